What follows belongs to an exercise in optimizing a design on an open flow for small area, a short achievable clock period and few clock cycles per item; a production flow would make more cautious choices.
RTL that was checked went through simulation tests only; none was proved equivalent to the original.
Order is by start time. A run may have started before the one above it ended, and the first run may already hold edits.
Some runs may be left out. An edit can pass the tests and still lose a function that they never use.
For run 2, only the layout was checked, not whether the RTL still works.
No activity file was given, so power comes from the tool's default toggle rates.

==> design.v <==
module ALU(
    input [31:0] A,
    input [31:0] B,
    input [3:0]ALU_op,
    output reg flag,
    output reg [31:0] C
    );
    wire [31:0] shifter [2:0];
    Shifter shifter0(
            .A(A),
            .B(B),
            .caze(2'b00),
            .shifter(shifter[0])
           );
      Shifter shifter1(
            .A(A),
            .B(B),
            .caze(2'b01),
            .shifter(shifter[1])
           );
       Shifter shifter2(
            .A(A),
            .B(B),
            .caze(2'b10),
            .shifter(shifter[2])
           );
    always@(*)
    begin
        C = 32'h0;
        flag = 0;
        case(ALU_op)
            4'b0000:    
            begin
                C = A + B;
	flag = 0;
            end
            4'b0001:
            begin
                C = A - B;
	flag = 0;
            end  
            4'b0010:
            begin
                C = A ^ B;
	flag = 0;
            end 
            4'b0011:
            begin
                C = A | B;
	flag = 0;
            end 
            4'b0100:
            begin
                C = A & B;
	flag = 0;
            end
            4'b0101:               
            begin
                 C = A - B;
                if(C == 0)
                begin
                    flag = 1;
                end
                else
                begin
                    flag = 0;
                end
            end
            4'b0110:                
            begin
                 C = A - B;
                if(C != 0)
                begin
                    flag = 1;
                end
                else
                begin
                    flag = 0;
                end
            end
            4'b0111:               
            begin
                 C = A - B;
                if($signed(A) < $signed(B))
                begin
                    flag = 1;
                end
                else
                begin
                    flag = 0;
                end
            end
            4'b1000:             
            begin
                 C = A - B;
                if(!($signed(A) < $signed(B)))
                begin
                    flag = 1;
                end
                else
                begin
                    flag = 0;
                end
            end
             4'b1001:
            begin
                C = shifter[0];
	flag = 0;
            end
            4'b1010:
            begin
                C = shifter[1];
	flag = 0;
            end
            4'b1011:
            begin
                C = shifter[2];
	flag = 0;
            end
            4'b1100:            
            begin
                C = B;
	flag = 0;
            end
        endcase
    end
endmodule
module Mux_ALU_B(
        input [31:0] imm,
        input [31:0] rD2,
        input ALU_B_sel,
        output [31:0] B
    );
    assign B = ALU_B_sel ? rD2 : imm;
endmodule
module cpu(
        input clk,
        input reset,
        input [31:0] IF_inst,
        input [31:0] MEM_WriteData,
        output WB_RegWrite,
        output [31:0] IF_pc,
	output [31:0] WB_pc,
        output [31:0] MEM_C,
        output [31:0] MEM_rD2,
        output MEM_wr_i,
        output WB_bubble,
        output [31:0] WB_WriteData,
output [31:0] WB_inst
    );
    wire case_A1;
    wire case_B1;
    wire case_C1;
	wire case_A2;
    wire case_B2;
    wire case_C2;
    wire [1:0] ID_pc_sel;
    wire [3:0] ID_ALU_op;
    wire ID_ALU_B_sel;
    wire [2:0] Imm_sel;
    wire ID_wr_i;
    wire jump;
    wire stop; 
    wire EX_branch;
    wire IF_bubble;
    wire [31:0] IF_pc4;  
    wire [31:0] ID_pc;
    wire [31:0] ID_pc4;
    wire [31:0] ID_inst;
    wire [31:0] ID_imm;
    wire [31:0] ID_A;
    wire [31:0] ID_B;
    wire [31:0] ID_rD2;
    wire [31:0] ID_pc_imm;
	wire ID_bubble;
	wire ID_bubble1;
    wire ID_bubble2;
	wire [1:0] ID_wD_sel;
	wire ID_RegWrite;
	wire ID_re1;
    	wire ID_re2;
   wire [31:0] EX_pc;
    wire [31:0] EX_pc4;
    wire [31:0] EX_pc_imm;
    wire [31:0] EX_npc;
    wire [31:0] EX_A;
    wire [31:0] EX_B;
    wire [31:0] EX_C;
    wire [1:0] EX_pc_sel;
    wire [3:0] EX_ALU_op;
    wire  EX_wr_i;
    wire [31:0] EX_rD2;
    wire [31:0] EX_inst;
    wire EX_bubble;
wire [1:0] EX_wD_sel;
wire EX_RegWrite;
wire [31:0] EX_imm;
	wire EX_re1;
    	wire EX_re2;
	wire EX_ALU__B_sel;
    wire [31:0] MEM_WriteData2;
	wire [31:0] MEM_pc;
    wire [31:0] MEM_inst;
    wire MEM_bubble;
wire [1:0] MEM_wD_sel;
wire [31:0] MEM_pc4;
wire MEM_RegWrite;
wire [31:0] MEM_imm;
wire MEM_re1;
    	wire MEM_re2;
wire [1:0] WB_wD_sel;
wire [31:0] WB_pc4;
wire [31:0] WB_C;
wire WB_re1;
    	wire WB_re2;
	wire cnt;
	assign cnt =(jump==1)?0:0;
    pc pc_1(
    .clk(clk),
    .reset(reset),
    .new_pc(EX_npc),
	.stop(stop),
    .pc(IF_pc)
    );
    pc_add pc_add_1(
    .pc(IF_pc),
    .pc4(IF_pc4)
    );
     IF_ID U_IF_ID(
        .clk(clk),
        .reset(reset),
        .jump(jump),
        .stop(stop),
        .pc_i(IF_pc),
        .pc4_i(IF_pc4),
        .inst_i(IF_inst), 
        .pc_o(ID_pc),
        .pc4_o(ID_pc4),
        .inst_o(ID_inst),
        .bubble(ID_bubble1)
    );
    RF RF_1(
    .clk(clk),
    .RegWrite(WB_RegWrite),
	.inst2(ID_inst),
    .inst5(WB_inst),
    .WriteData(WB_WriteData),
    .rD1(ID_A),
    .rD2(ID_rD2)
    );
     IMM IMM_1(
    .inst(ID_inst),
    .Imm_sel(Imm_sel),
    .imm(ID_imm)
    );
    npc npc_01(
    .pc(ID_pc),
    .imm(ID_imm),
    .new_pc(ID_pc_imm)
    );
    Mux_ALU_B Mux_ALU_B_1(
    .imm(EX_imm),
    .rD2(EX_rD2),
    .ALU_B_sel(EX_ALU_B_sel),
    .B(EX_B)
    );
    ID_EX U_ID_EX(
        .clk(clk),
        .reset(reset),
        .jump(jump),
        .stop(stop),
        .case_A1(case_A1),
        .case_B1(case_B1),
        .case_C1(case_C1),
        .case_A2(case_A2),
        .case_B2(case_B2),
        .case_C2(case_C2),
        .EX_to_ID(EX_C),
        .MEM_to_ID(MEM_WriteData2),
        .WB_to_ID(WB_WriteData),
        .wr_i_i(ID_wr_i),
        .pc_sel_i(ID_pc_sel),
        .ALU_op_i(ID_ALU_op),
        .A_i(ID_A),
        .rD2_i(ID_rD2),
        .inst_i(ID_inst),
        .pc_imm_i(ID_pc_imm),
        .bubble_i(ID_bubble),
	.wD_sel_i(ID_wD_sel),
	.pc4_i(ID_pc4),
	.pc_i(ID_pc),
	.RegWrite_i(ID_RegWrite),
	.imm_i(ID_imm),
	.re1_i(ID_re1),
	.re2_i(ID_re2),
	.ALU_B_sel_i(ID_ALU_B_sel),
        .wr_i_o(EX_wr_i),
        .pc_sel_o(EX_pc_sel),
        .ALU_op_o(EX_ALU_op),
        .A_o(EX_A),
        .rD2_o(EX_rD2),
        .inst_o(EX_inst),
        .pc_imm_o(EX_pc_imm),
        .bubble_o(EX_bubble),
	.wD_sel_o(EX_wD_sel),
	.pc4_o(EX_pc4),
	.pc_o(EX_pc),
	.RegWrite_o(EX_RegWrite),
	.imm_o(EX_imm),
	.re1_o(EX_re1),
	.re2_o(EX_re2),
	.ALU_B_sel_o(EX_ALU_B_sel)
    );
    ALU ALU_1(
    .A(EX_A),
    .B(EX_B),
    .ALU_op(EX_ALU_op),
    .flag(EX_branch),
    .C(EX_C)
    );
     Mux_pc Mux_pc_1(
    .pc_add_i(IF_pc4),
    .npc_i(EX_pc_imm),
    .ALU_i(EX_C),
    .branch(EX_branch),
    .pc_sel(EX_pc_sel),
    .pc(EX_npc)
    );
    EX_MEM U_EX_MEM(
    .clk(clk),
    .reset(reset),
    .C_i(EX_C),
    .rD2_i(EX_rD2),
    .wr_i_i(EX_wr_i),
    .inst_i(EX_inst),
    .bubble_i(EX_bubble),
	.wD_sel_i(EX_wD_sel),
	.pc_i(EX_pc),
	.pc4_i(EX_pc4),
	.RegWrite_i(EX_RegWrite),
	.imm_i(EX_imm),
	.re1_i(EX_re1),
	.re2_i(EX_re2),
    .C_o(MEM_C),
    .rD2_o(MEM_rD2),
    .wr_i_o(MEM_wr_i),
    .inst_o(MEM_inst),
    .bubble_o(MEM_bubble),
	.wD_sel_o(MEM_wD_sel),
	.pc_o(MEM_pc),
	.pc4_o(MEM_pc4),
	.RegWrite_o(MEM_RegWrite),
	.imm_o(MEM_imm),
	.re1_o(MEM_re1),
	.re2_o(MEM_re2)
    );
    MEM_WB U_MEM_WB(
    .clk(clk),
    .reset(reset),
    .WriteData_i(MEM_WriteData2),
    .inst_i(MEM_inst),
    .bubble_i(MEM_bubble),
	.wD_sel_i(MEM_wD_sel),
	.pc_i(MEM_pc),
	.pc4_i(MEM_pc4),
	.C_i(MEM_C),
	.RegWrite_i(MEM_RegWrite),
	.re1_i(MEM_re1),
	.re2_i(MEM_re2),
    .WriteData_o(WB_WriteData),
    .inst_o(WB_inst),
    .bubble_o(WB_bubble),
	.wD_sel_o(WB_wD_sel),
	.pc_o(WB_pc),
	.pc4_o(WB_pc4),
	.C_o(WB_C),
	.RegWrite_o(WB_RegWrite),
	.re1_o(WB_re1),
	.re2_o(WB_re2)
    );
    Mux_wD Mux_wD_1(
    .wD_sel(MEM_wD_sel),
    .pc4(MEM_pc4),
    .DRAM_i(MEM_WriteData),
    .C(MEM_C),
    .imm(MEM_imm),
    .WriteData(MEM_WriteData2)
    );
    control_unit control_unit_1(
	.jump(jump),
        .inst(ID_inst),
        .pc_sel(ID_pc_sel),
        .ALU_op(ID_ALU_op),
        .RegWrite(ID_RegWrite),
        .ALU_B_sel(ID_ALU_B_sel),
        .Imm_sel(Imm_sel),
        .wr_i(ID_wr_i),
        .wD_sel(ID_wD_sel),
        .re1(ID_re1),
        .re2(ID_re2)
    );
    data_hazard_test U_data_hazard_test(
        .reset(reset),
        .IF_inst(IF_inst),
        .ID_inst(ID_inst),
        .EX_inst(EX_inst),
        .MEM_inst(MEM_inst),
        .WB_inst(WB_inst),
        .RegWrite3(EX_RegWrite),
	.RegWrite4(MEM_RegWrite),
	.RegWrite5(WB_RegWrite),
        .re1(ID_re1),
        .re2(ID_re2),
        .case_A1(case_A1),
        .case_B1(case_B1),
        .case_C1(case_C1),
	.case_A2(case_A2),
        .case_B2(case_B2),
        .case_C2(case_C2)
    );
    jump_test U_jump_test(
	.inst(EX_inst),
        .branch(EX_branch),
        .pc_sel(EX_pc_sel),
	.bubble(EX_bubble),
	.bubble2(ID_bubble2),
        .jump(jump)
    );
    stop_test U_stop_test(
        .inst1(ID_inst),
        .inst2(EX_inst),
	.inst3(MEM_inst),
        .stop(stop)
    );
    Mux_ID_bubble U_Mux_ID_bubble(
    .jump(jump),
    .bubble1(ID_bubble1),
    .bubble2(ID_bubble2),
    .bubble(ID_bubble)
   );
endmodule
module control_unit(
	input jump,
        input [31:0] inst,
        output reg [1:0] pc_sel,
        output reg ALU_B_sel,
        output reg wr_i,
        output reg RegWrite,
        output reg [3:0] ALU_op,
        output reg [2:0] Imm_sel,
        output reg [1:0]wD_sel,
        output reg re1,
        output reg re2
      );
      wire [6:0] opcode;
      wire [6:0] funct7;
      wire [2:0] funct3;
      assign opcode = inst[6:0];
      assign funct7 = inst[31:25];
      assign funct3 = inst[14:12]; 
      always@(*)
      begin
	pc_sel = 0;
        ALU_B_sel = 0;
        wr_i = 0;
        RegWrite = 0;
        ALU_op = 0;
        Imm_sel = 0;
        wD_sel = 0;
        re1 = 0;
        re2 = 0;
	if(jump == 0)
	begin
        case(opcode)
            7'b0110011:
                begin
                    if(funct7 == 7'b0000000)
                    begin
                        if(funct3 == 3'b000)
                        begin 
                            pc_sel = 2'b00;
                            ALU_B_sel = 1;
                            wr_i = 0;
                            RegWrite = 1;
                            ALU_op = 'b0000;
                            Imm_sel = 3'b000;
                            wD_sel = 2'b01;
                            re1 = 1;
                            re2 = 1;
                        end
                        else if(funct3 == 3'b111)
                        begin 
                            pc_sel = 2'b00;
                            ALU_B_sel = 1;
                            wr_i = 0;
                            RegWrite = 1;
                            ALU_op = 'b0100;
                            Imm_sel = 3'b000;
                            wD_sel = 2'b01;
                            re1 = 1;
                            re2 = 1;
                        end
                        else if(funct3 == 3'b110)
                        begin 
                            pc_sel = 2'b00;
                            ALU_B_sel = 1;
                            wr_i = 0;
                            RegWrite = 1;
                            ALU_op = 'b0011;
                            Imm_sel = 3'b000;
                            wD_sel = 2'b01;
                            re1 = 1;
                            re2 = 1;
                        end
                        else if(funct3 == 3'b100)
                        begin 
                            pc_sel = 2'b00;
                            ALU_B_sel = 1;
                            wr_i = 0;
                            RegWrite = 1;
                            ALU_op = 'b0010;
                            Imm_sel = 3'b000;
                            wD_sel = 2'b01;
                            re1 = 1;
                            re2 = 1;
                        end
                        else if(funct3 == 3'b001)
                        begin 
                            pc_sel = 2'b00;
                            ALU_B_sel = 1;
                            wr_i = 0;
                            RegWrite = 1;
                            ALU_op = 'b1001;
                            Imm_sel = 3'b000;
                            wD_sel = 2'b01;
                            re1 = 1;
                            re2 = 1;
                        end
                        else if(funct3 == 3'b101)
                        begin 
                            pc_sel = 2'b00;
                            ALU_B_sel = 1;
                            wr_i = 0;
                            RegWrite = 1;
                            ALU_op = 'b1010;
                            Imm_sel = 3'b000;
                            wD_sel = 2'b01;
                            re1 = 1;
                            re2 = 1;
                        end
                    end
                    else if(funct7 == 7'b0100000)
                    begin
                        if(funct3 == 3'b000)
                        begin 
                            pc_sel = 2'b00;
                            ALU_B_sel = 1;
                            wr_i = 0;
                            RegWrite = 1;
                            ALU_op = 'b0001;
                            Imm_sel = 3'b000;
                            wD_sel = 2'b01;
                            re1 = 1;
                            re2 = 1;
                         end
                         else if(funct3 == 3'b101)
                         begin 
                            pc_sel = 2'b00;
                            ALU_B_sel = 1;
                            wr_i = 0;
                            RegWrite = 1;
                            ALU_op = 'b1011;
                            Imm_sel = 3'b000;
                            wD_sel = 2'b01;
                            re1 = 1;
                            re2 = 1;
                         end
                    end
                end
            7'b0010011:
                if(funct3 == 3'b000)
                begin 
                    pc_sel = 2'b00;
                    ALU_B_sel = 0;
                    wr_i = 0;
                    RegWrite = 1;
                    ALU_op = 'b0000;
                    Imm_sel = 3'b000;
                    wD_sel = 2'b01;
                    re1 = 1;
                    re2 = 0;
                end
                else if(funct3 == 3'b111)
                begin 
                    pc_sel = 2'b00;
                    ALU_B_sel = 0;
                    wr_i = 0;
                    RegWrite = 1;
                    ALU_op = 'b0100;
                    Imm_sel = 3'b000;
                    wD_sel = 2'b01;
                    re1 = 1;
                    re2 = 0;
                end
                else if(funct3 == 3'b110)
                begin 
                    pc_sel = 2'b00;
                    ALU_B_sel = 0;
                    wr_i = 0;
                    RegWrite = 1;
                    ALU_op = 'b0011;
                    Imm_sel = 3'b000;
                    wD_sel = 2'b01;
                    re1 = 1;
                    re2 = 0;
                end
                else if(funct3 == 3'b100)
                begin 
                    pc_sel = 2'b00;
                    ALU_B_sel = 0;
                    wr_i = 0;
                    RegWrite = 1;
                    ALU_op = 'b0010;
                    Imm_sel = 3'b000;
                    wD_sel = 2'b01;
                    re1 = 1;
                    re2 = 0;
                end
                else if(funct3 == 3'b001)
                begin 
                    pc_sel = 2'b00;
                    ALU_B_sel = 0;
                    wr_i = 0;
                    RegWrite = 1;
                    ALU_op = 'b1001;
                    Imm_sel = 3'b000;
                    wD_sel = 2'b01;
                    re1 = 1;
                    re2 = 0;
                end
                else if(funct3 == 3'b101)
                begin
                   if(funct7 == 7'b0000000)
                   begin 
                        pc_sel = 2'b00;
                        ALU_B_sel = 0;
                        wr_i = 0;
                        RegWrite = 1;
                        ALU_op = 'b1010;
                        Imm_sel = 3'b000;
                        wD_sel = 2'b01;
                        re1 = 1;
                        re2 = 0;
                   end
                   else if(funct7 == 7'b0100000)
                   begin 
                        pc_sel = 2'b00;
                        ALU_B_sel = 0;
                        wr_i = 0;
                        RegWrite = 1;
                        ALU_op = 'b1011;
                        Imm_sel = 3'b000;
                        wD_sel = 2'b01;
                        re1 = 1;
                        re2 = 0;
                   end
                end
            7'b0000011: 
            begin
                pc_sel = 2'b00;
                ALU_B_sel = 0;
                wr_i = 0;
                RegWrite = 1;
                ALU_op = 'b0000;
                Imm_sel = 3'b000;
                wD_sel = 2'b10;
                re1 = 1;
                re2 = 0;
            end
            7'b1100111:
            begin 
                pc_sel = 2'b11;
                ALU_B_sel = 0;
                wr_i = 0;
                RegWrite = 1;
                ALU_op = 'b0000;
                Imm_sel = 3'b000;
                wD_sel = 2'b00;
                re1 = 1;
                re2 = 0;
            end
            7'b0100011:
            begin 
                pc_sel = 2'b00;
                ALU_B_sel = 0;
                wr_i = 1;
                RegWrite = 0;
                ALU_op = 'b0000;
                Imm_sel = 3'b001;
                wD_sel = 2'b00;
                re1 = 1;
                re2 = 1;
            end
            7'b1100011:
            begin
                if(funct3 == 3'b000)
                begin 
                    pc_sel = 2'b01;
                    ALU_B_sel = 1;
                    wr_i = 0;
                    RegWrite = 0;
                    ALU_op = 'b0101;
                    Imm_sel = 3'b010;
                    wD_sel = 2'b00;
                    re1 = 1;
                    re2 = 1;
                end
                else if(funct3 == 3'b001)
                begin 
                    pc_sel = 2'b01;
                    ALU_B_sel = 1;
                    wr_i = 0;
                    RegWrite = 0;
                    ALU_op = 'b0110;
                    Imm_sel = 3'b010;
                    wD_sel = 2'b00;
                    re1 = 1;
                    re2 = 1;
                end
                else if(funct3 == 3'b100)
                begin 
                    pc_sel = 2'b01;
                    ALU_B_sel = 1;
                    wr_i = 0;
                    RegWrite = 0;
                    ALU_op = 'b0111;
                    Imm_sel = 3'b010;
                    wD_sel = 2'b00;
                    re1 = 1;
                    re2 = 1;
                end
                else if(funct3 == 3'b101)
                begin 
                    pc_sel = 2'b01;
                    ALU_B_sel = 1;
                    wr_i = 0;
                    RegWrite = 0;
                    ALU_op = 'b1000;
                    Imm_sel = 3'b010;
                    wD_sel = 2'b00;
                    re1 = 1;
                    re2 = 1;
                end
            end
            7'b0110111:
            begin 
                pc_sel = 2'b00;
                ALU_B_sel = 0;
                wr_i = 0;
                RegWrite = 1;
                ALU_op = 'b1100;
                Imm_sel = 3'b100;
                wD_sel = 2'b11;
                re1 = 0;
                re2 = 0;
            end
            7'b1101111:
            begin 
                pc_sel = 2'b10;
                ALU_B_sel = 1;
                wr_i = 0;
                RegWrite = 1;
                ALU_op = 'b0000;
                Imm_sel = 3'b011;
                wD_sel = 2'b00;
                re1 = 0;
                re2 = 0;
            end
        endcase
	end
else
	begin
	pc_sel = 0;
                ALU_B_sel = 0;
                wr_i = 0;
                RegWrite = 0;
                ALU_op = 0;
                Imm_sel = 0;
                wD_sel = 0;
                re1 = 0;
                re2 = 0;
	end
      end    
endmodule
module data_hazard_test(
    input reset,
    input [31:0] IF_inst,
    input [31:0] ID_inst,
    input [31:0] EX_inst,
    input [31:0] MEM_inst,
    input [31:0] WB_inst,
    input RegWrite3,
	input RegWrite4,
	input RegWrite5,
    input re1,
    input re2,
    output reg   case_A1,
    output reg  case_B1,
    output reg case_C1,
output reg   case_A2,
    output reg  case_B2,
    output reg case_C2
    );
    reg [4:0] ID_RS1;
    reg [4:0] ID_RS2;
    reg [4:0] EX_RD;
    reg [4:0] MEM_RD;
    reg [4:0] WB_RD;
    reg [6:0] ID_opcode;
    always@(*)
    begin
        ID_RS1 = ID_inst[19:15];
        ID_RS2 = ID_inst[24:20];
        ID_opcode = ID_inst[6:0];
        EX_RD = EX_inst[11:7];
        MEM_RD = MEM_inst[11:7];
        WB_RD = WB_inst[11:7];
        if(reset != 1)
        begin
            case_A1 = 0;
            case_B1 = 0;
            case_C1 = 0;
            case_A2 = 0;
            case_B2 = 0;
            case_C2 = 0;
        end
        if((ID_RS1 == EX_RD ) && (RegWrite3 == 1)&&(re1 == 1) &&(ID_RS1 != 0))
        begin
            case_A1 = 1;
        end
	else 
	begin
		case_A1 = 0;
	end
        if((ID_RS2 == EX_RD) && (RegWrite3 == 1)&&(re2 == 1)  &&(ID_RS2 != 0))
        begin
            case_A2 = 1;
        end
        else
        begin
            case_A2 = 0;
        end
        if((ID_RS1 == MEM_RD) && (RegWrite4 == 1) &&(re1 == 1) &&(ID_RS1!= 0))
        begin
            case_B1 = 1;
        end
	else 
	begin
	case_B1 = 0;
	end
        if((ID_RS2== MEM_RD) && (RegWrite4 == 1)&&(re2 == 1)  &&(ID_RS2 != 0))
        begin
            case_B2 = 1;
        end
        else
        begin
            case_B2 = 0;
        end
        if((ID_RS1 == WB_RD) && (RegWrite5 == 1)&&(re1 == 1)  &&(ID_RS1 != 0))
        begin
            case_C1 = 1;
        end
	else 
	begin
                      case_C1 = 0;
	end
        if((ID_RS2 == WB_RD) && (RegWrite5 == 1) &&(re2 == 1) &&(ID_RS2 != 0))
        begin
            case_C2 = 1;
        end
        else
        begin
            case_C2 = 0;
        end
    end
endmodule
module EX_MEM(
    input clk,
    input reset,
    input [31:0] C_i,
    input [31:0] rD2_i,
    input wr_i_i,
    input [31:0] inst_i,
    input bubble_i,
input [1:0] wD_sel_i,
input [31:0] pc_i,
input [31:0] pc4_i,
input RegWrite_i,
input [31:0] imm_i,
input re1_i,
	input re2_i,
    output reg [31:0] C_o,
    output reg [31:0] rD2_o,
    output reg wr_i_o,
    output reg [31:0] inst_o,
    output reg bubble_o,
output reg [1:0] wD_sel_o,
output reg [31:0] pc_o,
output reg [31:0] pc4_o,
output reg RegWrite_o,
output reg [31:0] imm_o,
output reg re1_o,
	output reg re2_o
    );
    always @ (posedge clk or negedge reset)
    begin
        if(~reset) 
        begin
            C_o <= 32'h0;
            rD2_o <= 32'h0;
            wr_i_o <= 'h0;  
            inst_o <= 32'h0;
            bubble_o <= 1;
wD_sel_o <= 2'h0;
pc_o <= 32'h0;
pc4_o <= 32'h0;
RegWrite_o <= 0;
imm_o <= 32'h0;
re1_o <= 0;
	re2_o <= 0;
        end
        else
        begin    
           C_o <= C_i;
           rD2_o <= rD2_i;
           wr_i_o <= wr_i_i;
           inst_o <= inst_i;
wD_sel_o <= wD_sel_i;
pc_o <= pc_i;
pc4_o <= pc4_i;
imm_o <= imm_i;
RegWrite_o <= RegWrite_i;
re1_o <= re1_i;
re2_o <= re2_i;
           if(bubble_i == 1)
            begin
                bubble_o <= 1;
            end
            else
            begin
                bubble_o <= 0;
            end
        end
    end    
endmodule
module ID_EX(
    input clk,
    input reset,
    input wr_i_i,
    input jump,
    input stop,
    input  case_A1,
    input  case_B1,
    input  case_C1,
	 input  case_A2,
    input  case_B2,
    input  case_C2,
    input [31:0] EX_to_ID,
    input [31:0] MEM_to_ID,
    input [31:0] WB_to_ID,
    input [1:0] pc_sel_i,
    input [3:0] ALU_op_i,
    input [31:0] A_i,
    input [31:0] rD2_i,
    input [31:0] inst_i,
    input [31:0] pc_imm_i,
    input bubble_i,
	input [31:0] pc4_i,
	input [1:0] wD_sel_i,
	input [31:0] pc_i,
	input RegWrite_i,
	input [31:0] imm_i,
	input re1_i,
	input re2_i,
	input ALU_B_sel_i,
    output reg wr_i_o,
    output reg [1:0] pc_sel_o,
    output reg [3:0] ALU_op_o,
    output reg [31:0] A_o,
    output reg [31:0] rD2_o,
    output reg [31:0] inst_o,
    output reg [31:0] pc_imm_o,
    output reg bubble_o,
	output reg [31:0] pc4_o,
	output reg [1:0] wD_sel_o,
	output reg [31:0] pc_o,
	output reg RegWrite_o,
	output reg [31:0] imm_o,
	output reg re1_o,
	output reg re2_o,
	output reg ALU_B_sel_o
    );
    always @ (posedge clk or negedge reset)
    begin
        if(~reset) 
        begin
            wr_i_o <= 'h0;
            pc_sel_o <= 2'h0;
            ALU_op_o <= 3'h0;
            A_o <= 32'h0;
            rD2_o <= 32'h0;
            inst_o <= 32'h0;
            pc_imm_o <= 32'h0;
            bubble_o <= 1;
	pc4_o <= 32'h0;
	wD_sel_o <= 2'h0;
	pc_o <= 32'h0;
	RegWrite_o <= 0;
	imm_o <= 32'h0;
	re1_o <= 0;
	re2_o <= 0;
	ALU_B_sel_o <= 0;
        end
        else if( stop == 1)
        begin
            wr_i_o <= 'h0;
            pc_sel_o <= 2'h0;
            ALU_op_o <= 3'h0;
            A_o <= 32'h0;
            rD2_o <= 32'h0;
            inst_o <= 32'h0;
            pc_imm_o <= 32'h0;
	wD_sel_o <= 2'h0;
	pc4_o <= 32'h0;
	pc_o <= 32'h0;
	RegWrite_o <= 0;
	imm_o <= 32'h0;
	re1_o <= 0;
	re2_o <= 0;
           	ALU_B_sel_o <= 0;
	bubble_o <= 1;
        end
       else if(jump == 1)
	begin
	wr_i_o <= 'h0;
            pc_sel_o <= 2'h0;
            ALU_op_o <= 3'h0;
            A_o <= 32'h0;
            rD2_o <= 32'h0;
            inst_o <= 32'h0;
            pc_imm_o <= 32'h0;
	wD_sel_o <= 2'h0;
	pc4_o <= 32'h0;
	pc_o <= 32'h0;
	RegWrite_o <= 0;
	imm_o <= 32'h0;
	re1_o <= 0;
	re2_o <= 0;
	bubble_o <= 1;
	end
    else if(stop==0) 
        begin  
           if(bubble_i == 1)
            begin
                bubble_o <= 1;
            end
            else
            begin
                bubble_o <= 0;
            end
           wr_i_o <= wr_i_i;
           pc_sel_o <= pc_sel_i;
           ALU_op_o <= ALU_op_i;
           inst_o <= inst_i;
           pc_imm_o <= pc_imm_i;
	pc4_o <= pc4_i;
	wD_sel_o <= wD_sel_i;
	pc_o <= pc_i;
	RegWrite_o <= RegWrite_i;
	imm_o <= imm_i;
	re1_o <= re1_i;
	re2_o <= re2_i;
	ALU_B_sel_o <= ALU_B_sel_i;
           if(case_A1 == 1)
           begin
                A_o <= EX_to_ID;
           end
           else if(case_B1 == 1)
           begin
                A_o <= MEM_to_ID;     
           end
           else if(case_C1 == 1 )
           begin
                A_o <= WB_to_ID;
           end
    else
           begin
                A_o <= A_i;
           end
           if(case_A2 == 1)
           begin
	rD2_o<= EX_to_ID; 
           end
           else if(case_B2 == 1)
           begin
	 rD2_o<= MEM_to_ID; 
           end
           else if(case_C2 == 1  )
           begin
	rD2_o<= WB_to_ID;
           end
           else
           begin
	rD2_o <= rD2_i;
           end 
        end
        else          
	 if(bubble_i == 1)
            begin
                bubble_o <= 1;
            end
            else
            begin
                bubble_o <= 0;
            end;
    end    
endmodule
module IF_ID(
    input clk,
    input reset,
    input jump,
    input stop,
    input [31:0] pc_i,
    input [31:0] pc4_i,
    input [31:0] inst_i,
    output reg [31:0] pc_o,
    output reg [31:0] pc4_o,
    output reg [31:0] inst_o,
    output reg bubble
    );
    always @ (posedge clk or negedge reset)
    begin
        if(~reset) 
        begin
            pc_o <= 32'h0;
            pc4_o <= 32'h0;
            inst_o <= 32'h0;
           bubble <= 1;
        end
        else if (stop == 1&&jump ==0)
        begin
            pc_o <= pc_o;
            pc4_o <= pc4_o;
            inst_o <= inst_o;
            bubble <= 0;
        end
        else if(stop == 0&&jump ==0)
        begin    
            pc_o <= pc_i;
            pc4_o <= pc4_i;
            inst_o <= inst_i;
            bubble <= 0;
        end
	else if(jump == 1)
	begin
	pc_o <= 0;
            pc4_o <= 0;
            inst_o <= 0;
            bubble <= 1;
	end
       else
	bubble <= 0;
end 
endmodule
module IMM(
    input [31:0] inst,
    input [2:0] Imm_sel,       
    output reg [31:0] imm
    );
    reg first;
always@(*)
begin
    imm = 32'h0;
    case(Imm_sel)
        3'b000:                      
        begin
            imm[11:0] = inst [31:20];
            if(inst[31] == 1)
            begin
                imm[31:12] = 20'hfffff;
            end
            else if(inst[31] == 0)
            begin
                imm[31:12] = 20'h00000;
            end
        end
        3'b001:                       
        begin
            imm[4:0] = inst[11:7];
            imm[11:5] = inst[31:25];
            if(inst[31] == 1)
            begin
                imm[31:12] = 20'hfffff;
            end
            else if(inst[31] == 0)
            begin
                imm[31:12] = 20'h00000;
            end
        end
        3'b010:                        
        begin
            imm[0] = 0;
            imm[4:1] = inst[11:8];
            imm[10:5] = inst[30:25];
            imm[11] = inst[7];
            if(inst[31] == 1)
            begin
                imm[31:12] = 20'hfffff;
            end
            else if(inst[31] == 0)
            begin
                imm[31:12] = 20'h00000;
            end
        end
        3'b011:                  
        begin
            imm[0] = 0;
            imm[19:12] = inst[19:12];
            imm[11] = inst[20];
            imm[10:1] = inst[30:21];
            imm[20] = inst[31];
            if(inst[31] == 1)
            begin
                imm[31:20] = 12'hfff;
            end
            else if(inst[31] == 0)
            begin
                imm[31:20] = 12'h000;
            end
        end
        3'b100:                 
        begin
            imm[31:12] = inst[31:12];
            imm[11:0] = 12'h000;
        end
   endcase 
end
endmodule
module MEM_WB(
    input clk,
    input reset,
    input [31:0] WriteData_i,
    input [31:0] inst_i,
    input bubble_i,
input [1:0] wD_sel_i,
input [31:0] pc_i,
input [31:0] pc4_i,
input [31:0] C_i,
input RegWrite_i,
input re1_i,
input re2_i,
    output reg [31:0] WriteData_o,
    output reg [31:0] inst_o,
    output reg bubble_o,
output reg [1:0] wD_sel_o,
output reg [31:0] pc_o,
output reg [31:0] pc4_o,
output reg [31:0] C_o,
output reg RegWrite_o,
output reg re1_o,
	output reg re2_o   
    );
    always @ (posedge clk or negedge reset)
    begin
        if(~reset) 
        begin
            WriteData_o <= 32'h0;
            inst_o <= 32'h0;
            bubble_o <= 1;
wD_sel_o <= 2'h0;
pc_o <= 32'h0;
pc4_o <= 32'h0;
C_o <= 32'h0;
RegWrite_o <= 0;
re1_o <= 0;
	re2_o <= 0;
        end
        else
        begin    
           WriteData_o <= WriteData_i;
           inst_o <= inst_i;
wD_sel_o <= wD_sel_i;
pc_o <= pc_i;
pc4_o <= pc4_i;
C_o<= C_i;
RegWrite_o <= RegWrite_i;
re1_o <= re1_i;
re2_o <= re2_i;
           if(bubble_i == 1)
            begin
                bubble_o <= 1;
            end
            else
            begin
                bubble_o <= 0;
            end
        end
    end    
endmodule
module npc(
        input [31:0] pc,
        input [31:0] imm,
        output reg [31:0] new_pc
    );
    always @(*)
    begin
        new_pc = pc + imm;
    end
endmodule
module pc(
    input clk,
    input reset,
    input [31:0] new_pc,
	input stop,
    output reg [31:0] pc 
    );
    always @(posedge clk or negedge reset)
    begin
        if(!reset)
        begin
           pc <= -4;
        end
	else if(stop == 1)
	begin
		pc <= pc;
	end
        else begin
            pc <= new_pc;
        end
    end
endmodule
module pc_add(
    input [31:0] pc,
    output [31:0] pc4
    );
    assign pc4 =pc + 4;
endmodule
module Mux_pc(
        input [31:0] pc_add_i,
        input [31:0] npc_i,
        input [31:0] ALU_i,
        input branch, 
        input [1:0] pc_sel,
        output reg [31:0] pc
    );
    always@ (*)
    begin
        case(pc_sel)     
            2'b00:        
                pc = pc_add_i;
            2'b01:        
                if(branch == 1)
                begin
                    pc = npc_i;
                end
                else begin
                pc = pc_add_i;
                end
            2'b10:        
                pc = npc_i;
            2'b11:        
                pc = ALU_i; 
        endcase
    end
endmodule
module RF(
    input clk,
    input RegWrite,
	input [31:0] inst2,
    input [31:0] inst5,
    input [31:0] WriteData,
    output  [31:0]  rD1,
    output  [31:0]  rD2
    );
    reg [4:0] rR1;
    reg [4:0] rR2;
    reg [4:0] Rw;
    reg [31:0] register[0:31];
    always@(*)
    begin
        rR1 = inst2 [19:15];
        rR2 = inst2 [24:20];
        Rw = inst5 [11:7];
    end
    assign rD1 = (rR1 == 0) ? 32'h0 : register[rR1];
    assign rD2 = (rR2 == 0) ? 32'h0 : register[rR2];
    always @(posedge clk)
    begin
        if(RegWrite && Rw != 0) 
        begin
            register[Rw] <= WriteData;
        end
    end
endmodule
module Shifter(
        input [31:0] A,
        input [31:0] B,
        input [1:0] caze,
        output [31:0] shifter
    );
    reg [31:0] temp;
    wire [4:0] b;
    assign b = B[4:0];
    assign shifter = temp;
    always@(*)
    begin
        temp = A;
        case(caze)
            2'b00: 
            begin
                temp = b[0] ? {A[30:0],1'b0} : A ;
                temp = b[1] ? {temp[29:0],2'b0} : temp;
                temp = b[2] ? {temp[27:0],4'b0} : temp;
                temp = b[3] ? {temp[23:0],8'b0} : temp;
                temp = b[4] ? {temp[15:0],16'b0} : temp; 
            end
            2'b01: 
            begin
                temp = b[0] ? {1'b0, A[31:1]} : A;
                temp = b[1] ? {2'b0, temp[31:2]} : temp;
                temp = b[2] ? {4'b0, temp[31:4]} : temp;
                temp = b[3] ? {8'b0, temp[31:8]} : temp;
                temp = b[4] ? {16'b0, temp[31:16]} : temp;
            end
            2'b10: 
            begin
                temp = b[0] ? {{A[31]}, A[31:1]} : A;
                temp = b[1] ? {{2{A[31]}}, temp[31:2]} : temp;
                temp = b[2] ? {{4{A[31]}}, temp[31:4]} : temp;
                temp = b[3] ? {{8{A[31]}}, temp[31:8]} : temp;
                temp = b[4] ? {{16{A[31]}}, temp[31:16]} : temp;
            end
        endcase
    end
endmodule
module stop_test(
    input [31:0] inst1, 
    input [31:0] inst2, 
 	input [31:0] inst3,	
    output reg stop
    );
    wire [6:0] EX_opcode;
    assign EX_opcode = inst2[6:0];
    always@(*)
    begin
        if(EX_opcode == 7'b0000011)
        begin
            if((inst1[24:20] == inst2[11:7])||(inst1[19:15] == inst2[11:7]))
            begin
                stop = 1;
            end
            else
            begin
                stop = 0;
            end
        end
        else
        begin
            stop = 0;
        end
    end
endmodule
module Mux_ID_bubble(
        input jump,
        input bubble1,
        input bubble2,
        output bubble
    );
    assign bubble=(jump == 0)?bubble1:bubble2;
endmodule
module jump_test(
	input [31:0] inst, 
    input branch, 
    input [1:0] pc_sel, 
input bubble,
	output reg bubble2,
    output reg jump 
    );
    reg pc_sel_2; 
    always@(*)
    begin
        if(pc_sel == 2'b00)
        begin
            jump = 0;
	bubble2 = 0;
        end  
        else if(pc_sel == 2'b01)
        begin
            if(branch == 1 && inst[6:0] == 7'b1100011)
            begin
               	bubble2 = 1;
                jump = 1;
            end
            else
            begin
	bubble2 = 0;
                jump = 0;
            end    
        end
        else 
	begin
	if(inst[6:0] == 7'b1100111 || inst[6:0] == 7'b1101111)
	 begin
	bubble2 = 1;
                jump = 1;
	end
	else 
	begin
	bubble2 = 0;
                jump = 0;
	end
	end
    end
endmodule
module riscv_top(
    input clk,
    input rst_n,
    output [15:0] imem_addr,
    input  [31:0] imem_rdata,
    output [15:0] dmem_addr,
    input  [31:0] dmem_rdata,
    output        dmem_we,
    output [31:0] dmem_wdata,
    output        debug_wb_have_inst,    
    output [31:0] debug_wb_pc,           
    output        debug_wb_ena,          
    output [4:0]  debug_wb_reg,          
    output [31:0] debug_wb_value         
    );
    wire RegWrite;
    wire [31:0] inst1;
wire [31:0] inst2;
    wire [31:0] pc1;
wire [31:0] pc2;
    wire [31:0] C;
    wire [31:0] rD2;
    wire wr_i;
    wire [31:0] WriteData;
    wire bubble;
wire [31:0] new_WriteData;
    cpu cpu_u (
    .clk(clk),
    .reset(rst_n),
    .IF_inst(inst1),
    .MEM_WriteData(WriteData),
    .WB_RegWrite(RegWrite),
    .IF_pc(pc1),
	.WB_pc(pc2),
    .MEM_C(C),
    .MEM_rD2(rD2),
    .MEM_wr_i(wr_i),
    .WB_bubble(bubble),
    .WB_WriteData(new_WriteData),
	.WB_inst(inst2)
    );
    assign debug_wb_have_inst = (bubble == 0)?1:0;
    assign debug_wb_pc = pc2;
    assign debug_wb_ena = RegWrite;
    assign debug_wb_reg = inst2[11:7];
    assign debug_wb_value = new_WriteData;
    assign imem_addr = pc1[17:2];
    assign inst1 = imem_rdata;
    assign dmem_addr = C[17:2];
    assign WriteData = dmem_rdata;
    assign dmem_we = wr_i;
    assign dmem_wdata = rD2;
endmodule
module Mux_wD(
    input [1:0]wD_sel,
    input [31:0] pc4,
    input [31:0] DRAM_i,
    input [31:0] imm,
    input [31:0] C,
    output reg [31:0] WriteData
    );
    always@ (*)
    begin
        if(wD_sel == 2'b00)               
        begin
            WriteData = pc4;
        end
        else if(wD_sel == 2'b01)
        begin
            WriteData = C;
        end
        else if(wD_sel == 2'b10)       
        begin
            WriteData = DRAM_i;
        end
        else                          
        begin
            WriteData = imm;
        end
    end
endmodule
==> run.sh <==
#!/bin/bash
# synth_recipe.tcl (not shown) runs the flow's synth.tcl, then flattens the netlist and writes it again
# the make line also repeats each setting of config.mk as NAME=value (left out here)
make -C /OpenROAD-flow-scripts/flow DESIGN_CONFIG=/design/flow/config.mk WORK_HOME=/design/flow/orfs CLKGATE_MAP_FILE= SYNTH_SCRIPT=/design/flow/synth_recipe.tcl finish
==> config.mk <==
export PLATFORM = sky130hd
export DESIGN_NAME = riscv_top
export DESIGN_NICKNAME = riscv_top
export VERILOG_FILES = /design/flow/design.v
export SDC_FILE = /design/flow/constraint.sdc
export NUM_CORES = 4
export LEC_CHECK = 0
export CAP_MARGIN = 20
export CORE_MARGIN = 2
export CORE_UTILIZATION = 40
export SLEW_MARGIN = 20
==> constraint.sdc <==
create_clock -name core_clock -period 10.5 [get_ports {clk}]
set_input_delay 2.1000 -clock core_clock [delete_from_list [all_inputs] [get_ports {clk}]]
set_output_delay 2.1000 -clock core_clock [all_outputs]
set_load 0.01 [all_outputs]
==> Flow_metrics.wiki, run 1 <==
{| class="wikitable"
! Metric !! Value
|-
| Clock tree from TritonCTS || done
|-
| Effective utilization at floorplan || 0.402
|-
| Nets || 6,184
|-
| Worst skew pair latency || 0.86 ns
|-
| Non-filler cells, final || 8,840
|-
| Setup violations, final || 0
|-
| Total Power || 18.6 mW
|-
| Number of vias in the routed layout || 55,200
|-
| Max VDD drop || 0.166 mV
|-
| Crit start category || flip-flop
|-
| Result of the run || finished clean
|-
| Crit-path max FO || 11
|-
| Final wirelength || 294 mm
|-
| Warnings, synthesis || 17
|-
| DR WL/cell || 33.3 microns
|-
| Vias in the first global route || 54,200
|-
| Routability Congestion || 0.989
|-
| Launching point of the worst reg2reg path || cpu_u.U_ID_EX.ALU_B_sel_o
|-
| Worst-margin pin slew || 1.31 ns
|-
| Die height || 454 microns
|-
| Worst hold path startpoint || cpu_u.U_ID_EX.pc4_o[28]
|-
| Total power density per cell area || 201 mW/mm^2
|-
| Filler Cells Inserted || 17,800
|-
| Row count || 165
|-
| Final worst-path cycle share || 0.957
|-
| Final ANT Viol Nets || 0
|-
| Sink Count || 1,610
|-
| Fmax || 0.0995 GHz
|-
| Sequential element share of the synthesized area || 0.560
|-
| Number of flip-flops under the largest register name || 1,024
|-
| H-tree Lvls || 4
|-
| Pin count of the biggest net entering global routing || 170
|-
| Final worst-path setup slack || 0.449 ns
|-
| Sum of negative setup slack || 0 ns
|-
| Maximum clock path buffer count || 3
|-
| Path type of the worst setup path || flip-flop to flip-flop
|-
| Pins Over Slew Limit || 0
|-
| Most frequently used flop master after synthesis || edfxtp_1
|-
| CTS-repair resized insts || 0
|-
| Crit path capture type || flip-flop
|-
| Count of mapped cells out of synthesis || 5,843
|-
| Number of buffers inserted during clock tree synthesis || 169
|-
| Global-route wire length before repair || 414 mm
|-
| Maximum cell stage delay along the critical path || 0.63 ns
|-
| Yosys reg bits || 1,610
|-
| Async S/R FF share, synth || 0.364
|-
| Crit Reg-Reg Endpoint || cpu_u.U_ID_EX.pc_imm_o[28]
|-
| Full die area || 0.206 sq mm
|-
| Clock Root Buffer || clkbuf_16
|-
| Average footprint of a synthesized cell || 13.9 sq um
|-
| Leakage power summed over all cells || 33.8 nW
|-
| DRC violations left || 0
|-
| Horiz. Die Dim || 454 microns
|-
| I/O pin count || 202
|-
| Hold Path Cell Cnt || 0
|-
| Unique cell type count in the Yosys netlist || 99
|-
| Setup repair after global routing missed its margin || false
|-
| Clock slew at the register clock pins of the worst setup and hold paths || 0.06 ns
|-
| Global route total overflow || 0
|-
| Overall routing resource usage || 0.284
|-
| Flop-to-flop setup slack || 0.45 ns
|-
| Core outline area || 0.202 sq mm
|-
| WP data required || 11.25 ns
|-
| WP data arrival || 10.80 ns
|-
| Hold violation count in the final report || 0
|-
| Top register by number of flip-flops || cpu_u.RF_1.register
|-
| Class of the tightest hold or removal check || flip-flop to flip-flop
|-
| Minimum setup slack after placement || 0.479 ns
|-
| Capture endpoint of the worst hold path || cpu_u.U_EX_MEM.pc4_o[28]
|-
| Total standard cell area after synthesis || 0.0811 sq mm
|-
| Synthesis-to-finish area growth || 14.1%
|-
| Skew final || 0.0739 ns
|-
| Via/cell ratio || 6.24
|-
| Fraction of layout cells with a size suffix above 1 || 0.214
|-
| Final min period || 10.05 ns
|-
| Initial antenna violation count || 18
|-
| End-of-flow core utilization || 0.459
|-
| Post-synth EDFFs || 1,024
|-
| Post-DP HPWL || 197 mm
|-
| Iteration-0 DRC count of the detailed router || 6,696
|-
| Number of instances in the placed design || 8,495
|-
| Slew headroom || 0.128
|-
| IO Port Bufs || 201
|-
| First-pass iteration count of the detailed router || 9
|-
| Master of the slowest instance on the critical path || or4_1
|-
| Number of cell instances on the worst register-to-register path || 37
|-
| Count of max-cap constraint violations || 0
|}
-- what timing repair did --
action / CTS / global route
buffers inserted: 0 / 2
setup endpoints to repair: 0 / 5
hold buffers: 0 / 0
-- cells in the mapped netlist (20+ instances only) --
library cell	n	area, sq um
a211oi_1	64	480
a21o_1	21	158
a21oi_1	306	1530
a22oi_1	20	150
a31oi_1	28	175
and2_1	31	194
and3_1	110	688
buf_1	106	398
buf_4	34	255
clkbuf_1	336	1260
dfrtp_1	552	13800
dfstp_2	34	893
edfxtp_1	1024	30700
ha_1	118	1480
inv_1	119	447
mux2i_1	231	2310
mux4_2	675	15200
nand2_1	447	1680
nand2b_1	20	125
nand3_1	57	285
nor2_1	499	1870
nor2b_1	37	231
nor3_1	61	305
nor4_1	20	125
o211ai_1	34	255
o21a_1	20	150
o21ai_0	329	1650
o221ai_1	21	184
o22ai_1	44	275
o31ai_1	37	278
xnor2_1	70	613
xor2_1	50	438
-- cell type report --
cell class              instances  area (sq um)  share of cell area
clock buffers                 222          4510              0.0487
inverters                     129           485             0.00524
flip-flops and latches       1610         45500               0.491
well taps                    2672          3340              0.0361
repair buffers                432          3830              0.0413
multi-input cells            3655         33800               0.365
clock inverters                93          1060              0.0115
diodes                         27          67.6            0.000729
-- logic make-up after synthesis --
group                      share of synthesized area
AOI/OAI and AO/OA                             0.0844
xor gates and xnor gates                      0.0132
adders and majority gates                     0.0196
buffers and inverters                         0.0299
DFF                                            0.560
muxes                                          0.218
other                                      0.0000462
and+or+nand+nor                               0.0743
-- placed cells by master, fill, tap and decap left out, types with 18 or more instances in the layout --
master	instances
mux2i_1	226
nand2b_1	19
clkbuf_16	169
o221ai_1	21
dfrtp_1	536
and3_1	110
nor3_1	60
nand2_1	445
o31ai_1	37
a21oi_1	306
nor2b_1	37
a22oi_1	20
nor2_1	464
nor4_1	18
o22ai_1	44
mux2_2	19
ha_1	118
nor2_4	33
mux4_2	675
o211ai_1	34
nand3_1	55
o21a_1	19
o21ai_0	328
xor2_1	50
xnor2_1	70
clkinv_2	28
clkdlybuf4s50_1	200
inv_1	119
edfxtp_1	1024
conb_1	32
clkinv_1	34
buf_4	224
and2_1	30
a31oi_1	28
clkbuf_1	45
dfstp_2	34
diode_2	27
a211oi_1	63
a21o_1	21
-- how the worst max path moves through the flow --
stage                                  to                 startpoint
2_1_floorplan  cpu_u.U_ID_EX.pc_imm_o[28]  cpu_u.U_ID_EX.ALU_B_sel_o
6_report       cpu_u.U_ID_EX.pc_imm_o[28]  cpu_u.U_ID_EX.ALU_B_sel_o
3_5_place_dp   cpu_u.U_ID_EX.pc_imm_o[28]  cpu_u.U_ID_EX.ALU_B_sel_o
5_1_grt        cpu_u.U_ID_EX.pc_imm_o[29]  cpu_u.U_ID_EX.ALU_B_sel_o
3_3_place_gp   cpu_u.U_ID_EX.pc_imm_o[30]  cpu_u.U_ID_EX.ALU_B_sel_o
4_1_cts        cpu_u.U_ID_EX.pc_imm_o[28]  cpu_u.U_ID_EX.ALU_B_sel_o
-- routing by layer --
metal / part of all wire / up-vias / global-route usage / wire, microns
met5: 0.00011 / - / 0 / 32
met4: 0.051 / 4 / 0.133 / 14900
met3: 0.082 / 523 / 0.0493 / 24200
met2: 0.46 / 2685 / 0.439 / 137000
met1: 0.40 / 29000 / 0.391 / 119000
li1: - / 22900 / - / -
-- stage by stage --
stage | hold slack (ns) | area, sq um
floorplan | 0.331 | 81300
global placement | 0.331 | 87000
detailed placement | 0.335 | 87000
CTS | 0.290 | 92500
global route | 0.293 | 92600
finish | 0.295 | 92600
-- where the power goes --
group / switching [mW] / internal (mW) / leakage (nW) / total, mW
Combinational: 2.55 / 1.53 / 14.7 / 4.08
Sequential: 0.590 / 7.86 / 16.3 / 8.45
Clock: 2.63 / 3.41 / 2.71 / 6.04
-- critical path: cells and delay by family (launching register included) --
family | cells | cell delay [ns]
AOI/OAI and AO/OA | 17 | 3.74
and+or+nand+nor | 11 | 3.10
adders and majority gates | 4 | 1.69
buffers and inverters | 3 | 0.49
muxes | 2 | 0.49
DFF | 1 | 0.45
Testbench counts, summed over its fixed seeds: cycles 19,542, instrs 15,783.
==> run 2, diff against run 1 <==
==> design.v (replaced) <==
module riscv_top(
    input clk,
    input rst_n,
    output [15:0] imem_addr,
    input  [31:0] imem_rdata,
    output [15:0] dmem_addr,
    input  [31:0] dmem_rdata,
    output        dmem_we,
    output [31:0] dmem_wdata,
    output        debug_wb_have_inst,
    output [31:0] debug_wb_pc,
    output        debug_wb_ena,
    output [4:0]  debug_wb_reg,
    output [31:0] debug_wb_value
    );
    reg  [30:0] pc_f;                     
    reg  [30:0] pc_d;                     
    reg  [31:0] inst_d;
    reg         v_d;
    reg  [30:0] pc_e;                     
    reg  [30:0] tgt_e;                    
    reg  [31:0] a_e, b_e, sd_e;
    reg  [4:0]  rd_e;
    reg  [2:0]  fn_e;                     
    reg         alt_e;                    
    reg         v_e, wen_e, ld_e, st_e, br_e, jalr_e, link_e, pred_e;
    reg  [30:0] pc_m;                     
    reg  [31:0] res_m, sd_m;
    reg  [4:0]  rd_m;
    reg         v_m, wen_m, ld_m, st_m;
    reg  [30:0] pc_w;                     
    reg  [31:0] val_w;
    reg  [4:0]  rd_w;
    reg         v_w, wen_w;
    reg  [31:0] rf [1:31];
    wire [6:0] op_d  = inst_d[6:0];
    wire [2:0] f3_d  = inst_d[14:12];
    wire [6:0] f7_d  = inst_d[31:25];
    wire [4:0] rs1_d = inst_d[19:15];
    wire [4:0] rs2_d = inst_d[24:20];
    wire [4:0] rd_d  = inst_d[11:7];
    wire is_op   = op_d == 7'b0110011;
    wire is_opi  = op_d == 7'b0010011;
    wire is_ld   = op_d == 7'b0000011;
    wire is_st   = op_d == 7'b0100011;
    wire is_br   = op_d == 7'b1100011;
    wire is_lui  = op_d == 7'b0110111;
    wire is_jal  = op_d == 7'b1101111;
    wire is_jalr = op_d == 7'b1100111;
    wire f3_ok   = f3_d[2:1] != 2'b01;                    
    wire r_ok    = is_op & f3_ok & ((f7_d == 7'b0000000) |
                   ((f7_d == 7'b0100000) & (f3_d == 3'b000 | f3_d == 3'b101)));
    wire i_ok    = is_opi & f3_ok & ((f3_d != 3'b101) | (f7_d == 7'b0000000) | (f7_d == 7'b0100000));
    wire br_ok   = is_br & (f3_d[2:1] == 2'b00 || f3_d[2:1] == 2'b10);
    wire use1    = r_ok | i_ok | is_ld | is_st | br_ok | is_jalr;
    wire use2    = r_ok | is_st | br_ok;
    wire wen_d   = r_ok | i_ok | is_ld | is_lui | is_jal | is_jalr;
    wire [31:0] imm_i = {{20{inst_d[31]}}, inst_d[31:20]};
    wire [31:0] imm_s = {{20{inst_d[31]}}, inst_d[31:25], inst_d[11:7]};
    wire [31:0] imm_b = {{20{inst_d[31]}}, inst_d[7], inst_d[30:25], inst_d[11:8], 1'b0};
    wire [31:0] imm_u = {inst_d[31:12], 12'b0};
    wire [31:0] imm_j = {{12{inst_d[31]}}, inst_d[19:12], inst_d[20], inst_d[30:21], 1'b0};
    wire [31:0] imm_d = is_st ? imm_s : is_lui ? imm_u : imm_i;
    wire [30:0] tgt_d = pc_d + (is_jal ? imm_j[31:1] : imm_b[31:1]);
    wire pred_d = is_jal | (br_ok & inst_d[31]);
    wire [31:0] rf1 = (rs1_d == 5'd0) ? 32'd0 : rf[rs1_d];
    wire [31:0] rf2 = (rs2_d == 5'd0) ? 32'd0 : rf[rs2_d];
    wire [31:0] res_e;
    wire [31:0] val_m = ld_m ? dmem_rdata : res_m;
    wire e1 = wen_e & (rd_e == rs1_d) & (rs1_d != 5'd0);
    wire m1 = wen_m & (rd_m == rs1_d) & (rs1_d != 5'd0);
    wire w1 = wen_w & (rd_w == rs1_d) & (rs1_d != 5'd0);
    wire e2 = wen_e & (rd_e == rs2_d) & (rs2_d != 5'd0);
    wire m2 = wen_m & (rd_m == rs2_d) & (rs2_d != 5'd0);
    wire w2 = wen_w & (rd_w == rs2_d) & (rs2_d != 5'd0);
    wire [31:0] fa = e1 ? res_e : m1 ? val_m : w1 ? val_w : rf1;
    wire [31:0] fb = e2 ? res_e : m2 ? val_m : w2 ? val_w : rf2;
    wire stall   = v_d & ld_e & (rd_e != 5'd0) &
                   ((use1 & (rs1_d == rd_e)) | (use2 & (rs2_d == rd_e)));
    wire redir_e;
    wire [30:0] rpc_e;
    wire redir_d = v_d & pred_d & ~stall;
    assign imem_addr = pc_f[16:1];
    always @(posedge clk or negedge rst_n) begin
        if (!rst_n) begin
            pc_f <= 31'h7ffffffe;
            v_d  <= 1'b0;
        end else if (redir_e) begin
            pc_f <= rpc_e;
            v_d  <= 1'b0;
        end else if (stall) begin
            pc_f <= pc_f;
        end else if (redir_d) begin
            pc_f <= tgt_d;
            v_d  <= 1'b0;
        end else begin
            pc_f <= pc_f + 31'd2;
            v_d  <= 1'b1;
        end
    end
    always @(posedge clk) begin
        if (!stall) begin
            pc_d   <= pc_f;
            inst_d <= imem_rdata;
        end
    end
    wire kill_e = redir_e | stall | ~v_d;
    always @(posedge clk or negedge rst_n) begin
        if (!rst_n) begin
            v_e <= 1'b0; wen_e <= 1'b0; ld_e <= 1'b0; st_e <= 1'b0;
            br_e <= 1'b0; jalr_e <= 1'b0; link_e <= 1'b0; pred_e <= 1'b0;
        end else if (kill_e) begin
            v_e <= 1'b0; wen_e <= 1'b0; ld_e <= 1'b0; st_e <= 1'b0;
            br_e <= 1'b0; jalr_e <= 1'b0; link_e <= 1'b0; pred_e <= 1'b0;
        end else begin
            v_e    <= 1'b1;
            wen_e  <= wen_d;
            ld_e   <= is_ld;
            st_e   <= is_st;
            br_e   <= br_ok;
            jalr_e <= is_jalr;
            link_e <= is_jal | is_jalr;
            pred_e <= pred_d;
        end
    end
    always @(posedge clk) begin
        pc_e  <= pc_d;
        tgt_e <= tgt_d;
        rd_e  <= rd_d;
        a_e   <= is_lui ? 32'd0 : fa;
        b_e   <= (r_ok | br_ok) ? fb : imm_d;
        sd_e  <= fb;
        fn_e  <= (r_ok | i_ok) ? f3_d : is_lui ? 3'b010 : br_ok ? {2'b00, ~f3_d[2]} : 3'b000;
        alt_e <= (r_ok & f7_d[5]) | (i_ok & (f3_d == 3'b101) & f7_d[5]) | br_ok;
    end
    wire [31:0] bb   = alt_e ? ~b_e : b_e;
    wire [31:0] sum  = a_e + bb + {31'd0, alt_e};
    wire [4:0]  sh   = b_e[4:0];
    wire [31:0] sll  = a_e << sh;
    wire [31:0] srx  = $signed({alt_e & a_e[31], a_e}) >>> sh;
    reg  [31:0] alu;
    always @(*) begin
        case (fn_e)
            3'b000: alu = sum;
            3'b001: alu = sll;
            3'b010: alu = b_e;
            3'b100: alu = a_e ^ b_e;
            3'b101: alu = srx;
            3'b110: alu = a_e | b_e;
            3'b111: alu = a_e & b_e;
            default: alu = sum;
        endcase
    end
    wire [30:0] link = pc_e + 31'd2;
    assign res_e = link_e ? {link, 1'b0} : alu;
    wire eq  = a_e == b_e;
    wire lt  = $signed(a_e) < $signed(b_e);
    reg  [1:0] bf_e;                      
    always @(posedge clk) bf_e <= {f3_d[2], f3_d[0]};
    wire cond  = (bf_e[1] ? lt : eq) ^ bf_e[0];
    assign redir_e = (br_e & (cond ^ pred_e)) | jalr_e;
    assign rpc_e   = jalr_e ? sum[31:1] : pred_e ? link : tgt_e;
    always @(posedge clk or negedge rst_n) begin
        if (!rst_n) begin
            v_m <= 1'b0; wen_m <= 1'b0; ld_m <= 1'b0; st_m <= 1'b0;
        end else begin
            v_m <= v_e; wen_m <= wen_e; ld_m <= ld_e; st_m <= st_e;
        end
    end
    always @(posedge clk) begin
        pc_m  <= pc_e;
        res_m <= res_e;
        sd_m  <= sd_e;
        rd_m  <= rd_e;
    end
    assign dmem_addr  = res_m[17:2];
    assign dmem_we    = st_m;
    assign dmem_wdata = sd_m;
    always @(posedge clk or negedge rst_n) begin
        if (!rst_n) begin
            v_w <= 1'b0; wen_w <= 1'b0;
        end else begin
            v_w <= v_m; wen_w <= wen_m;
        end
    end
    always @(posedge clk) begin
        pc_w  <= pc_m;
        val_w <= val_m;
        rd_w  <= rd_m;
    end
    always @(posedge clk) begin
        if (wen_w && rd_w != 5'd0) rf[rd_w] <= val_w;
    end
    assign debug_wb_have_inst = v_w;
    assign debug_wb_pc        = {pc_w, 1'b0};
    assign debug_wb_ena       = wen_w;
    assign debug_wb_reg       = rd_w;
    assign debug_wb_value     = val_w;
endmodule
==> run 2 against run 1 <==
  * Maximum frequency up 100%
  * Largest cell class unchanged
  * Clock power down 9.6%
  * Critical path type unchanged
  * Area after synthesis fell by 9.7%
  * Combinational power decreased by 9.8%
  * Highest routed layer unchanged
  * Final cell count fell by 12%
==> Flow_metrics.wiki, run 2 <==
{| class="wikitable"
! Metric !! Value
|-
| IO Port Bufs || 200 (was 201)
|-
| Number of buffers inserted during clock tree synthesis || 156 (was 169)
|-
| Global-route wire length before repair || 359 mm (was 414 mm)
|-
| Number of flip-flops under the largest register name || 992 (was 1,024)
|-
| Most frequent standard cell in the layout excluding fill and tap cells || edfxtp_1 (unchanged)
|-
| Synthesis-to-finish area growth || 12.9% (was 14.1%)
|-
| Post-synth EDFFs || 1,055 (was 1,024)
|-
| CTS-repair resized insts || 0 (unchanged)
|-
| Crit path capture type || flip-flop (unchanged)
|-
| Yosys reg bits || 1,448 (was 1,610)
|-
| Crit start category || flip-flop (unchanged)
|-
| Unique cell type count in the Yosys netlist || 105 (was 99)
|-
| Clock tree from TritonCTS || done (unchanged)
|-
| Initial antenna violation count || 9 (was 18)
|-
| Routability Congestion || 0.988 (was 0.989)
|-
| Leakage power summed over all cells || 28.4 nW (was 33.8 nW)
|-
| Non-filler cells, final || 7,810 (was 8,840)
|-
| Slew headroom || 0.223 (was 0.128)
|-
| Class of the tightest hold or removal check || flip-flop to flip-flop (unchanged)
|-
| Master of the slowest instance on the critical path || buf_4 (was or4_1)
|-
| Clock slew at the register clock pins of the worst setup and hold paths || 0.06 ns (about the same)
|-
| Total standard cell area after synthesis || 0.0733 sq mm (was 0.0811 sq mm)
|-
| Die height || 432 microns (was 454 microns)
|-
| Combined flip-flop and latch cell area || 0.0399 sq mm (was 0.0455 sq mm)
|-
| Hold violation count in the final report || 0 (unchanged)
|-
| Pin count of the biggest net entering global routing || 111 (was 170)
|-
| Buffers inserted by post-CTS timing repair || 0 (unchanged)
|-
| Cell taking the most area after synthesis || edfxtp_1 (unchanged)
|-
| Pins Over Slew Limit || 0 (unchanged)
|-
| CP cell instances || buf_12, buf_4, mux4_2, mux4_2, nand2_1, a21oi_1, a211oi_1, a211oi_1, a221oi_1, o21ai_0
|-
| Setup violations, final || 0 (unchanged)
|-
| Global route total overflow || 0 (unchanged)
|-
| WP data arrival || 5.58 ns (was 10.80 ns)
|-
| Effective utilization at floorplan || 0.402 (about the same)
|-
| Top register by number of flip-flops || rf (was cpu_u.RF_1.register)
|-
| Filler Cells Inserted || 16,000 (was 17,800)
|-
| Horiz. Die Dim || 432 microns (was 454 microns)
|-
| Skew final || 0.0401 ns (was 0.0739 ns)
|-
| DRC violations left || 0 (unchanged)
|-
| Full die area || 0.187 sq mm (was 0.206 sq mm)
|-
| Count of max-cap constraint violations || 0 (unchanged)
|-
| Result of the run || finished clean (unchanged)
|-
| Most frequently used cell type in the post-synthesis netlist || edfxtp_1 (unchanged)
|-
| Warnings, synthesis || 1 (was 17)
|-
| Setup repair after global routing missed its margin || false (unchanged)
|-
| Total power density per cell area || 204 mW/mm^2 (was 201 mW/mm^2)
|-
| Fraction of layout cells with a size suffix above 1 || 0.211 (was 0.214)
|-
| Nets || 5,523 (was 6,184)
|-
| Worst skew pair latency || 0.83 ns (was 0.86 ns)
|-
| Capture endpoint of the worst hold path || pc_w[14] (was cpu_u.U_EX_MEM.pc4_o[28])
|-
| Maximum cell stage delay along the critical path || 0.80 ns (was 0.63 ns)
|-
| WP data required || 11.16 ns (was 11.25 ns)
|-
| Hold Path Cell Cnt || 0 (unchanged)
|-
| Via/cell ratio || 6.32 (was 6.24)
|-
| Maximum clock path buffer count || 3 (unchanged)
|-
| I/O pin count || 202 (unchanged)
|-
| Clock Root Buffer || clkbuf_16 (unchanged)
|-
| Top cell type's share of synthesized area || 0.432 (was 0.379)
|-
| Row count || 157 (was 165)
|-
| Overall routing resource usage || 0.269 (was 0.284)
|-
| Final wirelength || 254 mm (was 294 mm)
|-
| DR WL/cell || 32.5 microns (was 33.3 microns)
|-
| Final ANT Viol Nets || 0 (unchanged)
|-
| Commonest non-fill, non-tap cells in the layout || edfxtp_1, mux4_2, nor2_1 (was edfxtp_1, mux4_2, dfrtp_1)
|-
| Final worst-path cycle share || 0.469 (was 0.957)
|-
| Most frequently used flop master after synthesis || edfxtp_1 (unchanged)
|-
| First-pass iteration count of the detailed router || 8 (was 9)
|-
| Number of cell instances on the worst register-to-register path || 10 (was 37)
|-
| Sequential element share of the synthesized area || 0.543 (was 0.560)
|-
| Async S/R FF share, synth || 0.0318 (was 0.364)
|-
| Flop-to-flop setup slack || 5.58 ns (was 0.45 ns)
|-
| Worst-margin pin slew || 1.15 ns (was 1.31 ns)
|-
| Most area-consuming cells after synthesis || edfxtp_1, mux4_2, dfxtp_1, ha_1, mux2i_1 (was edfxtp_1, mux4_2, dfrtp_1, mux2i_1, nor2_1)
|-
| Final min period || 4.92 ns (was 10.05 ns)
|-
| Multi-input combinational cell area || 0.0313 sq mm (was 0.0338 sq mm)
|-
| Vias in the first global route || 48,800 (was 54,200)
|-
| Worst hold path startpoint || pc_m[14] (was cpu_u.U_ID_EX.pc4_o[28])
|-
| Number of instances in the placed design || 7,522 (was 8,495)
|-
| Hold Buf Count CTS || 0 (unchanged)
|-
| Iteration-0 DRC count of the detailed router || 5,865 (was 6,696)
|-
| H-tree Lvls || 4 (unchanged)
|-
| Crit-path max FO || 101 (was 11)
|-
| Core outline area || 0.182 sq mm (was 0.202 sq mm)
|-
| Sink Count || 1,448 (was 1,610)
|-
| Crit Reg-Reg Endpoint || b_e[27] (was cpu_u.U_ID_EX.pc_imm_o[28])
|-
| Count of mapped cells out of synthesis || 5,220 (was 5,843)
|-
| Max VDD drop || 0.130 mV (was 0.166 mV)
|-
| Average footprint of a synthesized cell || 14.0 sq um (was 13.9 sq um)
|-
| Path type of the worst setup path || flip-flop to flip-flop (unchanged)
|-
| Fmax || 0.203 GHz (was 0.0995 GHz)
|-
| Post-DP HPWL || 159 mm (was 197 mm)
|-
| Number of vias in the routed layout || 49,300 (was 55,200)
|-
| Most instantiated cells after synthesis || edfxtp_1, mux4_2, nor2_1 (was edfxtp_1, mux4_2, dfrtp_1)
|-
| Sum of negative setup slack || 0 ns (unchanged)
|}
==> run 2: cell types whose count changed after synthesis, sizes merged, moves of 43 or more <==
cell	previous run	this run
dfxtp	0	347
o21ai	335	246
dfrtp	552	16
a211oi	65	148
nand2	447	270
a21oi	307	264
nor2	500	371
and3	110	31
clkbuf	336	240
mux4	675	605
==> run 2: how the worst max path moves through the flow <==
stage | startpoint | to | cells after the start
detailed placement | flip-flop | b_e[27] | 10
finish | flip-flop | b_e[27] | 10
floorplan | inst_d[5] | pc_f[16] | 20
global placement | flip-flop | b_e[27] | 10
global route | flip-flop | b_e[27] | 10
CTS | val_w[11] | debug_wb_value[11] | 1
==> run 2: kinds of logic after synthesis <==
logic type | synth area share
flip-flops | 0.543
AO/OA/AOI/OAI | 0.0954
AND/OR/NAND/NOR | 0.0620
multiplexers | 0.218
buffers and inverters | 0.0341
adder cells (fa/ha/maj) | 0.0277
XOR/XNOR | 0.0192
other | 0.0000512
==> run 2: through the flow <==
stage                     power [mW]  hold slack, ns  area (sq um)  worst slack (ns)  utilization
after floorplan                 9.78           0.310         73300              6.44            -
after global placement          11.5           0.310         77700              5.64        0.426
after detailed placement        11.5           0.312         77700              5.65        0.426
after CTS                       16.9           0.321         82700              5.48        0.453
after global routing            17.5           0.329         82800              5.32        0.454
final                           16.9           0.316         82800              5.58        0.454
==> run 2: cell type report <==
cell class / instances / share of cell area
flip-flops and latches: 1448 / 0.482
multi-input cells: 3214 / 0.378
clock buffers: 203 / 0.0515
repair buffers: 337 / 0.0373
well taps: 2385 / 0.0361
clock inverters: 80 / 0.00933
inverters: 139 / 0.00630
diodes: 4 / 0.000121
==> run 2: routing by layer <==
metal	track usage	up-vias	part of all wire
met5	0	-	0.000051
met4	0.150	2	0.061
met3	0.0457	597	0.079
met2	0.441	2561	0.48
met1	0.339	25400	0.38
li1	-	20800	-
==> run 2: power breakdown <==
part / leakage [nW] / switching, mW / internal (mW)
combinational: 12.9 / 2.27 / 1.41
clock: 2.48 / 2.33 / 3.13
sequential: 13.0 / 0.604 / 7.17
total: 28.4 / 5.21 / 11.7
==> run 2: worst max-delay path: cells and delay by family, from the launching register on <==
family          cells  cell delay (ns)
compound gates      5             1.25
buf+inv             2             1.43
flops               1             0.68
mux                 2             1.06
simple gates        1             0.08
==> run 3, diff against run 2 <==
--- a/design.v
+++ b/design.v
@@ -14,9 +14,11 @@
     output [31:0] debug_wb_value
     );
     reg  [30:0] pc_f;                     
+    reg         btb_v;                    
+    reg  [30:0] btb_pc, btb_tgt;
     reg  [30:0] pc_d;                     
     reg  [31:0] inst_d;
-    reg         v_d;
+    reg         v_d, bp_d;                
     reg  [30:0] pc_e;                     
     reg  [30:0] tgt_e;                    
     reg  [31:0] a_e, b_e, sd_e;
@@ -63,8 +65,16 @@
     wire [31:0] imm_d = is_st ? imm_s : is_lui ? imm_u : imm_i;
     wire [30:0] tgt_d = pc_d + (is_jal ? imm_j[31:1] : imm_b[31:1]);
     wire pred_d = is_jal | (br_ok & inst_d[31]);
-    wire [31:0] rf1 = (rs1_d == 5'd0) ? 32'd0 : rf[rs1_d];
-    wire [31:0] rf2 = (rs2_d == 5'd0) ? 32'd0 : rf[rs2_d];
+    reg  [31:0] rf1, rf2;
+    integer k;
+    always @(*) begin
+        rf1 = 32'd0;
+        rf2 = 32'd0;
+        for (k = 1; k < 32; k = k + 1) begin
+            rf1 = rf1 | ({32{rs1_d == k[4:0]}} & rf[k]);
+            rf2 = rf2 | ({32{rs2_d == k[4:0]}} & rf[k]);
+        end
+    end
     wire [31:0] res_e;
     wire [31:0] val_m = ld_m ? dmem_rdata : res_m;
     wire e1 = wen_e & (rd_e == rs1_d) & (rs1_d != 5'd0);
@@ -79,8 +89,21 @@
                    ((use1 & (rs1_d == rd_e)) | (use2 & (rs2_d == rd_e)));
     wire redir_e;
     wire [30:0] rpc_e;
-    wire redir_d = v_d & pred_d & ~stall;
+    wire redir_d = v_d & pred_d & ~bp_d & ~stall;
     assign imem_addr = pc_f[16:1];
+    wire hit_f = btb_v & (pc_f == btb_pc);
+    always @(posedge clk or negedge rst_n) begin
+        if (!rst_n)
+            btb_v <= 1'b0;
+        else if (redir_d)
+            btb_v <= 1'b1;
+    end
+    always @(posedge clk) begin
+        if (redir_d) begin
+            btb_pc  <= pc_d;
+            btb_tgt <= tgt_d;
+        end
+    end
     always @(posedge clk or negedge rst_n) begin
         if (!rst_n) begin
             pc_f <= 31'h7ffffffe;
@@ -94,7 +117,7 @@
             pc_f <= tgt_d;
             v_d  <= 1'b0;
         end else begin
-            pc_f <= pc_f + 31'd2;
+            pc_f <= hit_f ? btb_tgt : pc_f + 31'd2;
             v_d  <= 1'b1;
         end
     end
@@ -102,6 +125,7 @@
         if (!stall) begin
             pc_d   <= pc_f;
             inst_d <= imem_rdata;
+            bp_d   <= hit_f;
         end
     end
     wire kill_e = redir_e | stall | ~v_d;
@@ -120,7 +144,7 @@
             br_e   <= br_ok;
             jalr_e <= is_jalr;
             link_e <= is_jal | is_jalr;
-            pred_e <= pred_d;
+            pred_e <= pred_d;   
         end
     end
     always @(posedge clk) begin
==> run 3 against run 2 <==
  * Sequential share of layout area is 3.1 points higher
  * Non-clock buffer count grew 62
  * Flip-flop and latch count is 54 higher
  * Critical path depth unchanged
  * Clock skew up 0.036 ns
==> Flow_metrics.wiki, run 3 <==
{| class="wikitable"
! Metric !! Value
|-
| Hold Buf Count CTS || 0 (unchanged)
|-
| Cell family contributing the most delay on the critical path || simple AND/OR/NAND/NOR gates (was buffers and inverters)
|-
| Hold violation count in the final report || 0 (unchanged)
|-
| Sum of negative setup slack || 0 ns (unchanged)
|-
| Top cell type's share of synthesized area || 0.477 (was 0.432)
|-
| Async S/R FF share, synth || 0.0313 (was 0.0318)
|-
| Leakage power summed over all cells || 28.6 nW (was 28.4 nW)
|-
| Worst skew pair latency || 0.88 ns (was 0.83 ns)
|-
| Final min period || 5.33 ns (was 4.92 ns)
|-
| Buffers inserted by post-CTS timing repair || 0 (unchanged)
|-
| Number of instances in the placed design || 8,263 (was 7,522)
|-
| Master of the slowest instance on the critical path || a41o_1 (was buf_4)
|-
| Total standard cell area after synthesis || 0.0704 sq mm (was 0.0733 sq mm)
|-
| Horiz. Die Dim || 423 microns (was 432 microns)
|-
| Filler Cells Inserted || 15,700 (was 16,000)
|-
| Clock tree from TritonCTS || done (unchanged)
|-
| Total power density per cell area || 224 mW/mm^2 (was 204 mW/mm^2)
|-
| Global route total overflow || 0 (unchanged)
|-
| Top register by number of flip-flops || rf (unchanged)
|-
| Worst-margin pin slew || 1.26 ns (was 1.15 ns)
|-
| Maximum clock path buffer count || 3 (unchanged)
|-
| Number of vias in the routed layout || 60,800 (was 49,300)
|-
| Row count || 153 (was 157)
|-
| Minimum setup slack after placement || 5.27 ns (was 5.65 ns)
|-
| Commonest non-fill, non-tap cells in the layout || edfxtp_1, a22oi_1, nand2_1 (was edfxtp_1, mux4_2, nor2_1)
|-
| Full die area || 0.179 sq mm (was 0.187 sq mm)
|-
| CP cell instances || buf_4, inv_1, ha_1, nor4_1, nand3_1, a211oi_1, a41o_1, or2_1, nor2_1, o31ai_2 (was buf_12, buf_4, mux4_2, mux4_2, nand2_1, a21oi_1, a211oi_1, a211oi_1, a221oi_1, o21ai_0)
|-
| Final worst-path cycle share || 0.508 (was 0.469)
|-
| Pins Over Slew Limit || 0 (unchanged)
|-
| WP data required || 11.26 ns (was 11.16 ns)
|-
| Global-route wire length before repair || 468 mm (was 359 mm)
|-
| Overall routing resource usage || 0.375 (was 0.269)
|-
| Initial antenna violation count || 13 (was 9)
|-
| Vias in the first global route || 57,600 (was 48,800)
|-
| Effective utilization at floorplan || 0.403 (was 0.402)
|-
| Most frequently used flop master after synthesis || edfxtp_1 (unchanged)
|-
| WP data arrival || 6.10 ns (was 5.58 ns)
|-
| Non-filler cells, final || 8,569 (was 7,810)
|-
| DRC violations left || 0 (unchanged)
|-
| Final wirelength || 346 mm (was 254 mm)
|-
| Yosys reg bits || 1,502 (was 1,448)
|-
| IO Port Bufs || 200 (unchanged)
|-
| Final worst-path setup slack || 5.17 ns (was 5.58 ns)
|-
| Die height || 423 microns (was 432 microns)
|-
| Count of max-cap constraint violations || 0 (unchanged)
|-
| Clock Root Buffer || clkbuf_16 (unchanged)
|-
| Maximum cell stage delay along the critical path || 0.93 ns (was 0.80 ns)
|-
| Crit-path max FO || 43 (was 101)
|-
| Sink Count || 1,502 (was 1,448)
|-
| Routability Congestion || 0.996 (was 0.988)
|-
| Post-synth EDFFs || 1,118 (was 1,055)
|-
| Setup violations, final || 0 (unchanged)
|-
| Clock slew at the register clock pins of the worst setup and hold paths || 0.06 ns (about the same)
|-
| Post-DP HPWL || 206 mm (was 159 mm)
|-
| Sequential element share of the synthesized area || 0.590 (was 0.543)
|-
| Slew headroom || 0.160 (was 0.223)
|-
| Setup repair after global routing missed its margin || false (unchanged)
|-
| CTS-repair resized insts || 0 (unchanged)
|-
| Crit start category || flip-flop (unchanged)
|-
| Cell taking the most area after synthesis || edfxtp_1 (unchanged)
|-
| Nets || 6,324 (was 5,523)
|-
| Via/cell ratio || 7.10 (was 6.32)
|-
| Iteration-0 DRC count of the detailed router || 13,500 (was 5,865)
|-
| Class of the tightest hold or removal check || flip-flop to flip-flop (unchanged)
|-
| Fraction of layout cells with a size suffix above 1 || 0.119 (was 0.211)
|-
| H-tree Lvls || 4 (unchanged)
|-
| Path type of the worst setup path || flip-flop to flip-flop (unchanged)
|-
| Final ANT Viol Nets || 0 (unchanged)
|-
| Buffers & Inverters on Critical Path || 2 (unchanged)
|-
| Number of buffers inserted during clock tree synthesis || 156 (unchanged)
|-
| Most frequently used cell type in the post-synthesis netlist || edfxtp_1 (unchanged)
|-
| Synthesis-to-finish area growth || 15.2% (was 12.9%)
|-
| Fmax || 0.187 GHz (was 0.203 GHz)
|-
| Count of mapped cells out of synthesis || 5,969 (was 5,220)
|-
| Crit path capture type || flip-flop (unchanged)
|-
| Flop-to-flop setup slack || 5.17 ns (was 5.58 ns)
|-
| Most frequent standard cell in the layout excluding fill and tap cells || edfxtp_1 (unchanged)
|-
| Most instantiated cells after synthesis || edfxtp_1, a22oi_1, nand2_1 (was edfxtp_1, mux4_2, nor2_1)
|-
| First-pass iteration count of the detailed router || 13 (was 8)
|-
| Core outline area || 0.174 sq mm (was 0.182 sq mm)
|-
| Max VDD drop || 0.181 mV (was 0.130 mV)
|-
| Result of the run || finished clean (unchanged)
|-
| Unique cell type count in the Yosys netlist || 98 (was 105)
|-
| Warnings, synthesis || 1 (unchanged)
|-
| Pin count of the biggest net entering global routing || 71 (was 111)
|-
| Average footprint of a synthesized cell || 11.8 sq um (was 14.0 sq um)
|-
| Most area-consuming cells after synthesis || edfxtp_1, dfxtp_1, a22oi_1, ha_1, nand2_1 (was edfxtp_1, mux4_2, dfxtp_1, ha_1, mux2i_1)
|-
| DR WL/cell || 40.4 microns (was 32.5 microns)
|-
| Skew final || 0.0765 ns (was 0.0401 ns)
|-
| Number of flip-flops under the largest register name || 992 (unchanged)
|-
| I/O pin count || 202 (unchanged)
|}
==> run 3: cell families (layout without fill, tap and decap cells) <==
logic type	after synthesis	after routing	synth area share
buffers and inverters	560	823	0.0333
other	1	13	0.0000533
AND/OR/NAND/NOR	1532	1532	0.0998
multiplexers	165	165	0.0363
flip-flops	1502	1502	0.590
adder cells (fa/ha/maj)	161	161	0.0288
AO/OA/AOI/OAI	1846	1846	0.186
XOR/XNOR	202	202	0.0251
==> run 3: worst register-to-register path: stages (launching register included) <==
cell	delay [ns]
dfxtp_4	0.68
buf_4	0.69
inv_1	0.33
ha_1	0.37
nor4_1	0.62
nand3_1	0.32
a211oi_1	0.36
a41o_1	0.93
or2_1	0.64
nor2_1	0.12
o31ai_2	0.19
==> run 3: metrics by stage <==
step / power, mW / utilization / instance area, sq um / hold slack [ns]
2_1_floorplan: 10.2 / - / 70400 / 0.310
3_3_place_gp: 12.2 / 0.434 / 75700 / 0.310
3_5_place_dp: 12.3 / 0.434 / 75700 / 0.312
4_1_cts: 18.0 / 0.464 / 81000 / 0.326
5_1_grt: 18.6 / 0.465 / 81000 / 0.329
6_report: 18.2 / 0.465 / 81000 / 0.325
==> run 3: path summary, 6_finish.rpt <==
path                            startpoint  endpoint  depth (start not counted)
worst max register to register      b_e[0]   pc_f[7]                         10
max in group asynchronous            rst_n      ld_m                          2
worst min register to register    pc_m[23]  pc_w[23]                          0
worst min-delay path              pc_m[23]  pc_w[23]                          0
worst max-delay path                b_e[0]   pc_f[7]                         10
min in group asynchronous            rst_n     btb_v                          2
==> run 3: routing by layer <==
| layer | vias up | routed length [microns] | track usage |
|---|---|---|---|
| met2 | 5950 | 148000 | 0.560 |
| met3 | 1835 | 48600 | 0.129 |
| met5 | - | 156 | 0.00457 |
| met1 | 29500 | 115000 | 0.441 |
| met4 | 12 | 34400 | 0.291 |
| li1 | 23500 | - | - |
==> run 3: area by class of cell <==
type | instances | area [sq um] | area share
sequential | 1502 | 41600 | 0.513
tap | 2325 | 2910 | 0.0359
inverter | 131 | 493 | 0.00608
antenna | 12 | 30.0 | 0.000371
clock inverter | 88 | 1080 | 0.0133
timing repair buffer | 399 | 3490 | 0.0430
multi-input combinational | 3907 | 27200 | 0.336
clock buffer | 205 | 4250 | 0.0525
==> run 3: power breakdown <==
part / switching [mW] / total, mW / internal [mW]
logic: 2.62 / 3.99 / 1.36
clock network: 2.54 / 5.82 / 3.28
registers: 0.762 / 8.34 / 7.58
Testbench counts for the RTL of run 3, summed over its fixed seeds: cycles 17,645, instrs 15,783.
==> run 4, diff against run 3 <==
==> design.v (replaced) <==
module ks_add #(parameter W = 32) (
    input  [W-1:0] a,
    input  [W-1:0] b,
    input          cin,
    output [W-1:0] sum,
    output         cout
    );
    localparam L = (W > 16) ? 5 : (W > 8) ? 4 : (W > 4) ? 3 : (W > 2) ? 2 : 1;
    wire [W-1:0] p0 = a ^ b;
    wire [W-1:0] g0 = a & b;
    wire [W-1:0] g [0:L];
    wire [W-1:0] p [0:L];
    assign g[0] = {g0[W-1:1], g0[0] | (p0[0] & cin)};
    assign p[0] = p0;
    genvar l, i;
    generate
        for (l = 0; l < L; l = l + 1) begin : lvl
            for (i = 0; i < W; i = i + 1) begin : bt
                if (i >= (1 << l)) begin : comb
                    assign g[l+1][i] = g[l][i] | (p[l][i] & g[l][i - (1 << l)]);
                    assign p[l+1][i] = p[l][i] & p[l][i - (1 << l)];
                end else begin : ps
                    assign g[l+1][i] = g[l][i];
                    assign p[l+1][i] = p[l][i];
                end
            end
        end
    endgenerate
    assign sum  = p0 ^ {g[L][W-2:0], cin};
    assign cout = g[L][W-1];
endmodule
module incdec #(parameter W = 8) (
    input  [W-1:0] x,
    output [W-1:0] inc,
    output [W-1:0] dec
    );
    genvar i;
    generate
        for (i = 0; i < W; i = i + 1) begin : bt
            if (i == 0) begin : b0
                assign inc[0] = ~x[0];
                assign dec[0] = ~x[0];
            end else begin : bn
                assign inc[i] = x[i] ^ (&x[i-1:0]);
                assign dec[i] = x[i] ^ ~(|x[i-1:0]);
            end
        end
    endgenerate
endmodule
module riscv_top(
    input clk,
    input rst_n,
    output [15:0] imem_addr,
    input  [31:0] imem_rdata,
    output [15:0] dmem_addr,
    input  [31:0] dmem_rdata,
    output        dmem_we,
    output [31:0] dmem_wdata,
    output        debug_wb_have_inst,
    output [31:0] debug_wb_pc,
    output        debug_wb_ena,
    output [4:0]  debug_wb_reg,
    output [31:0] debug_wb_value
    );
    reg  [30:0] pc_f;                     
    reg  [30:0] pc_d;                     
    reg  [30:0] alt_d;                    
    reg  [31:0] inst_d;
    reg         v_d, pred_d;              
    reg  [31:1] s1_d, s2_d;               
    reg         f1_d, f2_d;               
    reg         c_use1, c_use2, c_wen, c_bsel, c_sub, c_alt, c_alu,
                c_link, c_lui, c_ld, c_st, c_br, c_jalr;
    reg  [30:0] pc_m;                     
    reg  [31:0] res_m, sd_m;
    reg  [4:0]  rd_m;
    reg         v_m, wen_m, ld_m, st_m;
    reg  [30:0] pc_w;                     
    reg  [31:0] val_w;
    reg  [4:0]  rd_w;
    reg         v_w, wen_w;
    reg  [31:0] rf [1:31];
    wire [31:0] fi = imem_rdata;
    wire [6:0]  op_f = fi[6:0];
    wire [2:0]  f3_f = fi[14:12];
    wire [6:0]  f7_f = fi[31:25];
    wire is_op   = op_f == 7'b0110011;
    wire is_opi  = op_f == 7'b0010011;
    wire is_ld   = op_f == 7'b0000011;
    wire is_st   = op_f == 7'b0100011;
    wire is_br   = op_f == 7'b1100011;
    wire is_lui  = op_f == 7'b0110111;
    wire is_jal  = op_f == 7'b1101111;
    wire is_jalr = op_f == 7'b1100111;
    wire f3_ok   = f3_f[2:1] != 2'b01;                    
    wire r_ok    = is_op & f3_ok & ((f7_f == 7'b0000000) |
                   ((f7_f == 7'b0100000) & (f3_f == 3'b000 | f3_f == 3'b101)));
    wire i_ok    = is_opi & f3_ok & ((f3_f != 3'b101) | (f7_f == 7'b0000000) | (f7_f == 7'b0100000));
    wire br_ok   = is_br & ~f3_f[1];                       
    wire pred_f  = is_jal | (br_ok & fi[31]);
    wire [19:0] offj = {fi[31], fi[19:12], fi[20], fi[30:21]};
    wire [11:0] offb = {fi[31], fi[7], fi[30:25], fi[11:8]};
    wire [19:0] lowj;
    wire [11:0] lowb;
    wire        cj, cb;
    ks_add #(20) add_j (.a(pc_f[19:0]), .b(offj), .cin(1'b0), .sum(lowj), .cout(cj));
    ks_add #(12) add_b (.a(pc_f[11:0]), .b(offb), .cin(1'b0), .sum(lowb), .cout(cb));
    wire [10:0] hij_p, hij_m;
    wire [18:0] hib_p, hib_m;
    incdec #(11) idj (.x(pc_f[30:20]), .inc(hij_p), .dec(hij_m));
    incdec #(19) idb (.x(pc_f[30:12]), .inc(hib_p), .dec(hib_m));
    wire [10:0] hij = (cj == fi[31]) ? pc_f[30:20] : cj ? hij_p : hij_m;
    wire [18:0] hib = (cb == fi[31]) ? pc_f[30:12] : cb ? hib_p : hib_m;
    wire [30:0] tgt_f = is_jal ? {hij, lowj} : {hib, lowb};
    wire [30:0] pc4_f = pc_f + 31'd2;
    assign imem_addr = pc_f[16:1];
    reg  [31:1] s1_f, s2_f;
    integer j;
    always @(*) begin
        for (j = 1; j < 32; j = j + 1) begin
            s1_f[j] = fi[19:15] == j[4:0];
            s2_f[j] = fi[24:20] == j[4:0];
        end
    end
    wire [2:0] f3_d  = inst_d[14:12];
    wire [4:0] rd_d  = inst_d[11:7];
    wire [31:0] imm_i = {{20{inst_d[31]}}, inst_d[31:20]};
    wire [31:0] imm_s = {{20{inst_d[31]}}, inst_d[31:25], inst_d[11:7]};
    wire [31:0] imm_u = {inst_d[31:12], 12'b0};
    wire [31:0] imm_d = c_st ? imm_s : imm_i;
    reg  [31:0] rf1, rf2;
    integer k;
    always @(*) begin
        rf1 = 32'd0;
        rf2 = 32'd0;
        for (k = 1; k < 32; k = k + 1) begin
            rf1 = rf1 | ({32{s1_d[k]}} & rf[k]);
            rf2 = rf2 | ({32{s2_d[k]}} & rf[k]);
        end
    end
    wire [31:0] val_m = ld_m ? dmem_rdata : res_m;
    wire [31:0] a  = f1_d ? res_m : rf1;
    wire [31:0] r2 = f2_d ? res_m : rf2;
    wire [31:0] b  = c_bsel ? r2 : imm_d;
    wire stall = v_d & ld_m & ((c_use1 & f1_d) | (c_use2 & f2_d));
    wire go    = v_d & ~stall;
    wire [31:0] sum;
    wire        sum_c;
    ks_add #(32) add_e (.a(a), .b(c_sub ? ~b : b), .cin(c_sub), .sum(sum), .cout(sum_c));
    wire [4:0]  sh  = b[4:0];
    wire        shl = ~f3_d[2];
    reg  [31:0] a_rev, sr_rev;
    integer q;
    always @(*) for (q = 0; q < 32; q = q + 1) a_rev[q] = a[31 - q];
    wire [31:0] sh_in = shl ? a_rev : a;
    wire [31:0] sr    = $signed({c_alt & ~shl & a[31], sh_in}) >>> sh;
    always @(*) for (q = 0; q < 32; q = q + 1) sr_rev[q] = sr[31 - q];
    wire [31:0] shr = shl ? sr_rev : sr;
    reg  [31:0] alu;
    always @(*) begin
        case (f3_d)
            3'b001:  alu = shr;
            3'b100:  alu = a ^ b;
            3'b101:  alu = shr;
            3'b110:  alu = a | b;
            3'b111:  alu = a & b;
            default: alu = sum;
        endcase
    end
    wire [31:0] res = c_link ? {alt_d, 1'b0} : c_lui ? imm_u : c_alu ? alu : sum;
    wire eq   = a == r2;
    wire lt   = (a[31] ^ r2[31]) ? a[31] : sum[31];    
    wire cond = (f3_d[2] ? lt : eq) ^ f3_d[0];
    wire redir = v_d & ((c_br & (cond ^ pred_d)) | c_jalr);
    wire [30:0] rpc = c_jalr ? sum[31:1] : alt_d;
    wire redir_go = redir & ~stall;
    always @(posedge clk or negedge rst_n) begin
        if (!rst_n) begin
            pc_f   <= 31'h7ffffffe;
            v_d    <= 1'b0;
            pred_d <= 1'b0;
        end else if (redir_go) begin
            pc_f   <= rpc;
            v_d    <= 1'b0;
            pred_d <= 1'b0;
        end else if (!stall) begin
            pc_f   <= pred_f ? tgt_f : pc4_f;
            v_d    <= 1'b1;
            pred_d <= pred_f;
        end
    end
    always @(posedge clk) begin
        if (!stall) begin
            pc_d   <= pc_f;
            alt_d  <= (pred_f | is_jalr) ? pc4_f : tgt_f;
            inst_d <= fi;
            s1_d   <= s1_f;
            s2_d   <= s2_f;
            c_use1 <= r_ok | i_ok | is_ld | is_st | br_ok | is_jalr;
            c_use2 <= r_ok | br_ok;                   
            c_wen  <= r_ok | i_ok | is_ld | is_lui | is_jal | is_jalr;
            c_bsel <= r_ok | br_ok;
            c_sub  <= (r_ok & f7_f[5] & (f3_f == 3'b000)) | br_ok;
            c_alt  <= f7_f[5];
            c_alu  <= r_ok | i_ok;
            c_link <= is_jal | is_jalr;
            c_lui  <= is_lui;
            c_ld   <= is_ld;
            c_st   <= is_st;
            c_br   <= br_ok;
            c_jalr <= is_jalr;
        end
    end
    always @(posedge clk) begin
        if (stall) begin
            f1_d <= 1'b0;
            f2_d <= 1'b0;
        end else begin
            f1_d <= go & c_wen & (rd_d == fi[19:15]) & (fi[19:15] != 5'd0);
            f2_d <= go & c_wen & (rd_d == fi[24:20]) & (fi[24:20] != 5'd0);
        end
    end
    always @(posedge clk or negedge rst_n) begin
        if (!rst_n) begin
            v_m <= 1'b0; wen_m <= 1'b0; ld_m <= 1'b0; st_m <= 1'b0;
        end else begin
            v_m   <= go;
            wen_m <= go & c_wen;
            ld_m  <= go & c_ld;
            st_m  <= go & c_st;
        end
    end
    always @(posedge clk) begin
        pc_m  <= pc_d;
        res_m <= res;
        sd_m  <= f2_d ? val_m : rf2;
        rd_m  <= rd_d;
    end
    assign dmem_addr  = res_m[17:2];
    assign dmem_we    = st_m;
    assign dmem_wdata = sd_m;
    always @(posedge clk) begin
        if (wen_m && rd_m != 5'd0) rf[rd_m] <= val_m;
    end
    always @(posedge clk or negedge rst_n) begin
        if (!rst_n) begin
            v_w <= 1'b0; wen_w <= 1'b0;
        end else begin
            v_w <= v_m; wen_w <= wen_m;
        end
    end
    always @(posedge clk) begin
        pc_w  <= pc_m;
        val_w <= val_m;
        rd_w  <= rd_m;
    end
    assign debug_wb_have_inst = v_w;
    assign debug_wb_pc        = {pc_w, 1'b0};
    assign debug_wb_ena       = wen_w;
    assign debug_wb_reg       = rd_w;
    assign debug_wb_value     = val_w;
endmodule
--- a/config.mk
+++ b/config.mk
@@ -8,4 +8,5 @@
 export CAP_MARGIN = 20
 export CORE_MARGIN = 2
 export CORE_UTILIZATION = 40
+export SETUP_SLACK_MARGIN = 5
 export SLEW_MARGIN = 20
==> run 4 against run 3 <==
  * Highest routed layer unchanged
  * Critical path type unchanged
  * Register-to-register slack worse by 1.0 ns
  * Final cell count is 11% lower
  * Still clean on timing, DRC and antenna
  * Clock power shrank 11%
  * Critical endpoint is now pc_f[24]
  * Total power is 11% lower
  * Sequential share of layout area is 0.57 points lower
  * Worst hold slack got worse by 0.00096 ns
  * Synthesized cell count fell by 15%
  * Global-route usage grew 0.95 points
  * Routed wire length down 6.5%
  * Clock skew down 0.023 ns
==> Flow_metrics.wiki, run 4 <==
{| class="wikitable"
! Metric !! Value
|-
| Nets || 5,638 (was 6,324)
|-
| Via/cell ratio || 7.44 (was 7.10)
|-
| Initial antenna violation count || 17 (was 13)
|-
| Routability Congestion || 1.01 (was 0.996)
|-
| Setup violations, final || 0 (unchanged)
|-
| Total standard cell area after synthesis || 0.0640 sq mm (was 0.0704 sq mm)
|-
| Maximum clock path buffer count || 3 (unchanged)
|-
| Skew final || 0.0538 ns (was 0.0765 ns)
|-
| Result of the run || finished clean (unchanged)
|-
| Path type of the worst setup path || flip-flop to flip-flop (unchanged)
|-
| Hold violation count in the final report || 0 (unchanged)
|-
| Average footprint of a synthesized cell || 12.6 sq um (was 11.8 sq um)
|-
| Crit-path max FO || 18 (was 43)
|-
| Sum of negative setup slack || 0 ns (unchanged)
|-
| Top register by number of flip-flops || rf (unchanged)
|-
| Die height || 404 microns (was 423 microns)
|-
| H-tree Lvls || 4 (unchanged)
|-
| Post-synth EDFFs || 1,152 (was 1,118)
|-
| Pin count of the biggest net entering global routing || 74 (was 71)
|-
| DRC violations left || 0 (unchanged)
|-
| Most frequently used flop master after synthesis || edfxtp_1 (unchanged)
|-
| Non-filler cells, final || 7,663 (was 8,569)
|-
| Top cell type's share of synthesized area || 0.540 (was 0.477)
|-
| Fmax || 0.157 GHz (was 0.187 GHz)
|-
| Multi-input combinational cell area || 0.0243 sq mm (was 0.0272 sq mm)
|-
| Synthesis-to-finish area growth || 20.2% (was 15.2%)
|-
| WP data required || 11.25 ns (was 11.26 ns)
|-
| Fraction of layout cells with a size suffix above 1 || 0.167 (was 0.119)
|-
| Row count || 146 (was 153)
|-
| Filler Cells Inserted || 13,800 (was 15,700)
|-
| Clock slew at the register clock pins of the worst setup and hold paths || 0.07 ns (was 0.06 ns)
|-
| Vias in the first global route || 52,600 (was 57,600)
|-
| Effective utilization at floorplan || 0.403 (about the same)
|-
| Sink Count || 1,361 (was 1,502)
|-
| Class of the tightest hold or removal check || flip-flop to flip-flop (unchanged)
|-
| Number of vias in the routed layout || 57,000 (was 60,800)
|-
| Count of max-cap constraint violations || 0 (unchanged)
|-
| Number of flip-flops under the largest register name || 992 (unchanged)
|-
| Worst skew pair latency || 0.84 ns (was 0.88 ns)
|-
| Most frequently used cell type in the post-synthesis netlist || edfxtp_1 (unchanged)
|-
| Warnings, synthesis || 4 (was 1)
|-
| Sequential element share of the synthesized area || 0.609 (was 0.590)
|-
| Clock Root Buffer || clkbuf_16 (unchanged)
|-
| Number of instances in the placed design || 7,198 (was 8,263)
|-
| Pins Over Slew Limit || 0 (unchanged)
|-
| Total power density per cell area || 209 mW/mm^2 (was 224 mW/mm^2)
|-
| Overall routing resource usage || 0.384 (was 0.375)
|-
| Yosys reg bits || 1,361 (was 1,502)
|-
| Unique cell type count in the Yosys netlist || 91 (was 98)
|-
| Number of buffers inserted during clock tree synthesis || 146 (was 156)
|-
| Crit path capture type || flip-flop (unchanged)
|-
| Horiz. Die Dim || 404 microns (was 423 microns)
|-
| Crit start category || flip-flop (unchanged)
|-
| Total Power || 16.1 mW (was 18.2 mW)
|-
| Max VDD drop || 0.178 mV (was 0.181 mV)
|-
| Combined flip-flop and latch cell area || 0.0390 sq mm (was 0.0416 sq mm)
|-
| Final wirelength || 324 mm (was 346 mm)
|-
| Global route total overflow || 0 (unchanged)
|-
| Most frequent standard cell in the layout excluding fill and tap cells || edfxtp_1 (unchanged)
|-
| Hold Buf Count CTS || 0 (unchanged)
|-
| Final min period || 6.36 ns (was 5.33 ns)
|-
| Commonest non-fill, non-tap cells in the layout || edfxtp_1, a22oi_1, buf_4 (was edfxtp_1, a22oi_1, nand2_1)
|-
| Cell taking the most area after synthesis || edfxtp_1 (unchanged)
|-
| Most instantiated cells after synthesis || edfxtp_1, a22oi_1, a221oi_1 (was edfxtp_1, a22oi_1, nand2_1)
|-
| First-pass iteration count of the detailed router || 14 (was 13)
|-
| Clock tree from TritonCTS || done (unchanged)
|-
| Most area-consuming cells after synthesis || edfxtp_1, dfxtp_1, a22oi_1, a221oi_1, a22o_1 (was edfxtp_1, dfxtp_1, a22oi_1, ha_1, nand2_1)
|-
| Count of mapped cells out of synthesis || 5,100 (was 5,969)
|-
| Final worst-path cycle share || 0.605 (was 0.508)
|-
| Setup repair after global routing missed its margin || true (was false)
|-
| Final ANT Viol Nets || 0 (unchanged)
|-
| Async S/R FF share, synth || 0.0287 (was 0.0313)
|-
| Post-DP HPWL || 188 mm (was 206 mm)
|-
| IO Port Bufs || 200 (unchanged)
|-
| Core outline area || 0.159 sq mm (was 0.174 sq mm)
|-
| I/O pin count || 202 (unchanged)
|-
| Global-route wire length before repair || 432 mm (was 468 mm)
|-
| Full die area || 0.163 sq mm (was 0.179 sq mm)
|-
| DR WL/cell || 42.3 microns (was 40.4 microns)
|-
| WP data arrival || 7.11 ns (was 6.10 ns)
|-
| Leakage power summed over all cells || 26.8 nW (was 28.6 nW)
|-
| Slew headroom || 0.214 (was 0.160)
|-
| Iteration-0 DRC count of the detailed router || 13,700 (was 13,500)
|-
| Worst-margin pin slew || 1.18 ns (was 1.26 ns)
|}
==> run 4: cell count changes in the layout (fill, tap and decap cells not counted), moves of 70 or more <==
cell / change
o21ai_0: -115
dfxtp_1: -154
a22oi_1: -484
nand2_1: -273
o211ai_1: -70
buf_4: +110
mux2i_1: +94
a221oi_1: +247
nor3_1: -77
a22o_1: +275
==> run 4: cell families (layout without fill, tap and decap cells) <==
group           Yosys count  after routing  share of synthesized area
compound gates         1699           1699                      0.199
flops                  1361           1361                      0.609
simple gates           1026           1026                     0.0776
buf+inv                 537           1002                     0.0343
mux                     191            191                     0.0331
xor+xnor                161            161                     0.0220
fa+ha+maj               124            124                     0.0246
other cells               1             27                  0.0000586
==> run 4: path summary, 6_finish.rpt <==
kind                          start       end  slack [ns]  cells after the start
hold reg to reg            pc_m[27]  pc_w[27]        0.32                      0
hold / removal             pc_m[27]  pc_w[27]        0.32                      0
min in group asynchronous     rst_n    pred_d        1.38                      2
setup / recovery               f1_d  pc_f[24]        4.14                     22
max in group asynchronous     rst_n      ld_m        8.66                      2
setup reg to reg               f1_d  pc_f[24]        4.14                     22
==> run 4: metrics by stage <==
step / instance area [sq um] / hold WS, ns / util / setup slack, ns
2_1_floorplan: 64300 / 0.310 / - / 4.88
4_1_cts: 76000 / 0.325 / 0.479 / 4.47
6_report: 76900 / 0.324 / 0.485 / 4.14
3_3_place_gp: 69100 / 0.311 / 0.435 / 2.80
3_5_place_dp: 69100 / 0.312 / 0.435 / 2.79
5_1_grt: 76900 / 0.332 / 0.484 / 4.14
==> run 4: layout make-up <==
| cell class | instances | area share |
|---|---|---|
| antenna | 26 | 0.000846 |
| timing repair buffer | 588 | 0.0738 |
| clock buffer | 180 | 0.0509 |
| inverter | 148 | 0.00774 |
| clock inverter | 85 | 0.0104 |
| tap | 2072 | 0.0337 |
| timing repair inverter | 1 | 0.000114 |
| multi-input combinational | 3202 | 0.315 |
| sequential | 1361 | 0.507 |
==> run 4: critical path: stages, from the launching register on <==
cell,delay [ns]
dfxtp_2,0.31
buf_4,0.24
inv_2,0.58
buf_4,0.57
o32a_1,0.81
ha_1,0.31
nand4_1,0.18
nor2_1,0.25
nor3_4,0.07
o41ai_4,0.06
o21ai_4,0.13
a2111oi_4,0.44
o2111ai_4,0.21
and3_4,0.24
or4b_4,0.51
o311a_4,0.16
a21oi_4,0.17
nor3_4,0.07
buf_6,0.15
buf_8,0.13
buf_8,0.13
buf_6,0.11
a221o_1,0.31
==> run 4: layer usage <==
metal  global-route usage  vias up  part of all wire
li1                     -    21200                 -
met1                0.498    27500              0.35
met2                0.501     6548              0.38
met3                0.187     1868              0.18
met4                0.252       14             0.088
met5              0.00268        -           0.00064
==> run 4: where the power goes <==
group,internal (mW),switching [mW],leakage (nW),total [mW]
sequential,6.81,0.461,12.6,7.27
combinational,1.32,2.33,11.9,3.65
clock,2.86,2.31,2.28,5.17
==> run 4: repair_timing <==
item                                    4_1_cts  5_1_grt
buffers inserted                            127       34
gates resized for setup                     209      108
pin swaps                                    52       73
endpoints found under the setup margin       73       64
gates cloned                                  9        3
Testbench counts for the RTL of run 4, summed over its fixed seeds: cycles 16,566, instrs 15,783.
==> run 5, diff against run 4 <==
==> design.v (replaced) <==
module ks_add #(parameter W = 32) (
    input  [W-1:0] a,
    input  [W-1:0] b,
    input          cin,
    output [W-1:0] sum,
    output         cout
    );
    localparam L = (W > 16) ? 5 : (W > 8) ? 4 : (W > 4) ? 3 : (W > 2) ? 2 : 1;
    wire [W-1:0] p0 = a ^ b;
    wire [W-1:0] g0 = a & b;
    wire [W-1:0] g [0:L];
    wire [W-1:0] p [0:L];
    assign g[0] = {g0[W-1:1], g0[0] | (p0[0] & cin)};
    assign p[0] = p0;
    genvar l, i;
    generate
        for (l = 0; l < L; l = l + 1) begin : lvl
            for (i = 0; i < W; i = i + 1) begin : bt
                if (i >= (1 << l)) begin : comb
                    assign g[l+1][i] = g[l][i] | (p[l][i] & g[l][i - (1 << l)]);
                    assign p[l+1][i] = p[l][i] & p[l][i - (1 << l)];
                end else begin : ps
                    assign g[l+1][i] = g[l][i];
                    assign p[l+1][i] = p[l][i];
                end
            end
        end
    endgenerate
    assign sum  = p0 ^ {g[L][W-2:0], cin};
    assign cout = g[L][W-1];
endmodule
module incdec #(parameter W = 8) (
    input  [W-1:0] x,
    output [W-1:0] inc,
    output [W-1:0] dec
    );
    genvar i;
    generate
        for (i = 0; i < W; i = i + 1) begin : bt
            if (i == 0) begin : b0
                assign inc[0] = ~x[0];
                assign dec[0] = ~x[0];
            end else begin : bn
                assign inc[i] = x[i] ^ (&x[i-1:0]);
                assign dec[i] = x[i] ^ ~(|x[i-1:0]);
            end
        end
    endgenerate
endmodule
module riscv_top(
    input clk,
    input rst_n,
    output [15:0] imem_addr,
    input  [31:0] imem_rdata,
    output [15:0] dmem_addr,
    input  [31:0] dmem_rdata,
    output        dmem_we,
    output [31:0] dmem_wdata,
    output        debug_wb_have_inst,
    output [31:0] debug_wb_pc,
    output        debug_wb_ena,
    output [4:0]  debug_wb_reg,
    output [31:0] debug_wb_value
    );
    reg  [30:0] pc_f;                     
    reg  [30:0] pc_d;                     
    reg  [31:0] inst_d;
    reg         v_d, pred_d;              
    reg  [30:0] pc_e;                     
    reg  [30:0] tgt_e;                    
    reg  [31:0] a_e, b_e, sd_e;
    reg  [4:0]  rd_e;
    reg  [2:0]  fn_e;                     
    reg         alt_e;                    
    reg         v_e, wen_e, ld_e, st_e, br_e, jalr_e, link_e, pred_e;
    reg  [30:0] pc_m;                     
    reg  [31:0] res_m, sd_m;
    reg  [4:0]  rd_m;
    reg         v_m, wen_m, ld_m, st_m;
    reg  [30:0] pc_w;                     
    reg  [31:0] val_w;
    reg  [4:0]  rd_w;
    reg         v_w, wen_w;
    reg  [31:0] rf [1:31];
    wire [6:0] op_d  = inst_d[6:0];
    wire [2:0] f3_d  = inst_d[14:12];
    wire [6:0] f7_d  = inst_d[31:25];
    wire [4:0] rs1_d = inst_d[19:15];
    wire [4:0] rs2_d = inst_d[24:20];
    wire [4:0] rd_d  = inst_d[11:7];
    wire is_op   = op_d == 7'b0110011;
    wire is_opi  = op_d == 7'b0010011;
    wire is_ld   = op_d == 7'b0000011;
    wire is_st   = op_d == 7'b0100011;
    wire is_br   = op_d == 7'b1100011;
    wire is_lui  = op_d == 7'b0110111;
    wire is_jal  = op_d == 7'b1101111;
    wire is_jalr = op_d == 7'b1100111;
    wire f3_ok   = f3_d[2:1] != 2'b01;                    
    wire r_ok    = is_op & f3_ok & ((f7_d == 7'b0000000) |
                   ((f7_d == 7'b0100000) & (f3_d == 3'b000 | f3_d == 3'b101)));
    wire i_ok    = is_opi & f3_ok & ((f3_d != 3'b101) | (f7_d == 7'b0000000) | (f7_d == 7'b0100000));
    wire br_ok   = is_br & (f3_d[2:1] == 2'b00 || f3_d[2:1] == 2'b10);
    wire use1    = r_ok | i_ok | is_ld | is_st | br_ok | is_jalr;
    wire use2    = r_ok | is_st | br_ok;
    wire wen_d   = r_ok | i_ok | is_ld | is_lui | is_jal | is_jalr;
    wire [31:0] imm_i = {{20{inst_d[31]}}, inst_d[31:20]};
    wire [31:0] imm_s = {{20{inst_d[31]}}, inst_d[31:25], inst_d[11:7]};
    wire [31:0] imm_b = {{20{inst_d[31]}}, inst_d[7], inst_d[30:25], inst_d[11:8], 1'b0};
    wire [31:0] imm_u = {inst_d[31:12], 12'b0};
    wire [31:0] imm_j = {{12{inst_d[31]}}, inst_d[19:12], inst_d[20], inst_d[30:21], 1'b0};
    wire [31:0] imm_d = is_st ? imm_s : is_lui ? imm_u : imm_i;
    wire [30:0] tgt_d = pc_d + (is_jal ? imm_j[31:1] : imm_b[31:1]);
    reg  [31:0] rf1, rf2;
    integer k;
    always @(*) begin
        rf1 = 32'd0;
        rf2 = 32'd0;
        for (k = 1; k < 32; k = k + 1) begin
            rf1 = rf1 | ({32{rs1_d == k[4:0]}} & rf[k]);
            rf2 = rf2 | ({32{rs2_d == k[4:0]}} & rf[k]);
        end
    end
    wire [31:0] res_e;
    wire [31:0] val_m = ld_m ? dmem_rdata : res_m;
    wire e1 = wen_e & (rd_e == rs1_d) & (rs1_d != 5'd0);
    wire m1 = wen_m & (rd_m == rs1_d) & (rs1_d != 5'd0);
    wire w1 = wen_w & (rd_w == rs1_d) & (rs1_d != 5'd0);
    wire e2 = wen_e & (rd_e == rs2_d) & (rs2_d != 5'd0);
    wire m2 = wen_m & (rd_m == rs2_d) & (rs2_d != 5'd0);
    wire w2 = wen_w & (rd_w == rs2_d) & (rs2_d != 5'd0);
    wire [31:0] fa = e1 ? res_e : m1 ? val_m : w1 ? val_w : rf1;
    wire [31:0] fb = e2 ? res_e : m2 ? val_m : w2 ? val_w : rf2;
    wire stall   = v_d & ld_e & (rd_e != 5'd0) &
                   ((use1 & (rs1_d == rd_e)) | (use2 & (rs2_d == rd_e)));
    wire redir_e;
    wire [30:0] rpc_e;
    assign imem_addr = pc_f[16:1];
    wire [31:0] fi = imem_rdata;
    wire pred_f = (fi[6:0] == 7'b1101111) | ((fi[6:0] == 7'b1100011) & ~fi[13] & fi[31]);
    wire jal_f  = fi[3];
    wire [19:0] offj = {fi[31], fi[19:12], fi[20], fi[30:21]};
    wire [11:0] offb = {fi[31], fi[7], fi[30:25], fi[11:8]};
    wire [19:0] lowj;
    wire [11:0] lowb;
    wire        cj, cb;
    ks_add #(20) add_j (.a(pc_f[19:0]), .b(offj), .cin(1'b0), .sum(lowj), .cout(cj));
    ks_add #(12) add_b (.a(pc_f[11:0]), .b(offb), .cin(1'b0), .sum(lowb), .cout(cb));
    wire [10:0] hij_p, hij_m;
    wire [18:0] hib_p, hib_m;
    incdec #(11) idj (.x(pc_f[30:20]), .inc(hij_p), .dec(hij_m));
    incdec #(19) idb (.x(pc_f[30:12]), .inc(hib_p), .dec(hib_m));
    wire [10:0] hij = (cj == fi[31]) ? pc_f[30:20] : cj ? hij_p : hij_m;
    wire [18:0] hib = (cb == fi[31]) ? pc_f[30:12] : cb ? hib_p : hib_m;
    wire [30:0] tgt_f = jal_f ? {hij, lowj} : {hib, lowb};
    always @(posedge clk or negedge rst_n) begin
        if (!rst_n) begin
            pc_f <= 31'h7ffffffe;
            v_d  <= 1'b0;
        end else if (redir_e) begin
            pc_f <= rpc_e;
            v_d  <= 1'b0;
        end else if (stall) begin
            pc_f <= pc_f;
        end else begin
            pc_f <= pred_f ? tgt_f : pc_f + 31'd2;
            v_d  <= 1'b1;
        end
    end
    always @(posedge clk) begin
        if (!stall) begin
            pc_d   <= pc_f;
            inst_d <= imem_rdata;
            pred_d <= pred_f;
        end
    end
    wire kill_e = redir_e | stall | ~v_d;
    always @(posedge clk or negedge rst_n) begin
        if (!rst_n) begin
            v_e <= 1'b0; wen_e <= 1'b0; ld_e <= 1'b0; st_e <= 1'b0;
            br_e <= 1'b0; jalr_e <= 1'b0; link_e <= 1'b0; pred_e <= 1'b0;
        end else if (kill_e) begin
            v_e <= 1'b0; wen_e <= 1'b0; ld_e <= 1'b0; st_e <= 1'b0;
            br_e <= 1'b0; jalr_e <= 1'b0; link_e <= 1'b0; pred_e <= 1'b0;
        end else begin
            v_e    <= 1'b1;
            wen_e  <= wen_d;
            ld_e   <= is_ld;
            st_e   <= is_st;
            br_e   <= br_ok;
            jalr_e <= is_jalr;
            link_e <= is_jal | is_jalr;
            pred_e <= pred_d;
        end
    end
    always @(posedge clk) begin
        pc_e  <= pc_d;
        tgt_e <= tgt_d;
        rd_e  <= rd_d;
        a_e   <= is_lui ? 32'd0 : fa;
        b_e   <= (r_ok | br_ok) ? fb : imm_d;
        sd_e  <= fb;
        fn_e  <= (r_ok | i_ok) ? f3_d : is_lui ? 3'b010 : br_ok ? {2'b00, ~f3_d[2]} : 3'b000;
        alt_e <= (r_ok & f7_d[5]) | (i_ok & (f3_d == 3'b101) & f7_d[5]) | br_ok;
    end
    wire [31:0] bb   = alt_e ? ~b_e : b_e;
    wire [31:0] sum  = a_e + bb + {31'd0, alt_e};
    wire [4:0]  sh   = b_e[4:0];
    wire [31:0] sll  = a_e << sh;
    wire [31:0] srx  = $signed({alt_e & a_e[31], a_e}) >>> sh;
    reg  [31:0] alu;
    always @(*) begin
        case (fn_e)
            3'b000: alu = sum;
            3'b001: alu = sll;
            3'b010: alu = b_e;
            3'b100: alu = a_e ^ b_e;
            3'b101: alu = srx;
            3'b110: alu = a_e | b_e;
            3'b111: alu = a_e & b_e;
            default: alu = sum;
        endcase
    end
    wire [30:0] link = pc_e + 31'd2;
    assign res_e = link_e ? {link, 1'b0} : alu;
    wire eq  = a_e == b_e;
    wire lt  = $signed(a_e) < $signed(b_e);
    reg  [1:0] bf_e;                      
    always @(posedge clk) bf_e <= {f3_d[2], f3_d[0]};
    wire cond  = (bf_e[1] ? lt : eq) ^ bf_e[0];
    assign redir_e = (br_e & (cond ^ pred_e)) | jalr_e;
    assign rpc_e   = jalr_e ? sum[31:1] : pred_e ? link : tgt_e;
    always @(posedge clk or negedge rst_n) begin
        if (!rst_n) begin
            v_m <= 1'b0; wen_m <= 1'b0; ld_m <= 1'b0; st_m <= 1'b0;
        end else begin
            v_m <= v_e; wen_m <= wen_e; ld_m <= ld_e; st_m <= st_e;
        end
    end
    always @(posedge clk) begin
        pc_m  <= pc_e;
        res_m <= res_e;
        sd_m  <= sd_e;
        rd_m  <= rd_e;
    end
    assign dmem_addr  = res_m[17:2];
    assign dmem_we    = st_m;
    assign dmem_wdata = sd_m;
    always @(posedge clk or negedge rst_n) begin
        if (!rst_n) begin
            v_w <= 1'b0; wen_w <= 1'b0;
        end else begin
            v_w <= v_m; wen_w <= wen_m;
        end
    end
    always @(posedge clk) begin
        pc_w  <= pc_m;
        val_w <= val_m;
        rd_w  <= rd_m;
    end
    always @(posedge clk) begin
        if (wen_w && rd_w != 5'd0) rf[rd_w] <= val_w;
    end
    assign debug_wb_have_inst = v_w;
    assign debug_wb_pc        = {pc_w, 1'b0};
    assign debug_wb_ena       = wen_w;
    assign debug_wb_reg       = rd_w;
    assign debug_wb_value     = val_w;
endmodule
==> run 5 against run 4 <==
  * Total power increased by 12%
  * Flip-flop and latch count is 78 higher
  * Still clean on timing, DRC and antenna
  * Non-clock buffer count fell by 181
  * Sequential share of layout area decreased by 1.5 points
  * Design area up 4.7%
  * Critical endpoint is now jalr_e
  * Largest power group unchanged
  * Clock power rose by 13%
  * Largest cell class unchanged
  * Sequential power is 8.4% higher
==> Flow_metrics.wiki, run 5 <==
{| class="wikitable"
! Metric !! Value
|-
| Final wirelength || 343 mm (was 324 mm)
|-
| Crit-path max FO || 23 (was 18)
|-
| Most frequently used cell type in the post-synthesis netlist || edfxtp_1 (unchanged)
|-
| Flop pwr share || 0.439 (was 0.452)
|-
| Hold Buf Count CTS || 0 (unchanged)
|-
| End-of-flow core utilization || 0.464 (was 0.485)
|-
| Worst setup path startpoint || b_e[23] (was f1_d)
|-
| Count of max-cap constraint violations || 0 (unchanged)
|-
| First-pass iteration count of the detailed router || 9 (was 14)
|-
| Master of the slowest instance on the critical path || a2111oi_0 (was o32a_1)
|-
| Most frequent standard cell in the layout excluding fill and tap cells || edfxtp_1 (unchanged)
|-
| Final worst-path cycle share || 0.523 (was 0.605)
|-
| Sink Count || 1,439 (was 1,361)
|-
| Pin count of the biggest net entering global routing || 69 (was 74)
|-
| Worst skew pair latency || 0.86 ns (was 0.84 ns)
|-
| Path type of the worst setup path || flip-flop to flip-flop (unchanged)
|-
| Top cell type's share of synthesized area || 0.454 (was 0.540)
|-
| Number of flip-flops under the largest register name || 992 (unchanged)
|-
| Top register by number of flip-flops || rf (unchanged)
|-
| Sequential element share of the synthesized area || 0.567 (was 0.609)
|-
| Post-synth EDFFs || 1,056 (was 1,152)
|-
| Launching point of the worst reg2reg path || b_e[23] (was f1_d)
|-
| Nets || 6,451 (was 5,638)
|-
| Max VDD drop || 0.167 mV (was 0.178 mV)
|-
| Routability Congestion || 1.00 (was 1.01)
|-
| Die height || 422 microns (was 404 microns)
|-
| Iteration-0 DRC count of the detailed router || 13,000 (was 13,700)
|-
| H-tree Lvls || 4 (unchanged)
|-
| Row count || 153 (was 146)
|-
| Skew final || 0.0706 ns (was 0.0538 ns)
|-
| Overall routing resource usage || 0.371 (was 0.384)
|-
| Total power density per cell area || 223 mW/mm^2 (was 209 mW/mm^2)
|-
| Setup violations, final || 0 (unchanged)
|-
| Capture point of the worst path || jalr_e (was pc_f[24])
|-
| Switching fraction of total power || 0.326 (was 0.317)
|-
| Cell taking the most area after synthesis || edfxtp_1 (unchanged)
|-
| Most area-consuming cells after synthesis || edfxtp_1, dfxtp_1, a22oi_1, ha_1, nand2_1 (was edfxtp_1, dfxtp_1, a22oi_1, a221oi_1, a22o_1)
|-
| Pins Over Slew Limit || 0 (unchanged)
|-
| Setup repair after global routing missed its margin || false (was true)
|-
| Slew headroom || 0.146 (was 0.214)
|-
| Most frequently used flop master after synthesis || edfxtp_1 (unchanged)
|-
| Leakage power summed over all cells || 28.7 nW (was 26.8 nW)
|-
| DRC violations left || 0 (unchanged)
|-
| Hold violation count in the final report || 0 (unchanged)
|-
| Number of vias in the routed layout || 61,400 (was 57,000)
|-
| WP data arrival || 6.23 ns (was 7.11 ns)
|-
| Yosys reg bits || 1,439 (was 1,361)
|-
| Sum of negative setup slack || 0 ns (unchanged)
|-
| Horiz. Die Dim || 422 microns (was 404 microns)
|-
| Total standard cell area after synthesis || 0.0699 sq mm (was 0.0640 sq mm)
|-
| Final instance area || 0.0806 sq mm (was 0.0769 sq mm)
|-
| Flop-to-flop setup slack || 5.01 ns (was 4.14 ns)
|-
| Warnings, synthesis || 3 (was 4)
|-
| Global-route wire length before repair || 464 mm (was 432 mm)
|-
| Most congested layer reported by global routing || met2 (unchanged)
|-
| Combinational share of power || 0.237 (was 0.227)
|-
| Core outline area || 0.174 sq mm (was 0.159 sq mm)
|-
| Crit start category || flip-flop (unchanged)
|-
| Fmax || 0.182 GHz (was 0.157 GHz)
|-
| Final ANT Viol Nets || 0 (unchanged)
|-
| Maximum cell stage delay along the critical path || 0.90 ns (was 0.81 ns)
|-
| Maximum clock path buffer count || 3 (unchanged)
|-
| Final min period || 5.49 ns (was 6.36 ns)
|-
| Crit path capture type || flip-flop (unchanged)
|-
| Full die area || 0.178 sq mm (was 0.163 sq mm)
|-
| Global-route track usage on met3 || 0.143 (was 0.187)
|-
| Clock tree from TritonCTS || done (unchanged)
|-
| Clock Root Buffer || clkbuf_16 (unchanged)
|-
| Synthesis-to-finish area growth || 15.3% (was 20.2%)
|-
| IO Port Bufs || 200 (unchanged)
|-
| Async S/R FF share, synth || 0.0320 (was 0.0287)
|-
| Via/cell ratio || 7.09 (was 7.44)
|-
| Effective utilization at floorplan || 0.402 (was 0.403)
|-
| Internal power consumption || 12.1 mW (was 11.0 mW)
|-
| Average footprint of a synthesized cell || 11.5 sq um (was 12.6 sq um)
|-
| Net Switching || 5.86 mW (was 5.10 mW)
|-
| Post-DP HPWL || 202 mm (was 188 mm)
|-
| Share of power burned in the clock network || 0.324 (was 0.321)
|-
| Unique cell type count in the Yosys netlist || 93 (was 91)
|-
| Class of the tightest hold or removal check || flip-flop to flip-flop (unchanged)
|-
| CP cell instances || inv_1, ha_1, inv_1, a2111oi_0, a311oi_1, a2111oi_1, buf_4, o2111ai_1, o211ai_1, mux2i_2, buf_4, nand2_1, inv_2, and3_1, nor4b_2 (was buf_4, inv_2, buf_4, o32a_1, ha_1, nand4_1, nor2_1, nor3_4, o41ai_4, o21ai_4, a2111oi_4, o2111ai_4, and3_4, or4b_4, o311a_4, a21oi_4, nor3_4, buf_6, buf_8, buf_8, buf_6, a221o_1)
|-
| Fraction of met1 tracks used by global routing || 0.437 (was 0.498)
|-
| Fraction of layout cells with a size suffix above 1 || 0.120 (was 0.167)
|-
| DR WL/cell || 39.7 microns (was 42.3 microns)
|-
| Met2 Resource Use GR || 0.546 (was 0.501)
|-
| Instance area at placement || 0.0752 sq mm (was 0.0691 sq mm)
|-
| Global route total overflow || 0 (unchanged)
|-
| Most instantiated cells after synthesis || edfxtp_1, a22oi_1, nand2_1 (was edfxtp_1, a22oi_1, a221oi_1)
|-
| Result of the run || finished clean (unchanged)
|-
| Number of cell instances on the worst register-to-register path || 15 (was 22)
|-
| Count of mapped cells out of synthesis || 6,082 (was 5,100)
|-
| Hold_ws || 0.325 ns (was 0.324 ns)
|-
| Number of buffers inserted during clock tree synthesis || 154 (was 146)
|-
| Worst-margin pin slew || 1.27 ns (was 1.18 ns)
|-
| Clock slew at the register clock pins of the worst setup and hold paths || 0.06 ns (was 0.07 ns)
|-
| I/O pin count || 202 (unchanged)
|-
| WP data required || 11.24 ns (was 11.25 ns)
|-
| Commonest non-fill, non-tap cells in the layout || edfxtp_1, a22oi_1, nand2_1 (was edfxtp_1, a22oi_1, buf_4)
|-
| Initial antenna violation count || 17 (unchanged)
|-
| Vias in the first global route || 57,700 (was 52,600)
|-
| Crit Reg-Reg Endpoint || jalr_e (was pc_f[24])
|}
run 5: power by group through the flow:
stage / registers [mW] / logic (mW) / clock network (mW)
after floorplan: 7.93 / 2.12 / 0
after global placement: 7.97 / 4.05 / 0
after detailed placement: 7.98 / 4.06 / 0
after CTS: 7.87 / 4.08 / 5.81
after global routing: 7.92 / 4.45 / 6.05
final: 7.88 / 4.25 / 5.82
run 5: final cells by class:
class	instances	area, sq um
tap	2325	2910
timing repair buffer	407	3570
clock inverter	86	1130
antenna	5	12.5
fill	15900	93200
inverter	149	559
multi-input combinational	4045	28500
sequential	1439	39700
clock buffer	198	4230
run 5: kinds of logic (layout without fill, tap and decap cells):
family | after synthesis | count (layout) | synth area share
compound gates | 1928 | 1928 | 0.197
simple gates | 1556 | 1556 | 0.102
flops | 1439 | 1439 | 0.567
buf+inv | 598 | 840 | 0.0352
mux | 193 | 193 | 0.0414
fa+ha+maj | 189 | 189 | 0.0343
xor+xnor | 178 | 178 | 0.0223
other cells | 1 | 6 | 0.0000537
run 5: how the worst min path moves through the flow:
stage | start | to | cells after the start
global route | sd_e[29] | sd_m[29] | 0
floorplan | pc_m[0] | pc_w[0] | 0
CTS | pc_m[17] | pc_w[17] | 0
finish | sd_e[3] | sd_m[3] | 0
detailed placement | pc_m[17] | pc_w[17] | 0
global placement | sd_e[26] | sd_m[26] | 0
run 5: critical path: cells and delay by family, from the launching register on:
family | cells | cell delay (ns)
DFF | 1 | 0.62
buffers and inverters | 5 | 1.09
adders and majority gates | 1 | 0.39
AOI/OAI and AO/OA | 5 | 1.99
and+or+nand+nor | 3 | 1.00
muxes | 1 | 0.26
run 5: per-layer routing:
metal / up-vias / part of all wire
met4: 12 / 0.098
met5: - / 0.00021
met2: 5934 / 0.42
met1: 29600 / 0.33
li1: 24000 / -
met3: 1813 / 0.15
run 5: stage by stage:
step           std cells  power [mW]  setup slack [ns]
2_1_floorplan       6082        10.1              5.64
3_3_place_gp        8364        12.0              4.33
3_5_place_dp        8364        12.0              4.28
4_1_cts             8648        17.8              5.14
5_1_grt             8650        18.4              5.06
6_report            8654        17.9              5.01
run 5: timing repair:
action / in CTS / in global routing
endpoints found under the hold margin: 0 / 0
resized for setup: 0 / 5
buffers inserted: 0 / 0
endpoints found under the setup margin: 0 / 20
Testbench counts for the RTL of run 5, summed over its fixed seeds: cycles 17,230, instrs 15,783.

## static timing again, ports no longer ideal
The flow's constraints put no driver on any port. The routed layouts listed below were extracted and timed again, unchanged, in two steps. Step 1 sets driving cells, clkbuf_16 on the clock port and buf_2 on the other inputs (assumed; they add their load-dependent delay and slew). Step 2, shift: input delay + t, output delay - t, t = (earliest + latest rising clock arrival at the registers) / 2. This alone moves slack from input paths to output paths. Three values: ideal, step 1, step 2; two values: the first two.
run	shift t [ns]	setup slack, ns	hold slack, ns	worst setup path after step 2
run 1	0.914	0.449 / 0.449 / 0.449	0.295 / 0.295 / 0.295	register to register
run 2	0.903	5.575 / 5.575 / 5.575	0.316 / 0.316 / 0.316	register to register
run 3	0.934	5.166 / 5.166 / 5.166	0.325 / 0.325 / 0.325	register to register
run 4	0.905	4.143 / 4.143 / 4.014	0.324 / 0.324 / 0.324	input to register
run 5	0.918	5.011 / 5.011 / 4.380	0.325 / 0.325 / 0.325	input to register
After both steps every run listed still meets setup and hold. The setup slack of run 5, which loses most, moves by 0.000 ns with the drivers and by -0.631 ns with both steps.
